Source: an optimization exercise on an open RTL-to-GDS flow (aim: small area, a short achievable clock period and few clock cycles). Production flows keep margins and buffers that such runs may drop.
In this exercise RTL edits were held to simulation tests only and were not proved equivalent to the original.
The runs stand in the order in which they began. Some may have run side by side, so a run need not build on the results above it, and the first need not be the original design.
Not every run is shown, and edits may drop behaviour that the tests do not exercise.
Power is estimated from default activity; no workload was simulated.

===== design/flow/config.mk =====
export PLATFORM = sky130hd
export DESIGN_NAME = rc4
export DESIGN_NICKNAME = rc4
export VERILOG_FILES = /design/flow/design.v
export SDC_FILE = /design/flow/constraint.sdc
export NUM_CORES = 4
export LEC_CHECK = 0
export CAP_MARGIN = 20
export CORE_MARGIN = 2
export CORE_UTILIZATION = 45
export PLACE_DENSITY = 0.6
export SLEW_MARGIN = 20

===== design/flow/constraint.sdc =====
create_clock -name core_clock -period 8.0 [get_ports {clk}]
set_input_delay 1.6000 -clock core_clock [delete_from_list [all_inputs] [get_ports {clk}]]
set_output_delay 1.6000 -clock core_clock [all_outputs]
set_load 0.01 [all_outputs]

===== design/flow/design.v =====
`default_nettype none
module rc4(clk,
rst,
key_start,
ct_we,
ct_addr,
ct_data,
pt_addr,
pt_data,
found,
failed,
key
);
input wire clk;
input wire rst;
input wire [23:0] key_start;
input wire ct_we;
input wire [4:0] ct_addr;
input wire [7:0] ct_data;
input wire [4:0] pt_addr;
output wire [7:0] pt_data;
output reg found;
output reg failed;
output wire [23:0] key;
reg [2047:0] S;           
reg [7:0] rot;            
reg [7:0] c;              
reg [7:0] xreg;           
reg [7:0] yreg;           
reg [7:0] qw;             
reg [7:0] j;              
reg [7:0] tv;             
reg [4:0] n;              
reg [1:0] m3;             
reg [23:0] kreg;          
reg s_init, s_ksa, s_c2, s_c3, s_chk;
reg [7:0] e_mem [0:31];   
reg [7:0] d_mem [0:31];   
wire [7:0] r0 = S[7:0];
wire [7:0] y = s_ksa ? r0 : yreg;
wire [7:0] q = c + y;
wire [7:0] port = S[{q, 3'b000} +: 8];
wire       we = s_ksa | s_c2 | s_c3;
wire [7:0] waddr = s_c3 ? qw : q;
wire [7:0] x = s_ksa ? r0 : xreg;
wire [7:0] pt = tv ^ e_mem[n];
wire pass = (pt == 8'h20) || ((pt >= 8'h61) && (pt <= 8'h7a));
wire keyend = (kreg >= 24'h3fffff);
wire init = s_init | (s_chk & ~pass & ~keyend);
wire [2047:0] D;
genvar p;
generate
  for (p = 0; p < 255; p = p + 1) begin : g_s
    wire sel = we & (waddr == p + 1);
    assign D[8*p +: 8] = init ? p : (sel ? x : S[8*(p+1) +: 8]);
  end
endgenerate
wire sel255 = we & (waddr == 8'd0);
assign D[2047:2040] = init ? 8'd255 : (s_ksa ? port : (sel255 ? x : r0));
wire [7:0] D1 = D[15:8];
reg [7:0] kb_next;
always @(*) begin
  case (m3)
    2'd0: kb_next = kreg[15:8];
    2'd1: kb_next = kreg[7:0];
    default: kb_next = kreg[23:16];
  endcase
end
wire [23:0] kinc = kreg + 24'd1;
always @(posedge clk) begin
  S <= D;
  rot <= init ? 8'd0 : rot + 8'd1;
  if (ct_we)
    e_mem[ct_addr] <= ct_data;
  if (s_chk)
    d_mem[n] <= pt;
end
always @(posedge clk) begin
  if (rst) begin
    kreg <= key_start;
    found <= 1'b0;
    failed <= 1'b0;
    s_init <= 1'b1;
    s_ksa <= 1'b0;
    s_c2 <= 1'b0;
    s_c3 <= 1'b0;
    s_chk <= 1'b0;
  end else begin
    s_init <= 1'b0;
    if (s_init) begin
      c <= kreg[23:16];
      m3 <= 2'd0;
      n <= 5'd0;
      j <= 8'd0;
      yreg <= 8'd0;
      s_ksa <= 1'b1;
    end
    if (s_ksa) begin
      m3 <= (m3 == 2'd2) ? 2'd0 : m3 + 2'd1;
      if (rot == 8'd255) begin
        c <= 8'd0;
        yreg <= D1;
        xreg <= D1;
        s_ksa <= 1'b0;
        s_c2 <= 1'b1;
      end else
        c <= q + kb_next - 8'd1;
    end
    if (s_c2) begin
      j <= j + yreg;
      c <= yreg - rot - 8'd1;
      yreg <= port;
      xreg <= port;
      qw <= {3'b000, n} - rot;
      s_c2 <= 1'b0;
      s_c3 <= 1'b1;
    end
    if (s_c3) begin
      tv <= (q == qw) ? xreg : port;
      c <= {3'b000, n} + 8'd1 - rot;
      yreg <= 8'd0;
      s_c3 <= 1'b0;
      s_chk <= 1'b1;
    end
    if (s_chk) begin
      s_chk <= 1'b0;
      if (pass) begin
        if (n == 5'd31)
          found <= 1'b1;
        else begin
          n <= n + 5'd1;
          xreg <= port;
          yreg <= port;
          c <= j - rot - 8'd1;
          s_c2 <= 1'b1;
        end
      end else if (keyend)
        failed <= 1'b1;
      else begin
        kreg <= kinc;
        c <= kinc[23:16];
        m3 <= 2'd0;
        n <= 5'd0;
        j <= 8'd0;
        yreg <= 8'd0;
        s_ksa <= 1'b1;
      end
    end
  end
end
assign pt_data = d_mem[pt_addr];
assign key = kreg;
endmodule

===== design/flow/run.sh =====
#!/bin/bash
# synth_recipe.tcl (not shown) runs the flow's synth.tcl, then flattens the netlist and writes it again
# the make line also repeats each setting of config.mk as NAME=value (left out here)
make -C /OpenROAD-flow-scripts/flow DESIGN_CONFIG=/design/flow/config.mk WORK_HOME=/design/flow/orfs CLKGATE_MAP_FILE= SYNTH_SCRIPT=/design/flow/synth_recipe.tcl finish

==> out/qor_table.md, run 1 <==
| Stage | Result | Value |
| --- | --- | --- |
| run status | Result of the run | timing/DRC/antenna clean |
| critical path | Worst path slowest cell | nor2_1 |
| placement | Count of buffers from port buffering | 78 |
| route | Drt drc | 0 |
| sta | Worst slew slack as a fraction of its limit | 10.6% |
| logic synthesis | Cell count after synthesis | 10,700 |
| placement | Detailed placer's ending HPWL | 250 mm |
| clock tree | CTS Buf Count | 304 |
| die | Die area | 0.259 sq mm |
| clock tree | Post-CTS setup repair buffer count | 0 |
| logic synthesis | Compound-cell area share of the yosys netlist | 16.5% |
| route | Antenna-violating nets left | 0 |
| min path | HP Class | flop to flop |
| placement | Pre-CTS WS | 1370 ps |
| finish | Final cell count without fillers | 14,000 |
| logic synthesis | Mux share of post-synthesis cell area | 15.0% |
| route | Via count | 87,600 |
| route | Final wirelength | 385 mm |
| finish | Post-route core utilization | 50.5% |
| grt | Global-route wire length before repair | 571 mm |
| power | Leakage power summed over all cells | 45.3 nW |
| sta | Setup Skew | 69.8 ps |
| logic synthesis | Sequential cell area fraction in the yosys report | 51.5% |
| die | Initial core utilization | 45.2% |
| sta | Hold violation total from the final report | 0 |
| sta | Final count of pins violating max slew | 0 |
| placement | Placed cells | 13,400 |
| logic synthesis | Number of synthesized register bits | 2,659 |
| critical path | Delay contributed by the slowest stage of the critical path | 1020 ps |
| clock tree | Clock latency at the later pin of the worst-skew pair | 980 ps |
| grt | Maximum number of pins on one net before global-route repair | 144 |
| route | Pre-antenna DRT Iters | 7 |
| logic synthesis | Count leader, synth | dfxtp_1 |
| placement | Placed Area | 0.118 sq mm |
| power | Overall Power | 38.0 mW |
| sta | RSZ-0062 raised after global routing | no |
| power | Power Density | 296 mW/mm^2 |
| logic synthesis | Synth top cells by count | dfxtp_1 (2,068), nand2_1 (1,545), nor2_1 (1,448) |
| sta | Worst setup margin | 1380 ps |
| critical path | Type of the setup path with the least slack | flop to flop |
| clock tree | CTS tree | built |
| clock tree | CTS root buffer | clkbuf_16 |
| logic synthesis | Dominant combinational cell family by area after synthesis | compound AO/OA/AOI/OAI gates |
| sta | Final TNS setup | 0 ps |
| critical path | Largest fanout of any net on the critical path | 26 |
| grt | Aggregate global routing overflow | 0 |
| clock tree | Clock transition at the registers of the reported paths | 60 ps |
| flow run | Max-capacitance violation count | 0 |
| critical path | Cell repeated most along the worst path | nor2_1 |
| die | Core area | 0.254 sq mm |
| sta | Number of endpoints failing setup at the final stage | 0 |
| finish | Layout-stage area growth over the synthesis result | 11.7% |
| die | Die Width | 509 um |
| sta | Minimum hold slack | 453 ps |
| finish | Final std cell area, no fill | 0.128 sq mm |
| critical path | WP data required | 8850 ps |
| sta | Least-Margin Pin Slew | 1340 ps |
| clock tree | Buffer depth of the longest clock path | 4 |
| critical path | Crit path DAT | 7480 ps |
| logic synthesis | Cell area after synthesis | 0.115 sq mm |
| sta | Peak Freq | 0.151 GHz |
| logic synthesis | Area fraction of the dominant cell type after synthesis | 36.1% |
| route | Routed via count divided by cell count | 6.28 |
| logic synthesis | Mean post-synth cell area | 10.7 sq um |
| finish | Share of cells above drive strength 1 | 16.5% |
| sta | Time the final worst path needs with I/O delays and setup | 6620 ps |
| grt | Initial antenna violation count | 15 |
| grt | Vias in the first global route | 84,100 |
| logic synthesis | Xor/xnor share of the synthesized area | 0.664% |
| logic synthesis | Post-synthesis async set-or-reset flop share | 0% |
| logic synthesis | Simple-gate area share of the yosys netlist | 11.8% |
| grt | Total Routing Usage GR | 29.2% |
| die | Number of I/O pins | 79 |
| die | Die Span Y | 509 um |
| route | Wire per inst | 27.6 um |
| clock tree | Number of clock sinks | 2,659 |
| die | Number of cell rows | 185 |
| critical path | Series of cell instances along the critical path | buf_4, nand2_1, o21a_1, fa_4, nand2b_1, a21oi_1, xor2_4, a21boi_0, nor2_1, nand2_1, nor2_1, nor2_1, a211oi_1 |
| logic synthesis | Number of warning messages in the yosys log | 1 |
| clock tree | Gates resized, CTS repair | 0 |
| critical path | Type of destination of the critical path | flop |
| power | Peak supply drop | 0.000382 V |
| placement | GPL Wtd Cong | 1.01 |
| logic synthesis | Top cell type by total area after synthesis | dfxtp_1 |
| clock tree | CTS H-tree depth | 5 |
| critical path | Startpoint Class | flop |
| logic synthesis | Number of library cell types mapped by synthesis | 73 |
| finish | Final net count | 10,500 |
| sta | Fin crit share | 82.8% |
| logic synthesis | Post-synth EDFFs | 591 |
| logic synthesis | Most used flip-flop cell after synthesis | dfxtp_1 |
| clock tree | CTS Hold Buffers Added | 0 |
| logic synthesis | Post-synthesis adder-cell area fraction | 0.811% |
| route | Number of DRC markers after the initial detailed-route iteration | 10,300 |
| critical path | Number of buffer and inverter stages on the critical path | 1 |
| critical path | Cell family with the largest share of critical-path delay | simple AND/OR/NAND/NOR gates |
| logic synthesis | Synth top area cells | dfxtp_1 (36%), edfxtp_1 (15%), mux4_2 (12%) |
| finish | Fillers | 22,200 |
-- flip-flops by register name (all words and copies together), names as in the netlist, named ones only --
name,cells
S,2048
c,8
d_mem,256
e_mem,256
failed,1
found,1
j,8
kreg,24
m3,2
n,5
qw,8
rot,8
s_c2,1
s_c3,1
s_chk,1
s_init,1
s_ksa,1
tv,8
xreg,8
yreg,8
-- worst register-to-register path: stages, from the launching register on --
cell      delay (ps)
dfxtp_2          580
buf_4            400
nand2_1          180
o21a_1           170
fa_4             460
nand2b_1         200
a21oi_1          350
xor2_4           790
a21boi_0         440
nor2_1           810
nand2_1          810
nor2_1          1030
nor2_1           100
a211oi_1         240
-- path summary, 6_finish.rpt --
path / cells past startpoint / start / endpoint / slack, ps
min: 2 / S[963] / S[955] / 450
max reg2reg: 13 / s_ksa / S[387] / 1380
max: 13 / s_ksa / S[387] / 1380
min reg2reg: 2 / S[963] / S[955] / 450
-- cells in the final DEF, fill, tap and decap left out, drive strengths merged, types with 55 or more instances in the layout --
cell | Yosys | layout
dfxtp | 2068 | 2068
nand2 | 1545 | 1545
nor2 | 1448 | 1448
a211oi | 1038 | 1038
o211ai | 851 | 851
mux4 | 605 | 605
edfxtp | 591 | 591
clkbuf | 588 | 429
o21ai | 260 | 260
buf | 336 | 226
nand3 | 218 | 218
mux2 | 181 | 181
mux2i | 150 | 150
a21oi | 106 | 106
inv | 76 | 85
o22ai | 79 | 79
clkdlybuf4s50 | 0 | 72
ha | 60 | 60
xnor2 | 55 | 55
-- cell families after synthesis --
logic type                 after synthesis
AOI/OAI and AO/OA                     2522
xor gates and xnor gates                87
adders and majority gates               69
buffers and inverters                 1001
DFF                                   2659
muxes                                  936
and+or+nand+nor                       3412
-- metal layers --
metal	part of all wire [%]	GRT usage (%)
met1	41	39.8
met3	9.5	7.02
met2	44	44.0
met4	5.1	13.4
met5	0.022	0
-- report_power, final --
group	internal, mW	leakage, nW	switching [mW]
Clock	8.36	4.85	5.60
Sequential	14.3	22.4	0.346
Combinational	2.92	18.1	6.43
Total	25.6	45.3	12.4
-- area by class of cell --
type / count / area, sq um / share of cell area, %
sequential: 2659 / 59200 / 46.1
timing repair buffer: 298 / 2980 / 2.32
clock inverter: 88 / 1110 / 0.868
tap: 3366 / 4210 / 3.28
inverter: 77 / 297 / 0.231
antenna: 8 / 20.0 / 0.0156
clock buffer: 429 / 8740 / 6.82
multi-input combinational: 7026 / 51800 / 40.4
Testbench counts, summed over its fixed seeds: cycles 183,002.
==> inputs of run 2 (changes only) <==
==> design/flow/design.v (replaced) <==
`default_nettype none
module rc4_sumgrp(a, b, g01, g23, g45, g67);
input wire [7:0] a;
input wire [7:0] b;
output wire [3:0] g01;
output wire [7:0] g23;
output wire [7:0] g45;
output wire [7:0] g67;
wire [7:0] ap = a ^ b;
wire [7:0] ag = a & b;
wire [7:0] ao = a | b;
wire [3:0] tm [0:7];
assign tm[0] = {2'b00, ap[0], ~ap[0]};
genvar ii, v;
generate
  for (ii = 1; ii < 8; ii = ii + 1) begin : g_tm
    assign tm[ii][0] = ~(ap[ii] ^ ao[ii-1]);
    assign tm[ii][1] = ~(ap[ii] ^ ag[ii-1]);
    assign tm[ii][2] =  (ap[ii] ^ ao[ii-1]);
    assign tm[ii][3] =  (ap[ii] ^ ag[ii-1]);
  end
  for (v = 0; v < 4; v = v + 1) begin : g_g01
    localparam [1:0] VV = v;
    assign g01[v] = tm[0][{1'b0, VV[0]}] & tm[1][VV];
  end
  for (v = 0; v < 8; v = v + 1) begin : g_ghi
    localparam [2:0] VV = v;
    assign g23[v] = tm[2][VV[1:0]] & tm[3][VV[2:1]];
    assign g45[v] = tm[4][VV[1:0]] & tm[5][VV[2:1]];
    assign g67[v] = tm[6][VV[1:0]] & tm[7][VV[2:1]];
  end
endgenerate
endmodule
module rc4_grpdec(g01, g23, g45, g67, dec);
input wire [3:0] g01;
input wire [7:0] g23;
input wire [7:0] g45;
input wire [7:0] g67;
output wire [255:0] dec;
genvar k;
generate
  for (k = 0; k < 256; k = k + 1) begin : g_dec
    localparam [7:0] KK = k;
    assign dec[k] = g01[KK[1:0]] & g23[KK[3:1]] & g45[KK[5:3]] & g67[KK[7:5]];
  end
endgenerate
endmodule
module rc4_rdport(s, dec, rd);
input wire [2047:0] s;
input wire [255:0] dec;
output wire [7:0] rd;
genvar b, k;
generate
  for (b = 0; b < 8; b = b + 1) begin : g_rd
    wire [255:0] terms;
    for (k = 0; k < 256; k = k + 1) begin : g_t
      assign terms[k] = dec[k] & s[8*k + b];
    end
    assign rd[b] = |terms;
  end
endgenerate
endmodule
module rc4(clk,
rst,
key_start,
ct_we,
ct_addr,
ct_data,
pt_addr,
pt_data,
found,
failed,
key
);
input wire clk;
input wire rst;
input wire [23:0] key_start;
input wire ct_we;
input wire [4:0] ct_addr;
input wire [7:0] ct_data;
input wire [4:0] pt_addr;
output wire [7:0] pt_data;
output reg found;
output reg failed;
output wire [23:0] key;
reg [2047:0] S;           
reg [7:0] rot;            
reg [7:0] c;              
reg [7:0] cc;             
reg [7:0] nk1;            
reg [7:0] xreg;           
reg [7:0] areg;           
reg [7:0] j;              
reg [7:0] tv;             
reg [4:0] n;              
reg [1:0] m3;             
reg [23:0] kreg;          
reg s_init, s_ksa, s_p, s_c2, s_w, s_t, s_chk;
reg [7:0] e_mem [0:31];   
reg [7:0] d_mem [0:31];   
wire [7:0] a1 = S[7:0];
wire [7:0] r1 = S[15:8];
wire [3:0] d1g01;
wire [7:0] d1g23, d1g45, d1g67;
rc4_sumgrp u_g1 (.a(c), .b(a1), .g01(d1g01), .g23(d1g23), .g45(d1g45), .g67(d1g67));
wire [255:0] dec1;
rc4_grpdec u_dec1 (.g01(d1g01), .g23(d1g23), .g45(d1g45), .g67(d1g67), .dec(dec1));
wire [7:0] rd1;
rc4_rdport u_rd1 (.s(S), .dec(dec1), .rd(rd1));
wire q1is1 = dec1[1];                  
wire [7:0] a2 = q1is1 ? a1 : r1;       
wire [7:0] csa_s = cc ^ a1 ^ r1;
wire [7:0] csa_c = (cc & a1) | (cc & r1) | (a1 & r1);
wire [3:0] dAg01, dBg01;
wire [7:0] dAg23, dAg45, dAg67, dBg23, dBg45, dBg67;
rc4_sumgrp u_gA (.a(cc), .b({a1[6:0], 1'b0}), .g01(dAg01), .g23(dAg23), .g45(dAg45), .g67(dAg67));
rc4_sumgrp u_gB (.a(csa_s), .b({csa_c[6:0], 1'b0}), .g01(dBg01), .g23(dBg23), .g45(dBg45), .g67(dBg67));
wire [3:0] d2g01 = q1is1 ? dAg01 : dBg01;
wire [7:0] d2g23 = q1is1 ? dAg23 : dBg23;
wire [7:0] d2g45 = q1is1 ? dAg45 : dBg45;
wire [7:0] d2g67 = q1is1 ? dAg67 : dBg67;
wire [255:0] dec2;
rc4_grpdec u_dec2 (.g01(d2g01), .g23(d2g23), .g45(d2g45), .g67(d2g67), .dec(dec2));
wire [7:0] rd2;
rc4_rdport u_rd2 (.s(S), .dec(dec2), .rd(rd2));
wire q2eqq1 = q1is1 ? (a1 == nk1) : (r1 == nk1);    
wire [7:0] b2 = dec2[0] ? rd1 : (q2eqq1 ? a1 : rd2);    
wire we1 = s_ksa | s_c2 | s_w;
wire [7:0] x1 = s_ksa ? a1 : xreg;
wire [7:0] pt = tv ^ e_mem[n];
wire pass = (pt == 8'h20) || ((pt >= 8'h61) && (pt <= 8'h7a));
wire keyend = (kreg >= 24'h3fffff);
wire init = s_init | (s_chk & ~pass & ~keyend);
wire [2047:0] D;
genvar p;
generate
  for (p = 0; p < 254; p = p + 1) begin : g_s
    wire w1 = we1 & dec1[p+2];
    wire w2 = s_ksa & dec2[p+2];
    assign D[8*p +: 8] = init ? p : (w2 ? a2 : (w1 ? x1 : S[8*(p+2) +: 8]));
  end
endgenerate
assign D[2039:2032] = init ? 8'd254 :
                      s_ksa ? (dec2[0] ? a2 : rd1) : ((we1 & dec1[0]) ? x1 : a1);
assign D[2047:2040] = init ? 8'd255 :
                      s_ksa ? b2 : ((we1 & dec1[1]) ? x1 : r1);
function [7:0] kbyte;
  input [1:0] m;
  input [23:0] kk;
  begin
    case (m)
      2'd0: kbyte = kk[23:16];
      2'd1: kbyte = kk[15:8];
      default: kbyte = kk[7:0];
    endcase
  end
endfunction
wire [1:0] m3p1 = (m3 == 2'd2) ? 2'd0 : m3 + 2'd1;
wire [1:0] m3p2 = (m3 == 2'd0) ? 2'd2 : m3 - 2'd1;
wire [7:0] k_i2 = kbyte(m3p2, kreg);    
wire [7:0] k_i3 = kbyte(m3, kreg);      
wire [7:0] k_i4 = kbyte(m3p1, kreg);    
wire [7:0] qA = cc + {a1[6:0], 1'b0};
wire [7:0] qB = cc + a1 + r1;
wire [7:0] q2 = q1is1 ? qA : qB;        
wire [7:0] c_next = q2 + (k_i2 - 8'd2);
wire [23:0] kinc = kreg + 24'd1;
always @(posedge clk) begin
  S <= D;
  rot <= init ? 8'd0 : rot + 8'd2;
  if (ct_we)
    e_mem[ct_addr] <= ct_data;
  if (s_chk)
    d_mem[n] <= pt;
end
wire [7:0] r2 = S[23:16];
wire [7:0] d0 = (we1 & dec1[2]) ? xreg : r2;
always @(posedge clk) begin
  if (rst) begin
    kreg <= key_start;
    found <= 1'b0;
    failed <= 1'b0;
    s_init <= 1'b1;
    s_ksa <= 1'b0;
    s_p <= 1'b0;
    s_c2 <= 1'b0;
    s_w <= 1'b0;
    s_t <= 1'b0;
    s_chk <= 1'b0;
  end else begin
    s_init <= 1'b0;
    if (s_init) begin
      c <= kreg[23:16];
      cc <= kreg[23:16] + kreg[15:8];
      nk1 <= 8'd0 - kreg[15:8];
      m3 <= 2'd0;
      n <= 5'd0;
      j <= 8'd0;
      s_ksa <= 1'b1;
    end
    if (s_ksa) begin
      m3 <= m3p2;
      c <= c_next;
      cc <= c_next + k_i3;
      nk1 <= 8'd0 - k_i3;
      if (rot == 8'd254) begin
        s_ksa <= 1'b0;
        s_p <= 1'b1;
      end
    end
    if (s_p) begin
      areg <= r1;
      xreg <= r1;
      c <= r1 - 8'd2 - r2;
      s_p <= 1'b0;
      s_c2 <= 1'b1;
    end
    if (s_c2) begin
      j <= j + areg;
      c <= {3'b000, n} - 8'd1 - rot - d0;
      xreg <= rd1;
      s_c2 <= 1'b0;
      s_w <= 1'b1;
    end
    if (s_w) begin
      c <= areg + xreg - rot - 8'd2 - d0;
      s_w <= 1'b0;
      s_t <= 1'b1;
    end
    if (s_t) begin
      tv <= rd1;
      c <= {3'b000, n} - rot - r2;
      s_t <= 1'b0;
      s_chk <= 1'b1;
    end
    if (s_chk) begin
      s_chk <= 1'b0;
      if (pass) begin
        if (n == 5'd31)
          found <= 1'b1;
        else begin
          n <= n + 5'd1;
          xreg <= rd1;
          areg <= rd1;
          c <= rd1 + (j - rot - 8'd2 - r2);
          s_c2 <= 1'b1;
        end
      end else if (keyend)
        failed <= 1'b1;
      else begin
        kreg <= kinc;
        c <= kinc[23:16];
        cc <= kinc[23:16] + kinc[15:8];
        nk1 <= 8'd0 - kinc[15:8];
        m3 <= 2'd0;
        n <= 5'd0;
        j <= 8'd0;
        s_ksa <= 1'b1;
      end
    end
  end
end
assign pt_data = d_mem[pt_addr];
assign key = kreg;
endmodule
--- a/design/flow/config.mk
+++ b/design/flow/config.mk
@@ -10,3 +10,4 @@
 export CORE_UTILIZATION = 45
 export PLACE_DENSITY = 0.6
+export SETUP_SLACK_MARGIN = 3
 export SLEW_MARGIN = 20
==> run 2 against run 1 <==
Against the previous run:
- the run now fails in global routing (5_1_grt)
- area after synthesis up 33%
- synthesized cell count is 79% higher
==> out/qor_table.md, run 2 <==
| Stage | Result | Value | Delta |
| --- | --- | --- | --- |
| run status | Result of the run | did not finish | was timing/DRC/antenna clean |
| run status | Failing step | global routing (5_1_grt) |  |
| run status | Run Error | [ERROR GRT-0116] Global routing finished with congestion. Check the congestion regions in the DRC Viewer. |  |
| logic synthesis | Area fraction of the dominant cell type after synthesis | 27.0% | was 36.1% |
| logic synthesis | Mean post-synth cell area | 8.01 sq um | was 10.7 sq um |
| logic synthesis | Cell count after synthesis | 19,100 | was 10,700 |
| logic synthesis | Synth top area cells | dfxtp_1 (27%), edfxtp_1 (12%), nor2_1 (7.6%) | was dfxtp_1 (36%), edfxtp_1 (15%), mux4_2 (12%) |
| logic synthesis | Synth top cells by count | nor2_1 (3,101), nand2_1 (2,166), dfxtp_1 (2,069) | was dfxtp_1 (2,068), nand2_1 (1,545), nor2_1 (1,448) |
| clock tree | CTS root buffer | clkbuf_16 | unchanged |
| placement | Detailed placer's ending HPWL | 1440 mm | was 250 mm |
| clock tree | CTS H-tree depth | 5 | unchanged |
| logic synthesis | Post-synthesis async set-or-reset flop share | 0% | unchanged |
| logic synthesis | Cell area after synthesis | 0.153 sq mm | was 0.115 sq mm |
| grt | Maximum number of pins on one net before global-route repair | 107 |  |
| grt | Vias in the first global route | 225,000 |  |
| logic synthesis | Number of library cell types mapped by synthesis | 96 | was 73 |
| placement | GPL Wtd Cong | 2.05 | was 1.01 |
| die | Number of cell rows | 214 | was 185 |
| die | Die Width | 587 um | was 509 um |
| logic synthesis | Count leader, synth | nor2_1 | was dfxtp_1 |
| logic synthesis | Number of synthesized register bits | 2,668 | was 2,659 |
| placement | Pre-CTS WS | 127 ps | was 1370 ps |
| placement | Count of buffers from port buffering | 78 | unchanged |
| die | Number of I/O pins | 79 | unchanged |
| clock tree | Buffer depth of the longest clock path | 4 | unchanged |
| logic synthesis | Number of warning messages in the yosys log | 2 | was 1 |
| grt | Global-route wire length before repair | 2640 mm |  |
| grt | Aggregate global routing overflow | 48,300 |  |
| logic synthesis | Top cell type by total area after synthesis | dfxtp_1 | unchanged |
| clock tree | Number of clock sinks | 2,668 | was 2,659 |
| logic synthesis | Sequential cell area fraction in the yosys report | 38.8% | was 51.5% |
| logic synthesis | Most used flip-flop cell after synthesis | dfxtp_1 | unchanged |
| die | Initial core utilization | 45.1% | was 45.2% |
| clock tree | CTS Buf Count | 290 | was 304 |
| logic synthesis | Post-synth EDFFs | 599 | was 591 |
| grt | Total Routing Usage GR | 114% |  |
| clock tree | CTS Hold Buffers Added | 0 | unchanged |
| die | Die Span Y | 587 um | was 509 um |
==> run 2: cell count changes after synthesis, moves of 205 or more <==
cell	delta
a21oi_1	+1754
o211ai_1	+210
a32oi_1	+205
nand4_1	+224
nor3_1	+303
a22o_1	+217
mux4_2	-477
nand2_1	+621
clkbuf_1	+883
nor2_1	+1653
a22oi_1	+1042
a211oi_1	+369
==> run 2: timing repair <==
item | in CTS
setup buffers | 363
endpoints found under the hold margin | 0
setup endpoints to repair | 2159
pin swaps | 170
gates cloned | 92
resized for setup | 1086
==> run 2: layer usage <==
metal / GRT overflow / track usage (%)
met4: 5578 / 110
met3: 6111 / 103
met1: 9373 / 107
met2: 26600 / 136
met5: 632 / 93.4
==> run 2: kinds of logic after synthesis <==
logic type	after synthesis	synth area share, %
xor gates and xnor gates	216	1.36
DFF	2668	38.8
adders and majority gates	206	1.95
AOI/OAI and AO/OA	6889	30.8
buffers and inverters	2047	5.43
muxes	262	2.79
and+or+nand+nor	6839	18.9
==> run 2: worst max path at each step <==
stage                     start    to  slack (ps)
after global placement     S[3]  c[7]        -120
after detailed placement   c[0]  c[7]         130
after floorplan            S[2]  c[7]        2720
after CTS                  c[6]  c[7]        1660
==> run 2: power by group through the flow <==
| stage | combinational [mW] | sequential [mW] | clock [mW] |
|---|---|---|---|
| floorplan | 12.2 | 15.3 | 0 |
| global placement | 32.0 | 17.0 | 0 |
| detailed placement | 32.0 | 17.0 | 0 |
| CTS | 35.6 | 16.7 | 13.7 |
==> run 2: stage by stage <==
step | TNS (ps) | util [%] | cells | cell area (sq um) | total power [mW]
3_5_place_dp | 0 | 50.0 | 23700 | 170000 | 49.0
3_3_place_gp | -120 | 50.0 | 23700 | 169000 | 49.0
2_1_floorplan | 0 | - | 19100 | 154000 | 27.4
4_1_cts | 0 | 55.9 | 24700 | 190000 | 66.0
Testbench counts for the RTL of run 2, summed over its fixed seeds: cycles 98,509.
==> inputs of run 3 (changes only) <==
--- a/design/flow/design.v
+++ b/design/flow/design.v
@@ -89,6 +89,11 @@
 reg [7:0] cc;             
 reg [7:0] nk1;            
+reg [7:0] c1m;            
 reg [7:0] xreg;           
 reg [7:0] areg;           
+reg [7:0] c2reg;          
+reg [7:0] y2reg;
+reg       anext_r1;       
+reg [4:0] cn;             
 reg [7:0] j;              
 reg [7:0] tv;             
@@ -96,7 +101,7 @@
 reg [1:0] m3;             
 reg [23:0] kreg;          
-reg s_init, s_ksa, s_p, s_c2, s_w, s_t, s_chk;
+reg s_init, s_ksa, s_p, s_c2, s_t, s_chk;
 reg [7:0] e_mem [0:31];   
-reg [7:0] d_mem [0:31];   
+reg [4:0] d_mem [0:31];
 wire [7:0] a1 = S[7:0];
 wire [7:0] r1 = S[15:8];
@@ -108,5 +113,5 @@
 wire [7:0] rd1;
 rc4_rdport u_rd1 (.s(S), .dec(dec1), .rd(rd1));
-wire q1is1 = dec1[1];                  
+wire q1is1 = (a1 == c1m);              
 wire [7:0] a2 = q1is1 ? a1 : r1;       
 wire [7:0] csa_s = cc ^ a1 ^ r1;
@@ -116,8 +121,11 @@
 rc4_sumgrp u_gA (.a(cc), .b({a1[6:0], 1'b0}), .g01(dAg01), .g23(dAg23), .g45(dAg45), .g67(dAg67));
 rc4_sumgrp u_gB (.a(csa_s), .b({csa_c[6:0], 1'b0}), .g01(dBg01), .g23(dBg23), .g45(dBg45), .g67(dBg67));
-wire [3:0] d2g01 = q1is1 ? dAg01 : dBg01;
-wire [7:0] d2g23 = q1is1 ? dAg23 : dBg23;
-wire [7:0] d2g45 = q1is1 ? dAg45 : dBg45;
-wire [7:0] d2g67 = q1is1 ? dAg67 : dBg67;
+wire [3:0] dCg01;
+wire [7:0] dCg23, dCg45, dCg67;
+rc4_sumgrp u_gC (.a(c2reg), .b(y2reg), .g01(dCg01), .g23(dCg23), .g45(dCg45), .g67(dCg67));
+wire [3:0] d2g01 = (q1is1 ? (dAg01 & {4{s_ksa}}) : (dBg01 & {4{s_ksa}})) | (dCg01 & {4{~s_ksa}});
+wire [7:0] d2g23 = (q1is1 ? (dAg23 & {8{s_ksa}}) : (dBg23 & {8{s_ksa}})) | (dCg23 & {8{~s_ksa}});
+wire [7:0] d2g45 = (q1is1 ? (dAg45 & {8{s_ksa}}) : (dBg45 & {8{s_ksa}})) | (dCg45 & {8{~s_ksa}});
+wire [7:0] d2g67 = (q1is1 ? (dAg67 & {8{s_ksa}}) : (dBg67 & {8{s_ksa}})) | (dCg67 & {8{~s_ksa}});
 wire [255:0] dec2;
 rc4_grpdec u_dec2 (.g01(d2g01), .g23(d2g23), .g45(d2g45), .g67(d2g67), .dec(dec2));
@@ -126,7 +134,8 @@
 wire q2eqq1 = q1is1 ? (a1 == nk1) : (r1 == nk1);    
 wire [7:0] b2 = dec2[0] ? rd1 : (q2eqq1 ? a1 : rd2);    
-wire we1 = s_ksa | s_c2 | s_w;
-wire [7:0] x1 = s_ksa ? a1 : xreg;
-wire [7:0] pt = tv ^ e_mem[n];
+wire we = s_ksa | s_c2;
+wire [7:0] x1 = s_ksa ? a1 : rd2;
+wire [7:0] x2 = s_ksa ? a2 : xreg;
+wire [7:0] pt = tv ^ e_mem[cn];
 wire pass = (pt == 8'h20) || ((pt >= 8'h61) && (pt <= 8'h7a));
 wire keyend = (kreg >= 24'h3fffff);
@@ -136,13 +145,15 @@
 generate
   for (p = 0; p < 254; p = p + 1) begin : g_s
-    wire w1 = we1 & dec1[p+2];
-    wire w2 = s_ksa & dec2[p+2];
-    assign D[8*p +: 8] = init ? p : (w2 ? a2 : (w1 ? x1 : S[8*(p+2) +: 8]));
+    wire w1 = we & dec1[p+2];
+    wire w2 = we & dec2[p+2];
+    assign D[8*p +: 8] = init ? p : (w2 ? x2 : (w1 ? x1 : S[8*(p+2) +: 8]));
   end
 endgenerate
 assign D[2039:2032] = init ? 8'd254 :
-                      s_ksa ? (dec2[0] ? a2 : rd1) : ((we1 & dec1[0]) ? x1 : a1);
+                      s_ksa ? (dec2[0] ? a2 : rd1) :
+                      ((we & dec2[0]) ? x2 : ((we & dec1[0]) ? x1 : a1));
 assign D[2047:2040] = init ? 8'd255 :
-                      s_ksa ? b2 : ((we1 & dec1[1]) ? x1 : r1);
+                      s_ksa ? b2 :
+                      ((we & dec2[1]) ? x2 : ((we & dec1[1]) ? x1 : r1));
 function [7:0] kbyte;
   input [1:0] m;
@@ -172,8 +183,8 @@
     e_mem[ct_addr] <= ct_data;
   if (s_chk)
-    d_mem[n] <= pt;
+    d_mem[cn] <= pt[4:0];
 end
 wire [7:0] r2 = S[23:16];
-wire [7:0] d0 = (we1 & dec1[2]) ? xreg : r2;
+wire [7:0] anext = anext_r1 ? r1 : rd1;
 always @(posedge clk) begin
   if (rst) begin
@@ -185,5 +196,4 @@
     s_p <= 1'b0;
     s_c2 <= 1'b0;
-    s_w <= 1'b0;
     s_t <= 1'b0;
     s_chk <= 1'b0;
@@ -192,8 +202,8 @@
     if (s_init) begin
       c <= kreg[23:16];
+      c1m <= 8'd1 - kreg[23:16];
       cc <= kreg[23:16] + kreg[15:8];
       nk1 <= 8'd0 - kreg[15:8];
       m3 <= 2'd0;
-      n <= 5'd0;
       j <= 8'd0;
       s_ksa <= 1'b1;
@@ -202,4 +212,5 @@
       m3 <= m3p2;
       c <= c_next;
+      c1m <= 8'd1 - c_next;
       cc <= c_next + k_i3;
       nk1 <= 8'd0 - k_i3;
@@ -212,5 +223,8 @@
       areg <= r1;
       xreg <= r1;
-      c <= r1 - 8'd2 - r2;
+      c <= 8'd255 - r2;
+      c2reg <= 8'd254;
+      y2reg <= r1;
+      n <= 5'd0;
       s_p <= 1'b0;
       s_c2 <= 1'b1;
@@ -218,18 +232,22 @@
     if (s_c2) begin
       j <= j + areg;
-      c <= {3'b000, n} - 8'd1 - rot - d0;
-      xreg <= rd1;
+      c <= {3'b000, n} - rot - (dec2[2] ? areg : r2);
+      anext_r1 <= ({3'b000, n} - rot == 8'd1);
+      c2reg <= areg - rot - 8'd2;
+      y2reg <= rd2;
       s_c2 <= 1'b0;
-      s_w <= 1'b1;
-    end
-    if (s_w) begin
-      c <= areg + xreg - rot - 8'd2 - d0;
-      s_w <= 1'b0;
       s_t <= 1'b1;
     end
     if (s_t) begin
-      tv <= rd1;
+      tv <= rd2;
+      areg <= anext;
+      xreg <= anext;
       c <= {3'b000, n} - rot - r2;
+      c2reg <= j - rot - 8'd2;
+      y2reg <= anext;
+      cn <= n;
+      n <= n + 5'd1;
       s_t <= 1'b0;
+      s_c2 <= 1'b1;
       s_chk <= 1'b1;
     end
@@ -237,29 +255,30 @@
       s_chk <= 1'b0;
       if (pass) begin
-        if (n == 5'd31)
+        if (cn == 5'd31) begin
           found <= 1'b1;
+          s_c2 <= 1'b0;
+          s_t <= 1'b0;
+        end
+      end else begin
+        s_c2 <= 1'b0;
+        s_t <= 1'b0;
+        if (keyend)
+          failed <= 1'b1;
         else begin
-          n <= n + 5'd1;
-          xreg <= rd1;
-          areg <= rd1;
-          c <= rd1 + (j - rot - 8'd2 - r2);
-          s_c2 <= 1'b1;
+          kreg <= kinc;
+          c <= kinc[23:16];
+          c1m <= 8'd1 - kinc[23:16];
+          cc <= kinc[23:16] + kinc[15:8];
+          nk1 <= 8'd0 - kinc[15:8];
+          m3 <= 2'd0;
+          j <= 8'd0;
+          s_ksa <= 1'b1;
         end
-      end else if (keyend)
-        failed <= 1'b1;
-      else begin
-        kreg <= kinc;
-        c <= kinc[23:16];
-        cc <= kinc[23:16] + kinc[15:8];
-        nk1 <= 8'd0 - kinc[15:8];
-        m3 <= 2'd0;
-        n <= 5'd0;
-        j <= 8'd0;
-        s_ksa <= 1'b1;
       end
     end
   end
 end
-assign pt_data = d_mem[pt_addr];
+wire [4:0] pt_low = d_mem[pt_addr];
+assign pt_data = {1'b0, |pt_low, 1'b1, pt_low};
 assign key = kreg;
 endmodule
--- a/design/flow/config.mk
+++ b/design/flow/config.mk
@@ -8,6 +8,7 @@
 export CAP_MARGIN = 20
 export CORE_MARGIN = 2
-export CORE_UTILIZATION = 45
-export PLACE_DENSITY = 0.6
-export SETUP_SLACK_MARGIN = 3
+export CORE_UTILIZATION = 30
+export PLACE_DENSITY = 0.5
+export SETUP_SLACK_MARGIN = 2.5
 export SLEW_MARGIN = 20
+export TNS_END_PERCENT = 20
==> run 3 against run 2 <==
Against the previous run:
- the flow again stops in global routing (5_1_grt)
- area after synthesis shrank 0.82%
- synthesized cell count down 0.94%
==> out/qor_table.md, run 3 <==
| Stage | Result | Value | Delta |
| --- | --- | --- | --- |
| run status | Run Error | [ERROR GRT-0116] Global routing finished with congestion. Check the congestion regions in the DRC Viewer. | unchanged |
| logic synthesis | Simple-gate area share of the yosys netlist | 22.9% | was 18.9% |
| logic synthesis | Count leader, synth | nand2_1 | was nor2_1 |
| logic synthesis | Cell count after synthesis | 18,900 | was 19,100 |
| placement | Pre-CTS WS | -131 ps | was 127 ps |
| logic synthesis | Top cell type by total area after synthesis | dfxtp_1 | unchanged |
| placement | Detailed placer's ending HPWL | 2010 mm | was 1440 mm |
| logic synthesis | Synth top cells by count | nand2_1 (2,597), dfxtp_1 (2,068), nand3_1 (1,710) | was nor2_1 (3,101), nand2_1 (2,166), dfxtp_1 (2,069) |
| logic synthesis | Post-synthesis async set-or-reset flop share | 0% | unchanged |
| logic synthesis | Number of library cell types mapped by synthesis | 105 | was 96 |
| logic synthesis | Most used flip-flop cell after synthesis | dfxtp_1 | unchanged |
| clock tree | CTS H-tree depth | 5 | unchanged |
| logic synthesis | Mean post-synth cell area | 8.02 sq um | was 8.01 sq um |
| logic synthesis | Post-synth EDFFs | 525 | was 599 |
| logic synthesis | Cell area after synthesis | 0.152 sq mm | was 0.153 sq mm |
| clock tree | CTS root buffer | clkbuf_16 | unchanged |
| logic synthesis | Mux share of post-synthesis cell area | 2.56% | was 2.79% |
| die | Number of cell rows | 261 | was 214 |
| grt | Vias in the first global route | 268,000 |  |
| logic synthesis | Synth top area cells | dfxtp_1 (27%), edfxtp_1 (10%), nand2_1 (6.4%) | was dfxtp_1 (27%), edfxtp_1 (12%), nor2_1 (7.6%) |
| clock tree | CTS Hold Buffers Added | 0 | unchanged |
| clock tree | Number of clock sinks | 2,593 | was 2,668 |
| logic synthesis | Dominant combinational cell family by area after synthesis | compound AO/OA/AOI/OAI gates | unchanged |
| grt | Maximum number of pins on one net before global-route repair | 119 |  |
| grt | Global-route wire length before repair | 3530 mm |  |
| grt | Aggregate global routing overflow | 30,500 |  |
| clock tree | CTS Buf Count | 310 | was 290 |
| die | Number of I/O pins | 79 | unchanged |
| die | Die Width | 716 um | was 587 um |
| logic synthesis | Compound-cell area share of the yosys netlist | 28.5% | was 30.8% |
| logic synthesis | Number of warning messages in the yosys log | 2 | unchanged |
| placement | Count of buffers from port buffering | 76 | was 78 |
| logic synthesis | Sequential cell area fraction in the yosys report | 37.6% | was 38.8% |
| logic synthesis | Number of synthesized register bits | 2,593 | was 2,668 |
| clock tree | Buffer depth of the longest clock path | 4 | unchanged |
| die | Die Span Y | 716 um | was 587 um |
| logic synthesis | Xor/xnor share of the synthesized area | 1.59% | was 1.36% |
| grt | Total Routing Usage GR | 103% |  |
| placement | GPL Wtd Cong | 1.62 | was 2.05 |
| logic synthesis | Area fraction of the dominant cell type after synthesis | 27.3% | was 27.0% |
| die | Initial core utilization | 30.1% | was 45.1% |
| run status | Failing step | global routing (5_1_grt) | unchanged |
| run status | Result of the run | did not finish | unchanged |
| logic synthesis | Post-synthesis adder-cell area fraction | 1.57% | was 1.95% |
[run 3: cells by family after synthesis]
| logic type | count (synthesis) |
|---|---|
| AND/OR/NAND/NOR | 7380 |
| AO/OA/AOI/OAI | 6302 |
| flip-flops | 2593 |
| buffers and inverters | 2011 |
| XOR/XNOR | 254 |
| multiplexers | 229 |
| adder cells (fa/ha/maj) | 177 |
| other | 2 |
[run 3: power groups by stage]
stage / combinational [mW] / sequential, mW / clock, mW
after detailed placement: 33.3 / 16.2 / 0
after floorplan: 9.62 / 14.6 / 0
after CTS: 36.3 / 15.9 / 15.2
after global placement: 33.1 / 16.2 / 0
[run 3: through the flow]
step                hold WS (ps)  TNS (ps)  std cells  area, sq um
CTS                          494         0      27700       203000
detailed placement           488      -165      26900       186000
global placement             458      -108      26800       185000
floorplan                    457         0      18900       152000
[run 3: how the worst max path moves through the flow]
stage | from | end | slack [ps] | depth (start not counted)
CTS | cc[4] | S[1401] | 1940 | 24
detailed placement | S[4] | S[859] | -130 | 19
global placement | S[4] | S[859] | -110 | 18
floorplan | pt_addr[0] | pt_data[6] | 2520 | 7
[run 3: timing repair]
| item | CTS |
|---|---|
| pin swaps | 134 |
| gates resized for setup | 511 |
| buffers inserted | 281 |
| setup endpoints to repair | 2146 |
| cloned | 15 |
[run 3: metal layers]
layer  track usage (%)  GRT overflow
met5              89.9           353
met1              99.4          4408
met4               101          5647
met3              96.9          3530
met2               113         16500
Testbench counts for the RTL of run 3, summed over its fixed seeds: cycles 95,202.
==> inputs of run 4 (changes only) <==
==> design/flow/design.v (replaced) <==
`default_nettype none
module rc4(clk,
rst,
key_start,
ct_we,
ct_addr,
ct_data,
pt_addr,
pt_data,
found,
failed,
key
);
input wire clk;
input wire rst;
input wire [23:0] key_start;
input wire ct_we;
input wire [4:0] ct_addr;
input wire [7:0] ct_data;
input wire [4:0] pt_addr;
output wire [7:0] pt_data;
output reg found;
output reg failed;
output wire [23:0] key;
reg [2047:0] S;           
reg [7:0] rot;            
reg [7:0] c;              
reg [7:0] xreg;           
reg [7:0] yreg;           
reg [7:0] tbase;          
reg [7:0] j;              
reg [7:0] tv;             
reg [4:0] n;              
reg [1:0] m3;             
reg [23:0] kreg;          
reg s_init, s_ksa, s_c2, s_w, s_t, s_chk;
reg [7:0] e_mem [0:31];   
reg [7:0] d_mem [0:31];   
wire [7:0] r0 = S[7:0];
wire [7:0] y = s_ksa ? r0 : yreg;
wire [7:0] ap = c ^ y;
wire [7:0] ag = c & y;
wire [7:0] ao = c | y;
wire [3:0] tm [0:7];
assign tm[0] = {2'b00, ap[0], ~ap[0]};
genvar ii;
generate
  for (ii = 1; ii < 8; ii = ii + 1) begin : g_tm
    assign tm[ii][0] = ~(ap[ii] ^ ao[ii-1]);         
    assign tm[ii][1] = ~(ap[ii] ^ ag[ii-1]);         
    assign tm[ii][2] =  (ap[ii] ^ ao[ii-1]);         
    assign tm[ii][3] =  (ap[ii] ^ ag[ii-1]);         
  end
endgenerate
wire       we = s_ksa | s_c2 | s_w;
wire [255:0] dec;
wire [255:0] wsel;
genvar k;
generate
  for (k = 0; k < 256; k = k + 1) begin : g_dec
    localparam [7:0] KK = k;
    wire g01 = tm[0][{1'b0, KK[0]}] & tm[1][{KK[1], KK[0]}];
    wire g23 = tm[2][{KK[2], KK[1]}] & tm[3][{KK[3], KK[2]}];
    wire g45 = tm[4][{KK[4], KK[3]}] & tm[5][{KK[5], KK[4]}];
    wire g67 = tm[6][{KK[6], KK[5]}] & tm[7][{KK[7], KK[6]}];
    assign dec[k] = g01 & g23 & g45 & g67;
    assign wsel[k] = we & g01 & g23 & g45 & g67;
  end
endgenerate
wire [7:0] rd;
genvar b;
generate
  for (b = 0; b < 8; b = b + 1) begin : g_rd
    wire [255:0] terms;
    for (k = 0; k < 256; k = k + 1) begin : g_t
      assign terms[k] = dec[k] & S[8*k + b];
    end
    assign rd[b] = |terms;
  end
endgenerate
wire [7:0] x = s_ksa ? r0 : xreg;
wire [7:0] pt = tv ^ e_mem[n];
wire pass = (pt == 8'h20) || ((pt >= 8'h61) && (pt <= 8'h7a));
wire keyend = (kreg >= 24'h3fffff);
wire init = s_init | (s_chk & ~pass & ~keyend);
wire [2047:0] D;
genvar p;
generate
  for (p = 0; p < 255; p = p + 1) begin : g_s
    assign D[8*p +: 8] = init ? p : (wsel[p+1] ? x : S[8*(p+1) +: 8]);
  end
endgenerate
assign D[2047:2040] = init ? 8'd255 : (s_ksa ? rd : (wsel[0] ? x : r0));
wire [7:0] D1 = D[15:8];
reg [7:0] kb_next;
always @(*) begin
  case (m3)
    2'd0: kb_next = kreg[15:8];
    2'd1: kb_next = kreg[7:0];
    default: kb_next = kreg[23:16];
  endcase
end
wire [7:0] ksum = c + y;   
wire [23:0] kinc = kreg + 24'd1;
always @(posedge clk) begin
  S <= D;
  rot <= init ? 8'd0 : rot + 8'd1;
  if (ct_we)
    e_mem[ct_addr] <= ct_data;
  if (s_chk)
    d_mem[n] <= pt;
end
always @(posedge clk) begin
  if (rst) begin
    kreg <= key_start;
    found <= 1'b0;
    failed <= 1'b0;
    s_init <= 1'b1;
    s_ksa <= 1'b0;
    s_c2 <= 1'b0;
    s_w <= 1'b0;
    s_t <= 1'b0;
    s_chk <= 1'b0;
  end else begin
    s_init <= 1'b0;
    if (s_init) begin
      c <= kreg[23:16];
      m3 <= 2'd0;
      n <= 5'd0;
      j <= 8'd0;
      yreg <= 8'd0;
      s_ksa <= 1'b1;
    end
    if (s_ksa) begin
      m3 <= (m3 == 2'd2) ? 2'd0 : m3 + 2'd1;
      if (rot == 8'd255) begin
        c <= 8'd0;
        yreg <= D1;
        xreg <= D1;
        s_ksa <= 1'b0;
        s_c2 <= 1'b1;
      end else
        c <= kb_next + (ksum - 8'd1);
    end
    if (s_c2) begin
      j <= j + yreg;
      tbase <= yreg - rot - 8'd2;
      c <= {3'b000, n} - rot;
      yreg <= 8'd0;
      xreg <= rd;
      s_c2 <= 1'b0;
      s_w <= 1'b1;
    end
    if (s_w) begin
      c <= tbase;
      yreg <= xreg;
      s_w <= 1'b0;
      s_t <= 1'b1;
    end
    if (s_t) begin
      tv <= rd;
      c <= {3'b000, n} + 8'd1 - rot;
      yreg <= 8'd0;
      s_t <= 1'b0;
      s_chk <= 1'b1;
    end
    if (s_chk) begin
      s_chk <= 1'b0;
      if (pass) begin
        if (n == 5'd31)
          found <= 1'b1;
        else begin
          n <= n + 5'd1;
          xreg <= rd;
          yreg <= rd;
          c <= j - rot - 8'd1;
          s_c2 <= 1'b1;
        end
      end else if (keyend)
        failed <= 1'b1;
      else begin
        kreg <= kinc;
        c <= kinc[23:16];
        m3 <= 2'd0;
        n <= 5'd0;
        j <= 8'd0;
        yreg <= 8'd0;
        s_ksa <= 1'b1;
      end
    end
  end
end
assign pt_data = d_mem[pt_addr];
assign key = kreg;
endmodule
--- a/design/flow/config.mk
+++ b/design/flow/config.mk
@@ -8,6 +8,6 @@
 export CAP_MARGIN = 20
 export CORE_MARGIN = 2
-export CORE_UTILIZATION = 30
-export PLACE_DENSITY = 0.5
+export CORE_UTILIZATION = 40
+export PLACE_DENSITY = 0.6
 export SETUP_SLACK_MARGIN = 2.5
 export SLEW_MARGIN = 20
==> run 4 against run 3 <==
Against the previous run:
- the flow again stops in global routing (5_1_grt)
- synthesized cell count decreased by 37%
- area after synthesis is 25% lower
==> out/qor_table.md, run 4 <==
| Stage | Result | Value | Delta |
| --- | --- | --- | --- |
| run status | Result of the run | did not finish | unchanged |
| run status | Failing step | global routing (5_1_grt) | unchanged |
| run status | Run Error | [ERROR GRT-0116] Global routing finished with congestion. Check the congestion regions in the DRC Viewer. | unchanged |
| clock tree | CTS Hold Buffers Added | 0 | unchanged |
| grt | Aggregate global routing overflow | 1,779 |  |
| logic synthesis | Post-synthesis async set-or-reset flop share | 0% | unchanged |
| logic synthesis | Compound-cell area share of the yosys netlist | 21.9% | was 28.5% |
| logic synthesis | Mux share of post-synthesis cell area | 3.21% | was 2.56% |
| logic synthesis | Sequential cell area fraction in the yosys report | 51.7% | was 37.6% |
| logic synthesis | Xor/xnor share of the synthesized area | 0.843% | was 1.59% |
| placement | Placed cells | 15,500 | was 26,900 |
| grt | Maximum number of pins on one net before global-route repair | 144 |  |
| logic synthesis | Cell count after synthesis | 12,000 | was 18,900 |
| die | Die Span Y | 539 um | was 716 um |
| logic synthesis | Post-synth EDFFs | 591 | was 525 |
| clock tree | Number of clock sinks | 2,660 | was 2,593 |
| logic synthesis | Synth top area cells | dfxtp_1 (36%), edfxtp_1 (16%), o211ai_1 (6.4%) | was dfxtp_1 (27%), edfxtp_1 (10%), nand2_1 (6.4%) |
| grt | Vias in the first global route | 142,000 |  |
| logic synthesis | Number of synthesized register bits | 2,660 | was 2,593 |
| logic synthesis | Top cell type by total area after synthesis | dfxtp_1 | unchanged |
| logic synthesis | Cell area after synthesis | 0.114 sq mm | was 0.152 sq mm |
| clock tree | CTS Buf Count | 295 | was 310 |
| placement | Count of buffers from port buffering | 78 | was 76 |
| logic synthesis | Simple-gate area share of the yosys netlist | 17.1% | was 22.9% |
| die | Number of cell rows | 196 | was 261 |
| placement | Pre-CTS WS | 604 ps | was -131 ps |
| die | Initial core utilization | 40.2% | was 30.1% |
| clock tree | CTS root buffer | clkbuf_16 | unchanged |
| clock tree | CTS H-tree depth | 5 | unchanged |
| logic synthesis | Post-synthesis adder-cell area fraction | 0.978% | was 1.57% |
| logic synthesis | Most used flip-flop cell after synthesis | dfxtp_1 | unchanged |
| logic synthesis | Number of warning messages in the yosys log | 1 | was 2 |
| logic synthesis | Number of library cell types mapped by synthesis | 87 | was 105 |
| placement | GPL Wtd Cong | 1.62 | about the same |
| logic synthesis | Mean post-synth cell area | 9.56 sq um | was 8.02 sq um |
| logic synthesis | Synth top cells by count | dfxtp_1 (2,069), nor2_1 (1,572), nand2_1 (1,540) | was nand2_1 (2,597), dfxtp_1 (2,068), nand3_1 (1,710) |
| logic synthesis | Dominant combinational cell family by area after synthesis | compound AO/OA/AOI/OAI gates | unchanged |
| die | Number of I/O pins | 79 | unchanged |
| placement | Detailed placer's ending HPWL | 756 mm | was 2010 mm |
| die | Die Width | 539 um | was 716 um |
| logic synthesis | Area fraction of the dominant cell type after synthesis | 36.2% | was 27.3% |
| grt | Global-route wire length before repair | 1610 mm |  |
| logic synthesis | Count leader, synth | dfxtp_1 | was nand2_1 |
| clock tree | Buffer depth of the longest clock path | 4 | unchanged |
| grt | Total Routing Usage GR | 81.6% |  |
| placement | Placed Area | 0.123 sq mm | was 0.186 sq mm |
run 4: worst max-delay path by stage:
stage	from	end	slack (ps)
2_1_floorplan	pt_addr[0]	pt_data[0]	2580
3_3_place_gp	s_ksa	yreg[3]	340
3_5_place_dp	s_ksa	xreg[3]	600
4_1_cts	pt_addr[0]	pt_data[7]	2310
run 4: timing repair:
item	in CTS
buffers inserted	150
resized for setup	336
setup endpoints to repair	2128
hold endpoints to repair	0
cloned	14
pin swaps	82
run 4: metal layers:
metal | global-route usage (%) | overflow
met5 | 60.5 | 37
met2 | 89.7 | 776
met4 | 73.7 | 442
met3 | 74.8 | 292
met1 | 84.0 | 232
run 4: power by group through the flow:
stage	Sequential, mW	Combinational [mW]	Clock [mW]
after CTS	15.2	14.4	14.3
after detailed placement	15.5	12.9	0
after global placement	15.5	12.8	0
after floorplan	14.7	5.26	0
run 4: kinds of logic after synthesis:
kind of cell,Yosys count
xor gates and xnor gates,103
adders and majority gates,81
AOI/OAI and AO/OA,3321
and+or+nand+nor,4469
muxes,244
buffers and inverters,1091
DFF,2660
run 4: through the flow:
stage	hold slack, ps	total power, mW
4_1_cts	482	43.9
3_5_place_dp	465	28.4
3_3_place_gp	457	28.4
2_1_floorplan	445	20.0
Testbench counts for the RTL of run 4, summed over its fixed seeds: cycles 184,996.
==> inputs of run 5 (changes only) <==
==> design/flow/design.v (replaced) <==
`default_nettype none
module rc4_sumgrp(a, b, g01, g23, g45, g67);
input wire [7:0] a;
input wire [7:0] b;
output wire [3:0] g01;
output wire [7:0] g23;
output wire [7:0] g45;
output wire [7:0] g67;
wire [7:0] ap = a ^ b;
wire [7:0] ag = a & b;
wire [7:0] ao = a | b;
wire [3:0] tm [0:7];
assign tm[0] = {2'b00, ap[0], ~ap[0]};
genvar ii, v;
generate
  for (ii = 1; ii < 8; ii = ii + 1) begin : g_tm
    assign tm[ii][0] = ~(ap[ii] ^ ao[ii-1]);
    assign tm[ii][1] = ~(ap[ii] ^ ag[ii-1]);
    assign tm[ii][2] =  (ap[ii] ^ ao[ii-1]);
    assign tm[ii][3] =  (ap[ii] ^ ag[ii-1]);
  end
  for (v = 0; v < 4; v = v + 1) begin : g_g01
    localparam [1:0] VV = v;
    assign g01[v] = tm[0][{1'b0, VV[0]}] & tm[1][VV];
  end
  for (v = 0; v < 8; v = v + 1) begin : g_ghi
    localparam [2:0] VV = v;
    assign g23[v] = tm[2][VV[1:0]] & tm[3][VV[2:1]];
    assign g45[v] = tm[4][VV[1:0]] & tm[5][VV[2:1]];
    assign g67[v] = tm[6][VV[1:0]] & tm[7][VV[2:1]];
  end
endgenerate
endmodule
module rc4_grpdec(g01, g23, g45, g67, dec);
input wire [3:0] g01;
input wire [7:0] g23;
input wire [7:0] g45;
input wire [7:0] g67;
output wire [255:0] dec;
genvar k;
generate
  for (k = 0; k < 256; k = k + 1) begin : g_dec
    localparam [7:0] KK = k;
    assign dec[k] = g01[KK[1:0]] & g23[KK[3:1]] & g45[KK[5:3]] & g67[KK[7:5]];
  end
endgenerate
endmodule
module rc4_rdseg(s, dec, y);
input wire [31:0] s;      
input wire [3:0] dec;
output wire [7:0] y;
assign y = (s[7:0] & {8{dec[0]}}) | (s[15:8] & {8{dec[1]}}) |
           (s[23:16] & {8{dec[2]}}) | (s[31:24] & {8{dec[3]}});
endmodule
module rc4_nor4x8(a, y);
input wire [31:0] a;
output wire [7:0] y;
assign y = ~(a[7:0] | a[15:8] | a[23:16] | a[31:24]);
endmodule
module rc4_nand4x8(a, y);
input wire [31:0] a;
output wire [7:0] y;
assign y = ~(a[7:0] & a[15:8] & a[23:16] & a[31:24]);
endmodule
module rc4_rdport(s, dec, rdn);
input wire [2047:0] s;
input wire [255:0] dec;
output wire [7:0] rdn;
wire [511:0] t1;       
wire [127:0] t2;       
wire [31:0] t3;        
genvar k, t;
generate
  for (k = 0; k < 64; k = k + 1) begin : g_seg
    wire [31:0] sb;
    wire [3:0] db;
    for (t = 0; t < 4; t = t + 1) begin : g_b
      localparam integer C = 4 * k + t;
      localparam integer POS = (C < 128) ? 2 * C : 2 * (255 - C) + 1;
      assign sb[8*t +: 8] = s[8*POS +: 8];
      assign db[t] = dec[POS];
    end
    rc4_rdseg u (.s(sb), .dec(db), .y(t1[8*k +: 8]));
  end
  for (k = 0; k < 16; k = k + 1) begin : g_2
    rc4_nor4x8 u (.a(t1[32*k +: 32]), .y(t2[8*k +: 8]));
  end
  for (k = 0; k < 4; k = k + 1) begin : g_3
    rc4_nand4x8 u (.a(t2[32*k +: 32]), .y(t3[8*k +: 8]));
  end
endgenerate
rc4_nor4x8 u_top (.a(t3), .y(rdn));
endmodule
module rc4_cell(nxt, x1, x2, we1, we2, d1, d2, init, dn);
input wire [7:0] nxt;
input wire [7:0] x1;
input wire [7:0] x2;
input wire we1;
input wire we2;
input wire d1;
input wire d2;
input wire init;
output wire [7:0] dn;
wire s1, s2, h;
rc4_cellsel u_sel (.we1(we1), .we2(we2), .d1(d1), .d2(d2), .init(init), .s1(s1), .s2(s2), .h(h));
rc4_cellao u_ao (.nxt(nxt), .x1(x1), .x2(x2), .s1(s1), .s2(s2), .h(h), .dn(dn));
endmodule
module rc4_cellsel(we1, we2, d1, d2, init, s1, s2, h);
input wire we1;
input wire we2;
input wire d1;
input wire d2;
input wire init;
output wire s1;
output wire s2;
output wire h;
wire w1 = we1 & d1;
wire w2 = we2 & d2;
assign s2 = w2 & ~init;
assign s1 = w1 & ~w2 & ~init;
assign h = ~(w1 | w2 | init);
endmodule
module rc4_cellao(nxt, x1, x2, s1, s2, h, dn);
input wire [7:0] nxt;
input wire [7:0] x1;
input wire [7:0] x2;
input wire s1;
input wire s2;
input wire h;
output wire [7:0] dn;
assign dn = ~(({8{s2}} & x2) | ({8{s1}} & x1) | ({8{h}} & nxt));
endmodule
module rc4_ptread(d, addr, q);
input wire [191:0] d;
input wire [4:0] addr;
output wire [5:0] q;
wire [31:0] oh;
genvar k, b;
generate
  for (k = 0; k < 32; k = k + 1) begin : g_oh
    assign oh[k] = (addr == k);
  end
  for (b = 0; b < 6; b = b + 1) begin : g_q
    wire [31:0] t;
    for (k = 0; k < 32; k = k + 1) begin : g_t
      assign t[k] = oh[k] & d[6*k + b];
    end
    assign q[b] = |t;
  end
endgenerate
endmodule
module rc4(clk,
rst,
key_start,
ct_we,
ct_addr,
ct_data,
pt_addr,
pt_data,
found,
failed,
key
);
input wire clk;
input wire rst;
input wire [23:0] key_start;
input wire ct_we;
input wire [4:0] ct_addr;
input wire [7:0] ct_data;
input wire [4:0] pt_addr;
output wire [7:0] pt_data;
output reg found;
output reg failed;
output wire [23:0] key;
reg [2047:0] S;           
reg [7:0] rot;            
reg [7:0] c;              
reg [7:0] cc;             
reg [7:0] nk1;            
reg [7:0] c1m;            
reg [7:0] xreg;           
reg [7:0] xreg1;          
reg [7:0] s1reg;          
reg [7:0] areg;           
reg [7:0] c2reg;          
reg [7:0] y2reg;
reg [4:0] cn;             
reg [7:0] j;              
reg [7:0] tv;             
reg [4:0] n;              
reg [1:0] m3;             
reg [23:0] kreg;          
reg s_init, s_ksa, s_c2, s_first, s_t, s_chk;
reg [7:0] e_mem [0:31];   
reg [5:0] d_mem [0:31];    
wire [7:0] a1 = S[7:0];
wire [7:0] r1 = S[15:8];
wire [3:0] d1g01;
wire [7:0] d1g23, d1g45, d1g67;
rc4_sumgrp u_g1 (.a(c), .b(a1), .g01(d1g01), .g23(d1g23), .g45(d1g45), .g67(d1g67));
wire [255:0] dec1;
rc4_grpdec u_dec1 (.g01(d1g01), .g23(d1g23), .g45(d1g45), .g67(d1g67), .dec(dec1));
wire [7:0] rd1_n;
rc4_rdport u_rd1 (.s(S), .dec(dec1), .rdn(rd1_n));
wire [7:0] rd1 = ~rd1_n;
wire q1is1 = (a1 == c1m);              
wire [7:0] a2 = q1is1 ? a1 : r1;       
wire [7:0] csa_s = cc ^ a1 ^ r1;
wire [7:0] csa_c = (cc & a1) | (cc & r1) | (a1 & r1);
wire [3:0] dAg01, dBg01;
wire [7:0] dAg23, dAg45, dAg67, dBg23, dBg45, dBg67;
rc4_sumgrp u_gA (.a(cc), .b({a1[6:0], 1'b0}), .g01(dAg01), .g23(dAg23), .g45(dAg45), .g67(dAg67));
rc4_sumgrp u_gB (.a(csa_s), .b({csa_c[6:0], 1'b0}), .g01(dBg01), .g23(dBg23), .g45(dBg45), .g67(dBg67));
wire [3:0] dCg01;
wire [7:0] dCg23, dCg45, dCg67;
rc4_sumgrp u_gC (.a(c2reg), .b(y2reg), .g01(dCg01), .g23(dCg23), .g45(dCg45), .g67(dCg67));
wire [3:0] d2g01 = (q1is1 ? (dAg01 & {4{s_ksa}}) : (dBg01 & {4{s_ksa}})) | (dCg01 & {4{~s_ksa}});
wire [7:0] d2g23 = (q1is1 ? (dAg23 & {8{s_ksa}}) : (dBg23 & {8{s_ksa}})) | (dCg23 & {8{~s_ksa}});
wire [7:0] d2g45 = (q1is1 ? (dAg45 & {8{s_ksa}}) : (dBg45 & {8{s_ksa}})) | (dCg45 & {8{~s_ksa}});
wire [7:0] d2g67 = (q1is1 ? (dAg67 & {8{s_ksa}}) : (dBg67 & {8{s_ksa}})) | (dCg67 & {8{~s_ksa}});
wire [255:0] dec2;
rc4_grpdec u_dec2 (.g01(d2g01), .g23(d2g23), .g45(d2g45), .g67(d2g67), .dec(dec2));
wire [7:0] rd2_n;
rc4_rdport u_rd2 (.s(S), .dec(dec2), .rdn(rd2_n));
wire [7:0] rd2 = ~rd2_n;
wire q2eqq1 = q1is1 ? (a1 == nk1) : (r1 == nk1);    
wire [7:0] b2 = dec2[0] ? rd1 : (q2eqq1 ? a1 : rd2);    
wire we1 = s_ksa | s_t;
wire we2 = s_ksa | s_c2;
wire [7:0] x1 = s_ksa ? a1 : xreg1;
wire [7:0] x2 = s_ksa ? a2 : xreg;
wire [7:0] pt = tv ^ e_mem[cn];
wire pass = (pt == 8'h20) || ((pt >= 8'h61) && (pt <= 8'h7a));
wire keyend = (kreg >= 24'h3fffff);
wire init = s_init | (s_chk & ~pass & ~keyend);
wire [2047:0] D;
genvar p;
generate
  for (p = 0; p < 254; p = p + 1) begin : g_s
    localparam [7:0] PP = p;
    wire [7:0] dn;
    rc4_cell u (.nxt(S[8*(p+2) +: 8]), .x1(x1), .x2(x2), .we1(we1), .we2(we2), .d1(dec1[p+2]), .d2(dec2[p+2]),
                .init(init), .dn(dn));
    assign D[8*p +: 8] = ~(dn & ~(PP & {8{init}}));
  end
endgenerate
assign D[2039:2032] = init ? 8'd254 :
                      s_ksa ? (dec2[0] ? a2 : rd1) :
                      ((we2 & dec2[0]) ? x2 : ((we1 & dec1[0]) ? x1 : a1));
assign D[2047:2040] = init ? 8'd255 :
                      s_ksa ? b2 :
                      ((we2 & dec2[1]) ? x2 : ((we1 & dec1[1]) ? x1 : r1));
function [7:0] kbyte;
  input [1:0] m;
  input [23:0] kk;
  begin
    case (m)
      2'd0: kbyte = kk[23:16];
      2'd1: kbyte = kk[15:8];
      default: kbyte = kk[7:0];
    endcase
  end
endfunction
wire [1:0] m3p1 = (m3 == 2'd2) ? 2'd0 : m3 + 2'd1;
wire [1:0] m3p2 = (m3 == 2'd0) ? 2'd2 : m3 - 2'd1;
wire [7:0] k_i2 = kbyte(m3p2, kreg);    
wire [7:0] k_i3 = kbyte(m3, kreg);      
wire [7:0] k_i4 = kbyte(m3p1, kreg);    
wire [7:0] qA = cc + {a1[6:0], 1'b0};
wire [7:0] qB = cc + a1 + r1;
wire [7:0] q2 = q1is1 ? qA : qB;        
wire [7:0] c_next = q2 + (k_i2 - 8'd2);
wire [23:0] kinc = kreg + 24'd1;
always @(posedge clk) begin
  S <= D;
  rot <= init ? 8'd0 : rot + 8'd2;
  if (ct_we)
    e_mem[ct_addr] <= ct_data;
  if (s_chk)
    d_mem[cn] <= {pt[6], pt[4:0]};
end
wire [7:0] r2 = S[23:16];
wire [7:0] D1 = D[15:8];
wire [7:0] ii = {3'b000, n} + 8'd1;           
wire [7:0] anext = (j == ii + 8'd1) ? areg : s1reg;    
wire [7:0] tfix = (areg + xreg1 == ii) ? xreg1 : rd2;  
always @(posedge clk) begin
  if (rst) begin
    kreg <= key_start;
    found <= 1'b0;
    failed <= 1'b0;
    s_init <= 1'b1;
    s_ksa <= 1'b0;
    s_c2 <= 1'b0;
    s_t <= 1'b0;
    s_chk <= 1'b0;
  end else begin
    s_init <= 1'b0;
    if (s_init) begin
      c <= kreg[23:16];
      c1m <= 8'd1 - kreg[23:16];
      cc <= kreg[23:16] + kreg[15:8];
      nk1 <= 8'd0 - kreg[15:8];
      m3 <= 2'd0;
      j <= 8'd0;
      s_ksa <= 1'b1;
    end
    if (s_ksa) begin
      m3 <= m3p2;
      c <= c_next;
      c1m <= 8'd1 - c_next;
      cc <= c_next + k_i3;
      nk1 <= 8'd0 - k_i3;
      if (rot == 8'd254) begin
        areg <= D1;
        xreg <= D1;
        c2reg <= 8'd0;
        y2reg <= D1;
        n <= 5'd0;
        s_ksa <= 1'b0;
        s_c2 <= 1'b1;
        s_first <= 1'b1;
      end
    end
    if (s_c2) begin
      j <= j + areg;
      s1reg <= s_first ? r2 : rd1;
      s_first <= 1'b0;
      xreg1 <= rd2;
      c <= {3'b000, n} - 8'd1 - rot - (dec2[2] ? areg : r2);
      c2reg <= areg - rot - 8'd2;
      y2reg <= rd2;
      s_c2 <= 1'b0;
      s_t <= 1'b1;
    end
    if (s_t) begin
      tv <= tfix;
      areg <= anext;
      xreg <= anext;
      c <= {3'b000, n} + 8'd1 - rot - (({3'b000, n} + 8'd1 - rot == 8'd2) ? xreg1 : r2);
      c2reg <= j - rot - 8'd2;
      y2reg <= anext;
      cn <= n;
      n <= n + 5'd1;
      s_t <= 1'b0;
      s_c2 <= 1'b1;
      s_chk <= 1'b1;
    end
    if (s_chk) begin
      s_chk <= 1'b0;
      if (pass) begin
        if (cn == 5'd31) begin
          found <= 1'b1;
          s_c2 <= 1'b0;
          s_t <= 1'b0;
        end
      end else begin
        s_c2 <= 1'b0;
        s_t <= 1'b0;
        if (keyend)
          failed <= 1'b1;
        else begin
          kreg <= kinc;
          c <= kinc[23:16];
          c1m <= 8'd1 - kinc[23:16];
          cc <= kinc[23:16] + kinc[15:8];
          nk1 <= 8'd0 - kinc[15:8];
          m3 <= 2'd0;
          j <= 8'd0;
          s_ksa <= 1'b1;
        end
      end
    end
  end
end
wire [191:0] d_flat;
genvar dq;
generate
  for (dq = 0; dq < 32; dq = dq + 1) begin : g_dflat
    assign d_flat[6*dq +: 6] = d_mem[dq];
  end
endgenerate
wire [5:0] pt_sel;
rc4_ptread u_ptread (.d(d_flat), .addr(pt_addr), .q(pt_sel));
assign pt_data = {1'b0, pt_sel[5], 1'b1, pt_sel[4:0]};
assign key = kreg;
endmodule
--- a/design/flow/config.mk
+++ b/design/flow/config.mk
@@ -7,8 +7,12 @@
 export LEC_CHECK = 0
 export CAP_MARGIN = 20
+export CELL_PAD_IN_SITES_DETAIL_PLACEMENT = 1
 export CORE_MARGIN = 2
-export CORE_UTILIZATION = 40
+export CORE_UTILIZATION = 45
+export MIN_ROUTING_LAYER = met2
 export PLACE_DENSITY = 0.6
-export SETUP_SLACK_MARGIN = 2.5
+export SETUP_SLACK_MARGIN = 3
 export SLEW_MARGIN = 20
+export SYNTH_HIERARCHICAL = 1
+export SYNTH_MINIMUM_KEEP_SIZE = 0
 export TNS_END_PERCENT = 20
==> run 5 against run 4 <==
Against the previous run:
- synthesized cell count grew 31%
- the flow again stops in global routing (5_1_grt)
- area after synthesis up 29%
==> out/qor_table.md, run 5 <==
| Stage | Result | Value | Delta |
| --- | --- | --- | --- |
| clock tree | CTS Buf Count | 314 | was 295 |
| logic synthesis | Post-synthesis async set-or-reset flop share | 0% | unchanged |
| clock tree | CTS H-tree depth | 5 | unchanged |
| run status | Failing step | global routing (5_1_grt) | unchanged |
| placement | Detailed placer's ending HPWL | 495 mm | was 756 mm |
| die | Number of I/O pins | 79 | unchanged |
| grt | Maximum number of pins on one net before global-route repair | 178 |  |
| logic synthesis | Area fraction of the dominant cell type after synthesis | 28.1% | was 36.2% |
| placement | GPL Wtd Cong | 1.12 | was 1.62 |
| run status | Result of the run | did not finish | unchanged |
| grt | Total Routing Usage GR | 74.3% |  |
| logic synthesis | Top cell type by total area after synthesis | dfxtp_1 | unchanged |
| logic synthesis | Synth top area cells | dfxtp_1 (28%), a222oi_1 (14%), edfxtp_1 (12%) | was dfxtp_1 (36%), edfxtp_1 (16%), o211ai_1 (6.4%) |
| logic synthesis | Most used flip-flop cell after synthesis | dfxtp_1 | unchanged |
| clock tree | Buffer depth of the longest clock path | 4 | unchanged |
| logic synthesis | Sequential cell area fraction in the yosys report | 39.8% | was 51.7% |
| logic synthesis | Synth top cells by count | nand2_1 (2,415), a22oi_1 (2,108), dfxtp_1 (2,067) | was dfxtp_1 (2,069), nor2_1 (1,572), nand2_1 (1,540) |
| grt | Aggregate global routing overflow | 25 |  |
| placement | Count of buffers from port buffering | 76 | was 78 |
| logic synthesis | Number of synthesized register bits | 2,640 | was 2,660 |
| die | Die Span Y | 576 um | was 539 um |
| die | Number of cell rows | 210 | was 196 |
| logic synthesis | Count leader, synth | nand2_1 | was dfxtp_1 |
| logic synthesis | Number of library cell types mapped by synthesis | 82 | was 87 |
| logic synthesis | Number of warning messages in the yosys log | 8 | was 1 |
| clock tree | CTS root buffer | clkbuf_16 | unchanged |
| clock tree | CTS Hold Buffers Added | 0 | unchanged |
| run status | Run Error | [ERROR GRT-0232] Routing congestion too high. Check the congestion heatmap in the GUI. | was [ERROR GRT-0116] Global routing finished with congestion. Check the congestion regions in the DRC Viewer. |
| logic synthesis | Mean post-synth cell area | 9.40 sq um | was 9.56 sq um |
| placement | Placed cells | 18,900 | was 15,500 |
| clock tree | Number of clock sinks | 2,640 | was 2,660 |
| die | Die Width | 576 um | was 539 um |
| die | Initial core utilization | 45.1% | was 40.2% |
| logic synthesis | Cell area after synthesis | 0.147 sq mm | was 0.114 sq mm |
| logic synthesis | Cell count after synthesis | 15,700 | was 12,000 |
| logic synthesis | Post-synth EDFFs | 573 | was 591 |
==> run 5: cell count changes after synthesis, moves of 268 or more <==
| cell | delta |
|---|---|
| o211ai_1 | -977 |
| clkbuf_1 | -540 |
| and4_1 | +469 |
| a222oi_1 | +2006 |
| a22oi_1 | +1805 |
| nand2_1 | +875 |
| inv_1 | +1168 |
| nor4_2 | +268 |
| nor2_1 | -991 |
| nand3_1 | -336 |
| clkbuf_2 | +637 |
| buf_2 | +347 |
| a211oi_1 | -715 |
==> run 5: stage by stage <==
stage                     hold WS, ps  instance area (sq um)  setup slack (ps)  util [%]
after floorplan                   424                 148000              2620         -
after global placement            477                 149000               951      45.6
after detailed placement          484                 149000              1040      45.6
after CTS                         487                 165000              2340      50.6
==> run 5: kinds of logic after synthesis <==
group,count (synthesis),share of synthesized area [%]
adder cells (fa/ha/maj),200,1.82
buffers and inverters,2747,8.61
AND/OR/NAND/NOR,4383,15.5
other,2,0.00510
multiplexers,308,2.51
XOR/XNOR,275,1.79
flip-flops,2640,39.8
AO/OA/AOI/OAI,5113,29.9
==> run 5: what timing repair did <==
action | in CTS
gates resized for setup | 815
setup buffers | 190
endpoints found under the setup margin | 2138
pin swaps | 189
gates cloned | 40
==> run 5: power by group through the flow <==
stage	Clock [mW]	Combinational (mW)	Sequential, mW
after CTS	15.1	15.6	15.5
after detailed placement	0	13.6	15.8
after global placement	0	13.4	15.8
after floorplan	0	6.88	15.3
==> run 5: worst max-delay path by stage <==
| stage | start | slack [ps] | endpoint |
|---|---|---|---|
| after floorplan | flop | 2620 | y2reg[6] |
| after global placement | S[4] | 950 | tv[1] |
| after detailed placement | S[4] | 1040 | tv[7] |
| after CTS | S[6] | 2340 | tv[3] |
==> run 5: per-module statistics from Yosys (local to each module, per instance), excerpt <==
module	cell area (sq um)	flip-flops and latches	copies in the design	cells inside
rc4	80100	2640	1	6634
rc4_cellao	90.1	0	254	10
rc4_cellsel	33.8	0	254	5
rc4_grpdec	2920	0	2	356
rc4_nand4x8	50.0	0	8	8
rc4_nor4x8	100	0	34	8
rc4_ptread	1760	0	1	260
rc4_rdseg	170	0	128	28
rc4_sumgrp	637	0	4	83
==> run 5: layer usage <==
layer  track usage, %  overflow
met5             64.7         0
met3             84.9        18
met2             77.3         2
met4             52.2         5
met1                -         -
Testbench counts for the RTL of run 5, summed over its fixed seeds: cycles 94,521.
==> inputs of run 6 (changes only) <==
==> design/flow/design.v (replaced) <==
`default_nettype none
module rc4(clk,
rst,
key_start,
ct_we,
ct_addr,
ct_data,
pt_addr,
pt_data,
found,
failed,
key
);
input wire clk;
input wire rst;
input wire [23:0] key_start;
input wire ct_we;
input wire [4:0] ct_addr;
input wire [7:0] ct_data;
input wire [4:0] pt_addr;
output wire [7:0] pt_data;
output reg found;
output reg failed;
output wire [23:0] key;
reg [2047:0] S;           
reg [7:0] rot;            
reg [7:0] c;              
reg [7:0] xreg;           
reg [7:0] yreg;           
reg [7:0] qw;             
reg [7:0] j;              
reg [7:0] tv;             
reg [4:0] n;              
reg [1:0] m3;             
reg [23:0] kreg;          
reg s_init, s_ksa, s_c2, s_c3, s_chk;
reg [7:0] e_mem [0:31];   
reg [4:0] d_mem [0:31];
wire [7:0] r0 = S[7:0];
wire [7:0] y = s_ksa ? r0 : yreg;
wire [7:0] q = c + y;
wire [7:0] port = S[{q, 3'b000} +: 8];
wire       we = s_ksa | s_c2 | s_c3;
wire [7:0] waddr = s_c3 ? qw : q;
wire [7:0] x = s_ksa ? r0 : xreg;
wire [7:0] pt = tv ^ e_mem[n];
wire pass = (pt == 8'h20) || ((pt >= 8'h61) && (pt <= 8'h7a));
wire keyend = (kreg >= 24'h3fffff);
wire init = s_init | (s_chk & ~pass & ~keyend);
wire [2047:0] D;
genvar p;
generate
  for (p = 0; p < 255; p = p + 1) begin : g_s
    wire sel = we & (waddr == p + 1);
    assign D[8*p +: 8] = init ? p : (sel ? x : S[8*(p+1) +: 8]);
  end
endgenerate
wire sel255 = we & (waddr == 8'd0);
assign D[2047:2040] = init ? 8'd255 : (s_ksa ? port : (sel255 ? x : r0));
wire [7:0] D1 = D[15:8];
reg [7:0] kb_next;
always @(*) begin
  case (m3)
    2'd0: kb_next = kreg[15:8];
    2'd1: kb_next = kreg[7:0];
    default: kb_next = kreg[23:16];
  endcase
end
wire [23:0] kinc = kreg + 24'd1;
always @(posedge clk) begin
  S <= D;
  rot <= init ? 8'd0 : rot + 8'd1;
  if (ct_we)
    e_mem[ct_addr] <= ct_data;
  if (s_chk)
    d_mem[n] <= pt[4:0];
end
always @(posedge clk) begin
  if (rst) begin
    kreg <= key_start;
    found <= 1'b0;
    failed <= 1'b0;
    s_init <= 1'b1;
    s_ksa <= 1'b0;
    s_c2 <= 1'b0;
    s_c3 <= 1'b0;
    s_chk <= 1'b0;
  end else begin
    s_init <= 1'b0;
    if (s_init) begin
      c <= kreg[23:16];
      m3 <= 2'd0;
      n <= 5'd0;
      j <= 8'd0;
      yreg <= 8'd0;
      s_ksa <= 1'b1;
    end
    if (s_ksa) begin
      m3 <= (m3 == 2'd2) ? 2'd0 : m3 + 2'd1;
      if (rot == 8'd255) begin
        c <= 8'd0;
        yreg <= D1;
        xreg <= D1;
        s_ksa <= 1'b0;
        s_c2 <= 1'b1;
      end else
        c <= q + kb_next - 8'd1;
    end
    if (s_c2) begin
      j <= j + yreg;
      c <= yreg - rot - 8'd1;
      yreg <= port;
      xreg <= port;
      qw <= {3'b000, n} - rot;
      s_c2 <= 1'b0;
      s_c3 <= 1'b1;
    end
    if (s_c3) begin
      tv <= (q == qw) ? xreg : port;
      c <= {3'b000, n} + 8'd1 - rot;
      yreg <= 8'd0;
      s_c3 <= 1'b0;
      s_chk <= 1'b1;
    end
    if (s_chk) begin
      s_chk <= 1'b0;
      if (pass) begin
        if (n == 5'd31)
          found <= 1'b1;
        else begin
          n <= n + 5'd1;
          xreg <= port;
          yreg <= port;
          c <= j - rot - 8'd1;
          s_c2 <= 1'b1;
        end
      end else if (keyend)
        failed <= 1'b1;
      else begin
        kreg <= kinc;
        c <= kinc[23:16];
        m3 <= 2'd0;
        n <= 5'd0;
        j <= 8'd0;
        yreg <= 8'd0;
        s_ksa <= 1'b1;
      end
    end
  end
end
wire [4:0] pt_low = d_mem[pt_addr];
assign pt_data = {1'b0, |pt_low, 1'b1, pt_low};
assign key = kreg;
endmodule
==> design/flow/config.mk (replaced) <==
export PLATFORM = sky130hd
export DESIGN_NAME = rc4
export DESIGN_NICKNAME = rc4
export VERILOG_FILES = /design/flow/design.v
export SDC_FILE = /design/flow/constraint.sdc
export NUM_CORES = 4
export LEC_CHECK = 0
export CAP_MARGIN = 20
export CORE_MARGIN = 2
export CORE_UTILIZATION = 45
export PLACE_DENSITY = 0.6
export SETUP_SLACK_MARGIN = 2
export SLEW_MARGIN = 20
export TNS_END_PERCENT = 20
==> run 6 against run 5 <==
Against the previous run:
- the run now finishes clean
- synthesized cell count fell by 34%
- area after synthesis fell by 25%
==> out/qor_table.md, run 6 <==
| Stage | Result | Value | Delta |
| --- | --- | --- | --- |
| route | Final wirelength | 355 mm |  |
| power | Overall Power | 35.9 mW |  |
| clock tree | Buffer depth of the longest clock path | 4 | unchanged |
| finish | Leading cell type in the layout, fill and taps excluded | dfxtp_1 |  |
| power | Power Density | 294 mW/mm^2 |  |
| route | Drt drc | 0 |  |
| route | Antenna-violating nets left | 0 |  |
| grt | Aggregate global routing overflow | 0 |  |
| clock tree | CTS tree | built |  |
| logic synthesis | Cell count after synthesis | 10,300 | was 15,700 |
| critical path | Cell depth of the worst flop-to-flop path | 13 |  |
| grt | Maximum number of pins on one net before global-route repair | 185 |  |
| finish | Commonest cells after routing, fill and taps aside | dfxtp_1 (2,066), nor2_1 (1,462), nand2_1 (1,408) |  |
| logic synthesis | Number of library cell types mapped by synthesis | 79 | was 82 |
| logic synthesis | Mean post-synth cell area | 10.7 sq um | was 9.40 sq um |
| grt | Global-route wire length before repair | 531 mm |  |
| clock tree | CTS H-tree depth | 5 | unchanged |
| grt | Total Routing Usage GR | 27.8% |  |
| critical path | Type of the setup path with the least slack | flop to flop |  |
| finish | Layout-stage area growth over the synthesis result | 10.7% |  |
| clock tree | CTS root buffer | clkbuf_16 | unchanged |
| route | Number of DRC markers after the initial detailed-route iteration | 9,658 |  |
| flow run | Max-capacitance violation count | 0 |  |
| placement | Detailed placer's ending HPWL | 229 mm | was 495 mm |
| critical path | Crit path DAT | 6660 ps |  |
| placement | Placed Area | 0.113 sq mm | was 0.149 sq mm |
| run status | Result of the run | timing/DRC/antenna clean | was did not finish |
| power | Peak supply drop | 0.000320 V |  |
| sta | Worst slew slack as a fraction of its limit | 17.0% |  |
| finish | Registers with the most flip-flops | S x2048, e_mem x256, d_mem x160 |  |
| clock tree | CTS Buf Count | 290 | was 314 |
| die | Die Span Y | 499 um | was 576 um |
| critical path | Type of destination of the critical path | flop |  |
| placement | GPL Wtd Cong | 0.934 | was 1.12 |
| die | Initial core utilization | 45.3% | was 45.1% |
| finish | Max reg flops | 2,048 |  |
| sta | Minimum hold slack | 431 ps |  |
| logic synthesis | Top cell type by total area after synthesis | dfxtp_1 | unchanged |
| logic synthesis | Number of warning messages in the yosys log | 1 | was 8 |
| logic synthesis | Synth top cells by count | dfxtp_1 (2,068), nor2_1 (1,484), nand2_1 (1,424) | was nand2_1 (2,415), a22oi_1 (2,108), dfxtp_1 (2,067) |
| sta | Number of endpoints failing setup at the final stage | 0 |  |
| min path | HP Class | flop to flop |  |
| finish | Register with the most flip-flops | S |  |
| critical path | Startpoint Class | flop |  |
| logic synthesis | Sequential cell area fraction in the yosys report | 51.0% | was 39.8% |
| sta | Time the final worst path needs with I/O delays and setup | 6020 ps |  |
| logic synthesis | Number of synthesized register bits | 2,563 | was 2,640 |
| logic synthesis | Count leader, synth | dfxtp_1 | was nand2_1 |
| finish | Final std cell area, no fill | 0.122 sq mm |  |
| sta | Final TNS setup | 0 ps |  |
| logic synthesis | Cell area after synthesis | 0.110 sq mm | was 0.147 sq mm |
| finish | Share of cells above drive strength 1 | 14.2% |  |
| grt | Vias in the first global route | 80,100 |  |
| route | Wire per inst | 26.6 um |  |
| critical path | WP data required | 8640 ps |  |
| route | Via count | 83,600 |  |
| logic synthesis | Most used flip-flop cell after synthesis | dfxtp_1 | unchanged |
| route | Pre-antenna DRT Iters | 6 |  |
| sta | Final count of pins violating max slew | 0 |  |
| finish | Final net count | 10,000 |  |
| die | Core area | 0.243 sq mm |  |
| logic synthesis | Post-synth EDFFs | 495 | was 573 |
| sta | Peak Freq | 0.166 GHz |  |
| sta | RSZ-0062 raised after global routing | yes |  |
| placement | Count of buffers from port buffering | 76 | unchanged |
| critical path | Largest fanout of any net on the critical path | 55 |  |
| clock tree | Clock transition at the registers of the reported paths | 70 ps |  |
| die | Die Width | 499 um | was 576 um |
| sta | Setup Skew | 82.4 ps |  |
| sta | Fin crit share | 75.3% |  |
| min path | Hold Path Cell Cnt | 2 |  |
| logic synthesis | Area fraction of the dominant cell type after synthesis | 37.5% | was 28.1% |
| die | Number of I/O pins | 79 | unchanged |
| clock tree | Clock latency at the later pin of the worst-skew pair | 960 ps |  |
| grt | Initial antenna violation count | 11 |  |
| die | Die area | 0.249 sq mm |  |
| logic synthesis | Post-synthesis async set-or-reset flop share | 0% | unchanged |
| power | Leakage power summed over all cells | 43.1 nW |  |
| die | Number of cell rows | 181 | was 210 |
| clock tree | Number of clock sinks | 2,563 | was 2,640 |
| clock tree | CTS Hold Buffers Added | 0 | unchanged |
| finish | Post-route core utilization | 50.1% |  |
| sta | Least-Margin Pin Slew | 1240 ps |  |
| sta | Hold violation total from the final report | 0 |  |
| logic synthesis | Synth top area cells | dfxtp_1 (38%), mux4_2 (14%), edfxtp_1 (13%) | was dfxtp_1 (28%), a222oi_1 (14%), edfxtp_1 (12%) |
| route | Routed via count divided by cell count | 6.26 |  |
==> run 6: cell count changes after synthesis, moves of 776 or more <==
| cell | delta |
|---|---|
| a211oi_1 | +987 |
| a222oi_1 | -2032 |
| a22oi_1 | -2065 |
| inv_1 | -1183 |
| nand2_1 | -991 |
| nor2_1 | +903 |
| o211ai_1 | +776 |
==> run 6: report_power, final <==
group	internal (mW)	leakage (nW)	switching, mW
sequential	13.7	21.5	0.371
combinational	3.11	17.2	5.90
clock	7.44	4.40	5.31
total	24.3	43.1	11.6
==> run 6: worst paths after layout <==
check | start | to | slack, ps
hold reg to reg | S[1598] | S[1590] | 430
setup / recovery | s_ksa | tv[2] | 1980
hold / removal | S[1598] | S[1590] | 430
setup reg to reg | s_ksa | tv[2] | 1980
==> run 6: critical path, stage by stage (launching register included) <==
cell and delay (ps):
dfxtp_4 490, buf_4 300, o21ai_0 340, ha_4 190
inv_1 50, fa_4 1160, buf_4 230, buf_6 490
mux4_2 410, mux4_2 600, a211oi_1 540, o41ai_1 270
o221ai_1 410, o21ai_0 160
==> run 6: repair_timing <==
action / in CTS / in global routing
setup buffers: 1 / 4
endpoints found under the setup margin: 49 / 143
pin swaps: 1 / 1
resized for setup: 5 / 11
gates cloned: 0 / 1
==> run 6: logic make-up after synthesis <==
kind of cell | after synthesis | synth area share (%)
adder cells (fa/ha/maj) | 69 | 0.844
other | 2 | 0.00681
AND/OR/NAND/NOR | 3271 | 11.7
multiplexers | 861 | 15.8
XOR/XNOR | 90 | 0.745
AO/OA/AOI/OAI | 2433 | 15.8
buffers and inverters | 1032 | 4.17
flip-flops | 2563 | 51.0
==> run 6: final cells by class <==
class / count / area [sq um]
tap: 3202 / 4010
fill: 21400 / 121000
clock buffer: 425 / 8350
antenna: 6 / 15.0
timing repair buffer: 275 / 2730
sequential: 2563 / 56300
multi-input combinational: 6726 / 49800
clock inverter: 67 / 562
inverter: 79 / 305
==> run 6: through the flow <==
| step | setup WS [ps] | instances |
|---|---|---|
| finish | 1980 | 13300 |
| global route | 1840 | 13300 |
| CTS | 2020 | 13300 |
| detailed placement | 1660 | 12800 |
| global placement | 1670 | 12800 |
| floorplan | 2370 | 10300 |
==> run 6: layer usage <==
| layer | share of wire, % | GRT usage, % | vias to the layer above |
|---|---|---|---|
| met1 | 42 | 38.5 | 41500 |
| met5 | 0.0037 | 0 | - |
| met4 | 4.9 | 12.5 | 2 |
| met2 | 45 | 42.8 | 3859 |
| met3 | 8.5 | 4.87 | 769 |
| li1 | - | - | 37500 |
Testbench counts for the RTL of run 6, summed over its fixed seeds: cycles 183,002.
==> inputs of run 7 (changes only) <==
--- a/design/flow/config.mk
+++ b/design/flow/config.mk
@@ -8,7 +8,7 @@
 export CAP_MARGIN = 20
 export CORE_MARGIN = 2
-export CORE_UTILIZATION = 45
-export PLACE_DENSITY = 0.6
-export SETUP_SLACK_MARGIN = 2
+export CORE_UTILIZATION = 55
+export PLACE_DENSITY = 0.65
+export SETUP_SLACK_MARGIN = 2.5
 export SLEW_MARGIN = 20
 export TNS_END_PERCENT = 20
==> run 7 against run 6 <==
Against the previous run:
- still clean
- sequential power about the same
- global-route usage up 4.9 points
- clock skew down 43 ps
- combinational power up 0.6%
- first-iteration DRC count up 5.0%
- flip-flop and latch count unchanged
- clock power about the same
- cell area down 0.21%
- via count down 0.39%
- largest power group unchanged
==> out/qor_table.md, run 7 <==
| Stage | Result | Value | Delta |
| --- | --- | --- | --- |
| logic synthesis | Mean post-synth cell area | 10.7 sq um | unchanged |
| clock tree | CTS H-tree depth | 5 | unchanged |
| critical path | Setup slack, reg-to-reg | 2480 ps | was 1980 ps |
| critical path | Startpoint Class | flop | unchanged |
| die | Core area | 0.199 sq mm | was 0.243 sq mm |
| logic synthesis | Area fraction of the dominant cell type after synthesis | 37.5% | unchanged |
| finish | Layout-stage area growth over the synthesis result | 10.4% | was 10.7% |
| min path | HP Class | flop to flop | unchanged |
| critical path | Largest fanout of any net on the critical path | 36 | was 55 |
| clock tree | Clock transition at the registers of the reported paths | 60 ps | was 70 ps |
| logic synthesis | Synth top cells by count | dfxtp_1 (2,068), nor2_1 (1,484), nand2_1 (1,424) | unchanged |
| die | Initial core utilization | 55.3% | was 45.3% |
| die | Number of I/O pins | 79 | unchanged |
| flow run | Max-capacitance violation count | 0 | unchanged |
| power | Leakage power summed over all cells | 43.1 nW | about the same |
| critical path | Termination of the worst setup path | yreg[3] | was tv[2] |
| sta | Setup Skew | 39.5 ps | was 82.4 ps |
| power | Peak supply drop | 0.000429 V | was 0.000320 V |
| sta | Least-Margin Pin Slew | 1270 ps | was 1240 ps |
| power | Sequential power share | 39.3% | about the same |
| route | Drt drc | 0 | unchanged |
| power | Clock share of power | 35.5% | about the same |
| grt | Total Routing Usage GR | 32.7% | was 27.8% |
| clock tree | Buffer depth of the longest clock path | 4 | unchanged |
| route | Pre-antenna DRT Iters | 8 | was 6 |
| critical path | Cell family with the largest share of critical-path delay | compound AO/OA/AOI/OAI gates | unchanged |
| logic synthesis | Cell count after synthesis | 10,300 | unchanged |
| logic synthesis | Number of synthesized register bits | 2,563 | unchanged |
| power | Switching share of power | 31.9% | was 32.3% |
| critical path | Startpoint of the worst register-to-register path | s_ksa | unchanged |
| critical path | Crit path DAT | 6130 ps | was 6660 ps |
| finish | Share of cells above drive strength 1 | 15.0% | was 14.2% |
| critical path | Crit. path cell count | 12 | was 13 |
| sta | Worst slew slack as a fraction of its limit | 15.5% | was 17.0% |
| critical path | Number of buffer and inverter stages on the critical path | 3 | was 4 |
| clock tree | CTS root buffer | clkbuf_16 | unchanged |
| die | Die Width | 452 um | was 499 um |
| clock tree | CTS Buf Count | 285 | was 290 |
| logic synthesis | Most used flip-flop cell after synthesis | dfxtp_1 | unchanged |
| placement | Pre-CTS WS | 1630 ps | was 1660 ps |
| sta | Fin crit share | 69.0% | was 75.3% |
| die | Die area | 0.204 sq mm | was 0.249 sq mm |
| finish | Final std cell area, no fill | 0.122 sq mm | about the same |
| critical path | Worst path slowest cell | fa_4 | unchanged |
| finish | Max reg flops | 2,048 | unchanged |
| run status | Result of the run | timing/DRC/antenna clean | unchanged |
| power | Power dissipated by switching net loads | 11.5 mW | was 11.6 mW |
| finish | Final net count | 10,000 | about the same |
| finish | Commonest cells after routing, fill and taps aside | dfxtp_1 (2,065), nand2_1 (1,405), nor2_1 (1,396) | was dfxtp_1 (2,066), nor2_1 (1,462), nand2_1 (1,408) |
| critical path | WP data required | 8610 ps | was 8640 ps |
| route | Antenna-violating nets left | 0 | unchanged |
| finish | Post-route core utilization | 61.1% | was 50.1% |
| logic synthesis | Number of warning messages in the yosys log | 1 | unchanged |
| clock tree | Number of clock sinks | 2,563 | unchanged |
| power | Overall Power | 35.9 mW | about the same |
| clock tree | Clock latency at the later pin of the worst-skew pair | 930 ps | was 960 ps |
| finish | Leading cell type in the layout, fill and taps excluded | dfxtp_1 | unchanged |
| placement | Count of buffers from port buffering | 76 | unchanged |
| logic synthesis | Top cell type by total area after synthesis | dfxtp_1 | unchanged |
| route | Final wirelength | 340 mm | was 355 mm |
| power | Power Density | 295 mW/mm^2 | was 294 mW/mm^2 |
| critical path | Type of the setup path with the least slack | flop to flop | unchanged |
| die | Die Span Y | 452 um | was 499 um |
| logic synthesis | Post-synth EDFFs | 495 | unchanged |
| grt | Global-route wire length before repair | 511 mm | was 531 mm |
| critical path | Series of cell instances along the critical path | buf_8, nand2_1, o21a_1, fa_4, buf_12, buf_4, mux4_2, mux4_2, a211oi_2, nor3_1, o221ai_1, o32ai_1 | was buf_4, o21ai_0, ha_4, inv_1, fa_4, buf_4, buf_6, mux4_2, mux4_2, a211oi_1, o41ai_1, o221ai_1, o21ai_0 |
| finish | Registers with the most flip-flops | S x2048, e_mem x256, d_mem x160 | unchanged |
| route | Routed via count divided by cell count | 6.52 | was 6.26 |
| sta | Final count of pins violating max slew | 0 | unchanged |
| power | Logic gate share of total power | 25.2% | was 25.1% |
| logic synthesis | Count leader, synth | dfxtp_1 | unchanged |
| grt | Vias in the first global route | 79,300 | was 80,100 |
| grt | Initial antenna violation count | 9 | was 11 |
| logic synthesis | Post-synthesis async set-or-reset flop share | 0% | unchanged |
| sta | Peak Freq | 0.181 GHz | was 0.166 GHz |
| logic synthesis | Cell area after synthesis | 0.110 sq mm | unchanged |
| finish | Final cell count without fillers | 12,800 | was 13,300 |
| route | Via count | 83,200 | was 83,600 |
| route | Number of DRC markers after the initial detailed-route iteration | 10,100 | was 9,658 |
| critical path | Worst setup path startpoint | s_ksa | unchanged |
| grt | Aggregate global routing overflow | 0 | unchanged |
| sta | RSZ-0062 raised after global routing | yes | unchanged |
| grt | Maximum number of pins on one net before global-route repair | 192 | was 185 |
| critical path | Cell repeated most along the worst path | mux4_2 |  |
| placement | Placed cells | 12,300 | was 12,800 |
| critical path | Type of destination of the critical path | flop | unchanged |
| sta | Final TNS setup | 0 ps | unchanged |
| finish | Register with the most flip-flops | S | unchanged |
| sta | Number of endpoints failing setup at the final stage | 0 | unchanged |
| finish | Fillers | 16,100 | was 21,400 |
| sta | Worst setup margin | 2480 ps | was 1980 ps |
| sta | Minimum hold slack | 463 ps | was 431 ps |
| power | Int Power | 24.5 mW | was 24.3 mW |
| critical path | Delay contributed by the slowest stage of the critical path | 840 ps | was 1160 ps |
| route | Wire per inst | 26.7 um | was 26.6 um |
| logic synthesis | Synth top area cells | dfxtp_1 (38%), mux4_2 (14%), edfxtp_1 (13%) | unchanged |
| clock tree | CTS tree | built | unchanged |
| critical path | Critical R2R Capture | yreg[3] | was tv[2] |
| placement | Placed Area | 0.112 sq mm | was 0.113 sq mm |
| critical path | Cell depth of the worst flop-to-flop path | 12 | was 13 |
| sta | Time the final worst path needs with I/O delays and setup | 5520 ps | was 6020 ps |
| sta | Hold violation total from the final report | 0 | unchanged |
| placement | Detailed placer's ending HPWL | 218 mm | was 229 mm |
| logic synthesis | Number of library cell types mapped by synthesis | 79 | unchanged |
| logic synthesis | Sequential cell area fraction in the yosys report | 51.0% | unchanged |
| clock tree | CTS Hold Buffers Added | 0 | unchanged |
| die | Number of cell rows | 164 | was 181 |
| placement | GPL Wtd Cong | 0.917 | was 0.934 |
-- run 7: changes by cell type in the layout (fill, tap and decap cells not counted), moves of 11 or more --
cell | previous run | this run
clkinv_2 | 42 | 28
nor2_1 | 1462 | 1396
nor2_2 | 23 | 78
buf_4 | 159 | 147
nor2_4 | 4 | 15
clkbuf_1 | 83 | 69
-- run 7: worst min-delay path by stage --
stage                     startpoint      end  cells past startpoint
final                        S[1322]  S[1314]                      2
after global routing          S[961]   S[953]                      2
after CTS                    S[1322]  S[1314]                      2
after detailed placement     S[2026]  S[2018]                      2
after global placement       S[1387]  S[1379]                      2
after floorplan              S[2040]  S[2032]                      2
-- run 7: area by class of cell --
class / count / area (sq um) / share of cell area (%)
Antenna cell: 2 / 5.00 / 0.00411
Clock buffer: 413 / 8280 / 6.80
Clock inverter: 65 / 668 / 0.548
Inverter: 79 / 347 / 0.284
Multi-Input combinational cell: 6726 / 50100 / 41.2
Sequential cell: 2563 / 56300 / 46.2
Tap cell: 2656 / 3320 / 2.73
Timing Repair Buffer: 267 / 2790 / 2.29
-- run 7: repair_timing --
action	CTS	global route
setup buffers	6	4
endpoints found under the setup margin	1618	1657
gates cloned	5	0
pin swaps	2	1
gates resized for setup	46	102
-- run 7: routing by layer --
metal	global-route usage, %	up-vias	routed length (um)
met5	0	-	49
met4	14.8	8	16100
met3	5.78	765	30100
met2	51.1	3978	157000
met1	44.6	41000	137000
li1	-	37500	-
-- run 7: power groups by stage --
stage	logic [mW]	clock network (mW)	registers, mW
after floorplan	5.65	0	14.2
after global placement	8.46	0	14.4
after detailed placement	8.54	0	14.4
after CTS	8.75	12.8	14.1
after global routing	9.38	13.4	14.2
final	9.06	12.8	14.1
-- run 7: tightest hold or removal path, cell delays in order, from the launching register on --
cell and delay, ps:
dfxtp_1 320, nand2_1 50, o211ai_1 70
-- run 7: kinds of logic (layout without fill, tap and decap cells) --
family	Yosys count	after routing	share of synthesized area (%)
simple gates	3271	3271	11.7
flops	2563	2563	51.0
compound gates	2433	2433	15.8
buf+inv	1032	824	4.17
mux	861	861	15.8
xor+xnor	90	90	0.745
fa+ha+maj	69	69	0.844
other cells	2	4	0.00681

==> re-timing with driven ports <==
Ports are ideal in the flow. The routed layouts listed here were re-timed in OpenROAD. Step 1 sets driving cells, clkbuf_16 on the clock port and buf_2 on the other inputs (assumed; they add their load-dependent delay and slew). Step 2 moves the port delays by t, midway between the first and last clock arrival at a register: inputs arrive t later, outputs are due t later. That takes back most of the time a late clock gives input paths. Slacks: no drivers / after step 1 / after step 2; pairs: no drivers / after step 1.
run | t (ns) | setup WS [ns] | hold WS [ns] | worst setup path at the end | slew at the worst register clock pin (ns)
run 1 | 1.035 | 1.378 / 1.378 / 1.378 | 0.453 / 0.453 / 0.453 | register to register | 0.07 / 0.07
run 6 | 1.016 | 1.979 / 1.979 / 1.979 | 0.431 / 0.431 / 0.431 | register to register | 0.07 / 0.07
run 7 | 0.996 | 2.478 / 2.473 / 2.473 | 0.463 / 0.463 / 0.463 | input to output | 0.07 / 0.07
After both steps setup and hold are still met in every run listed. For run 7, which loses most, drivers alone change the setup slack by -0.005 ns; drivers and shift together by -0.005 ns.
